Source: an optimization exercise on an open RTL-to-GDS flow (aim: small area). Production flows keep margins and buffers that such runs may drop.
The RTL was checked by simulation tests, not by an equivalence proof against the original design.
Runs are listed by start time; runs that overlapped did not see each other's results, and the first one shown may already differ from the original design.
The series may have gaps, and a smaller design here may also do less where the tests do not look.
No driver is modelled on the clock port, so clocking that relies on it looks cheaper here than on a real chip.
Power figures rest on the tool's default switching activity, not on a simulated workload.

### config.mk
export PLATFORM = sky130hd
export DESIGN_NAME = automaton
export DESIGN_NICKNAME = automaton
export VERILOG_FILES = /design/flow/design.v
export SDC_FILE = /design/flow/constraint.sdc
export NUM_CORES = 8
export LEC_CHECK = 0
export CAP_MARGIN = 20
export CORE_MARGIN = 2
export CORE_UTILIZATION = 50
export PLACE_DENSITY = 0.6
export SLEW_MARGIN = 20
### design.v
`timescale 1ns / 1ps
module cell_unit(
    input wire CLK,
    input wire i_rst,
    input wire i_cal_stb,
    input wire i_flip,     
    input wire i_lf_tp,
    input wire i_md_tp,
    input wire i_rt_tp,
    input wire i_lf_md,
    input wire i_rt_md,
    input wire i_lf_bt,
    input wire i_md_bt,
    input wire i_rt_bt,
    output wire o_sta
    );
    reg state;
    wire state_next;
    wire [3:0] sum;
    assign sum = i_lf_tp + 
                 i_md_tp + 
                 i_rt_tp + 
                 i_lf_md + 
                 i_rt_md + 
                 i_lf_bt + 
                 i_md_bt + 
                 i_rt_bt;
    assign state_next = (sum == 2 & state) | (sum == 3);
    always @ (posedge CLK or posedge i_rst)
    begin
        if(i_rst) state <= 0;
        else
        begin
            if(i_cal_stb) state <= state_next;
            else state <= i_flip ^ state;
        end
    end
    assign o_sta = state;
endmodule
`timescale 1ns / 1ps
module automaton # (
    parameter SCREEN_WIDTH    = 1024,
    parameter SCREEN_HEIGHT   = 768,
    parameter BOARD_WIDTH     = 50,
    parameter BOARD_HEIGHT    = 38,
    parameter CELL_SIZE       = 20,
    parameter PIXEL_X_WIDTH   = 11,
    parameter PIXEL_Y_WIDTH   = 11,
    parameter CORD_X_WIDTH    = 7,
    parameter CORD_Y_WIDTH    = 7,
    parameter LR_SPACE        = (SCREEN_WIDTH - CELL_SIZE * BOARD_WIDTH) / 2,
    parameter UD_SPACE        = (SCREEN_HEIGHT - CELL_SIZE * BOARD_HEIGHT) / 2
    ) (
    input wire CLK,
    input wire i_rst,
    input wire i_cal_stb,      
    input wire i_clk_tick,      
    input wire [PIXEL_X_WIDTH-1:0] i_inq_x,
    input wire [PIXEL_Y_WIDTH-1:0] i_inq_y,
    input wire [PIXEL_X_WIDTH-1:0] i_sel_x,
    input wire [PIXEL_Y_WIDTH-1:0] i_sel_y,
    output wire o_sta
    );
    (* MAX_FANOUT = 50 *) reg [PIXEL_X_WIDTH-1:0] sel_x_fb1;
    (* MAX_FANOUT = 50 *) reg [PIXEL_Y_WIDTH-1:0] sel_y_fb1;
    (* MAX_FANOUT = 50 *) reg [PIXEL_X_WIDTH-1:0] inq_x_fb1;
    (* MAX_FANOUT = 50 *) reg [PIXEL_Y_WIDTH-1:0] inq_y_fb1;
    (* MAX_FANOUT = 50 *) reg [PIXEL_X_WIDTH-1:0] sel_x_fb2;
    (* MAX_FANOUT = 50 *) reg [PIXEL_Y_WIDTH-1:0] sel_y_fb2;
    (* MAX_FANOUT = 50 *) reg [PIXEL_X_WIDTH-1:0] inq_x_fb2;
    (* MAX_FANOUT = 50 *) reg [PIXEL_Y_WIDTH-1:0] inq_y_fb2;
    reg [CORD_X_WIDTH-1:0] sel_x_fb3;
    reg [CORD_Y_WIDTH-1:0] sel_y_fb3;
    reg [CORD_X_WIDTH-1:0] inq_x_fb3;
    reg [CORD_Y_WIDTH-1:0] inq_y_fb3;
    wire [0:BOARD_WIDTH*BOARD_HEIGHT-1] is_sel;
    wire [0:BOARD_WIDTH*BOARD_HEIGHT-1] cell_sta;
    wire [0:BOARD_WIDTH*BOARD_HEIGHT-1] lf_tp_i;  
    wire [0:BOARD_WIDTH*BOARD_HEIGHT-1] md_tp_i;
    wire [0:BOARD_WIDTH*BOARD_HEIGHT-1] rt_tp_i;
    wire [0:BOARD_WIDTH*BOARD_HEIGHT-1] lf_md_i;
    wire [0:BOARD_WIDTH*BOARD_HEIGHT-1] rt_md_i;
    wire [0:BOARD_WIDTH*BOARD_HEIGHT-1] lf_bt_i;
    wire [0:BOARD_WIDTH*BOARD_HEIGHT-1] md_bt_i;
    wire [0:BOARD_WIDTH*BOARD_HEIGHT-1] rt_bt_i;
    wire [0:BOARD_WIDTH*BOARD_HEIGHT-1] lf_tp_o;  
    wire [0:BOARD_WIDTH*BOARD_HEIGHT-1] md_tp_o;
    wire [0:BOARD_WIDTH*BOARD_HEIGHT-1] rt_tp_o;
    wire [0:BOARD_WIDTH*BOARD_HEIGHT-1] lf_md_o;
    wire [0:BOARD_WIDTH*BOARD_HEIGHT-1] rt_md_o;
    wire [0:BOARD_WIDTH*BOARD_HEIGHT-1] lf_bt_o;
    wire [0:BOARD_WIDTH*BOARD_HEIGHT-1] md_bt_o;
    wire [0:BOARD_WIDTH*BOARD_HEIGHT-1] rt_bt_o;
    always @ (posedge CLK)
    begin
        sel_x_fb1 <= i_sel_x;
        sel_y_fb1 <= i_sel_y;
        inq_x_fb1 <= i_inq_x;
        inq_y_fb1 <= i_inq_y;
        sel_x_fb2 <= sel_x_fb1 - LR_SPACE;
        sel_y_fb2 <= sel_y_fb1 - UD_SPACE;
        inq_x_fb2 <= inq_x_fb1 - LR_SPACE;
        inq_y_fb2 <= inq_y_fb1 - UD_SPACE;
        if(
            sel_x_fb2 >= 0 &&
            sel_x_fb2 <= CELL_SIZE * BOARD_WIDTH &&
            sel_y_fb2 >= 0 &&
            sel_y_fb2 <= CELL_SIZE * BOARD_HEIGHT
        )
        begin
            sel_x_fb3 <= sel_x_fb2 / CELL_SIZE;
            sel_y_fb3 <= sel_y_fb2 / CELL_SIZE;
        end
        else
        begin
            sel_x_fb3 <= 63;
            sel_y_fb3 <= 63;
        end
        if(
            inq_x_fb2 >= 0 &&
            inq_x_fb2 <= CELL_SIZE * BOARD_WIDTH &&
            inq_y_fb2 >= 0 &&
            inq_y_fb2 <= CELL_SIZE * BOARD_HEIGHT
        )
        begin
            inq_x_fb3 <= inq_x_fb2 / CELL_SIZE;
            inq_y_fb3 <= inq_y_fb2 / CELL_SIZE;
        end
        else
        begin
            inq_x_fb3 <= 63;
            inq_y_fb3 <= 63;
        end
    end
    wire [0:(BOARD_WIDTH+2)*(BOARD_HEIGHT+2)-1] pad_sta;
    genvar i, j;
    generate
        for(i = 0; i < BOARD_HEIGHT + 2; i = i + 1)
        begin : pad_row
            for(j = 0; j < BOARD_WIDTH + 2; j = j + 1)
            begin : pad_col
                if(i == 0 || j == 0 || i == BOARD_HEIGHT + 1 || j == BOARD_WIDTH + 1)
                    assign pad_sta[i*(BOARD_WIDTH+2)+j] = 1'b0;
                else
                    assign pad_sta[i*(BOARD_WIDTH+2)+j] = cell_sta[(i-1)*BOARD_WIDTH+(j-1)];
            end
        end
        for(i = 0; i < BOARD_HEIGHT; i = i + 1)
        begin
            for(j = 0; j < BOARD_WIDTH; j = j + 1)
            begin
                assign is_sel[i*BOARD_WIDTH+j] = (sel_y_fb3 == i && sel_x_fb3 == j);
                cell_unit cell_ins (
                    .CLK(CLK),
                    .i_rst(i_rst),
                    .i_cal_stb(i_cal_stb),
                    .i_flip(i_clk_tick & is_sel[i*BOARD_WIDTH+j]),
                    .i_lf_tp(pad_sta[(i)*(BOARD_WIDTH+2)+j]),
                    .i_md_tp(pad_sta[(i)*(BOARD_WIDTH+2)+j+1]),
                    .i_rt_tp(pad_sta[(i)*(BOARD_WIDTH+2)+j+2]),
                    .i_lf_md(pad_sta[(i+1)*(BOARD_WIDTH+2)+j]),
                    .i_rt_md(pad_sta[(i+1)*(BOARD_WIDTH+2)+j+2]),
                    .i_lf_bt(pad_sta[(i+2)*(BOARD_WIDTH+2)+j]),
                    .i_md_bt(pad_sta[(i+2)*(BOARD_WIDTH+2)+j+1]),
                    .i_rt_bt(pad_sta[(i+2)*(BOARD_WIDTH+2)+j+2]),
                    .o_sta(cell_sta[i*BOARD_WIDTH+j])
                );
            end
        end
    endgenerate
    assign o_sta = (inq_x_fb3 < BOARD_WIDTH && inq_y_fb3 < BOARD_HEIGHT) ?
                   cell_sta[inq_y_fb3*BOARD_WIDTH+inq_x_fb3] : 1'b0;
endmodule
### constraint.sdc
create_clock -name core_clock -period 15.0 [get_ports {CLK}]
set_input_delay 3.0000 -clock core_clock [delete_from_list [all_inputs] [get_ports {CLK}]]
set_output_delay 3.0000 -clock core_clock [all_outputs]
set_load 0.01 [all_outputs]
### run.sh
#!/bin/bash
# synth_recipe.tcl (not shown) runs the flow's synth.tcl, then flattens the netlist and writes it again
# the make line also repeats each setting of config.mk as NAME=value (left out here)
make -C /OpenROAD-flow-scripts/flow DESIGN_CONFIG=/design/flow/config.mk WORK_HOME=/design/flow/orfs CLKGATE_MAP_FILE= SYNTH_SCRIPT=/design/flow/synth_recipe.tcl finish
==> impl_metrics.py, run 1 <==
metrics = {
    "status": {
        "result_of_the_run": "complete, no violations",
    },
    "hold_path": {
        "worst_hold_class": "register to register",
        "hp-start": "inq_y_fb1[1]$_DFF_P_",
    },
    "synth": {
        "synth-warning-count": 2,
        "synthCells": 41670,
        "synth_edf_count": 0,
        "synthesis.area_per_instance_um2": 9.940,
        "number_of_synthesized_register_bits": 2016,
        "ys_seq_area_frac": 0.1204,
        "synth_top_cell_by_area": "fa_1",
        "ys_async_rst_share": 0.9425,
        "synth.top_cells.by_count": "inv_1, fa_1, ha_1, nor2_1, xnor2_1",
        "yosys-top-cells-area": "fa_1, ha_1, dfrtp_1",
        "syn_area_um2": 414200,
        "synth_top_area_frac": 0.3506,
        "synth-main-ff-cell": "dfrtp_1",
        "yosysUniqueCellTypes": 92,
        "leading_cell_type_by_number_of_instances_after_synthesis": "inv_1",
    },
    "cts": {
        "cts_max_path_buffers": 4,
        "clock_tree.htree_level_count": 5,
        "insertion_delay_ps": 1070,
        "cts_tree": "built",
        "tritoncts.num_buffers": 321,
        "cts.root.buffer_cell": "clkbuf_16",
        "post_cts_buffers": 0,
        "post_cts_resized": 0,
        "clk_pin_slew_worst_paths_ps": 60,
        "cts.sinks": 2016,
        "post_cts_hold_buffer_count": 0,
    },
    "cells_and_area": {
        "layout.filler_cells": 73430,
        "final_nets": 54200,
        "register_area_um2": 49870,
        "multi_input_area_um2": 324800,
        "area.growth.synth_to_final_pct": 5.858,
        "post_route_cells_drive_above_1_share": 0.03703,
    },
    "die": {
        "core_area_um2": 826600,
        "design.die.area_um2": 835800,
        "boundaryPins": 49,
        "initial_utilization": 0.5011,
        "die_height_um": 914.2,
        "die_width_um": 914.2,
        "fp-row-count": 334,
    },
    "sta": {
        "post-route-worst-setup-slack_ps": 3297,
        "tightest_slew_ps": 1241,
        "hold_viol_final": 0,
        "worst_case_headroom_to_the_max_slew_limit": 0.1694,
        "min_period_over_period": 0.7802,
        "slew_violations": 0,
        "unrepaired_setup_endpoints_after_global_routing": "false",
        "timing.setup.tns_ps": 0,
        "worst_clk_skew_ps": 51.02,
        "fmax_ghz": 0.08545,
        "timing.final.crit_period_ps": 11700,
        "finalSetupViolations": 0,
    },
    "place": {
        "place_ws_ps": 4401,
        "detailed_place_hpwl_um": 941300,
        "placement.io_buffers": 48,
        "place_congestion": 0.9027,
    },
    "power_and_ir_drop": {
        "worst_ir_drop_vdd_mv": 0.2194,
        "power_leakage_uw": 0.1756,
        "power_density_nw_per_um2": 36.75,
    },
    "global_route": {
        "antenna_found_initial": 45,
        "all_layer_global_routing_usage": 0.2891,
        "grt_pass1_wl_um": 1875000,
        "first_global_vias": 321100,
        "grt_overflow_total": 0,
        "grt_start_max_net_pins": 192,
    },
    "worst_setup_path": {
        "path_class": "register to output pin",
        "critical-path-top-cell-by-count": "mux4_2",
        "timing.critical_path.required_ps": 12000,
        "timing.reg2reg.worst_path_depth": 15,
        "worst_ep_arrival_time_ps": 8700,
        "critical-path-max-stage-delay_ps": 910,
        "worst_setup_path_end_kind": "output pin",
        "crit_path_top_delay_cell": "buf_4",
        "cp_cell_sequence": "inv_1 -> ha_4 -> inv_1 -> fa_4 -> xor2_4 -> buf_12 -> buf_4 -> mux4_2 -> mux4_2 -> mux4_2 -> mux4_2 -> mux2i_1 -> a2111oi_2 -> buf_4 -> clkdlybuf4s50_1",
        "critPathCapture": "o_sta",
        "r2r_setup_slack_ps": 9710,
        "worstReg2RegEnd": "inq_y_fb3[0]$_SDFF_PN1_",
        "worst_setup_start_kind": "register",
        "critPathMaxFanout": 43,
        "crit_start": "inq_y_fb3[0]$_SDFF_PN1_",
        "critical_path.reg2reg.startpoint": "inq_y_fb2[9]$_DFF_P_",
    },
    "drt": {
        "route.detailed.wl_per_inst_um": 22.68,
        "viasPerCell": 5.632,
        "ant_nets": 0,
        "initialDrtViolationCount": 18690,
        "finalWirelength_um": 1191000,
        "remaining_drc_errors": 0,
        "dr.pass1.iters": 8,
        "detailroute.via_count": 295800,
    },
    "job": {
        "cap_viol_max_count": 0,
    },
}
## sequential cells by signal, summed over array words and instances, names as in the netlist
register                        count
inq_y_fb1                          11
sel_x_fb3                           7
inq_x_fb2                          11
inq_y_fb2                          11
sel_y_fb2                          11
sel_x_fb2                          11
inq_x_fb1                          11
inq_x_fb3                           7
sel_y_fb1                          11
inq_y_fb3                           7
sel_x_fb1                          11
sel_y_fb3                           7
genblk2.genblk1.cell_ins.state   1900
## final cells by class
class	instances	share of cell area
Multi-Input combinational cell	28940	0.7408
Sequential cell	2016	0.1137
Inverter	9755	0.08351
Tap cell	10920	0.03116
Clock buffer	482	0.02195
Timing Repair Buffer	317	0.006534
Clock inverter	86	0.002286
Antenna cell	10	0.00005707
## report_power, final
part	internal, uW	switching, uW	total [uW]	leakage [uW]
Clock	4670	3440	8110	0.00525
Combinational	717	1790	2510	0.143
Sequential	5460	45.2	5500	0.0275
## per-layer routing
metal	wire [um]	GRT usage	vias to the layer above
met3	62510	0.03511	2267
li1	-	-	132400
met5	191	0	-
met2	590200	0.5047	7302
met4	63440	0.1232	30
met1	474800	0.3638	153900
## layout by cell type (no fill, tap or decap), drive strengths merged, types with 12 or more instances in the layout
cell / count
bufinv: 14
and2: 12
xor2: 27
nand3b: 566
nand3: 786
clkdlybuf4s50: 46
a211oi: 14
o2111ai: 167
nand2b: 804
nor2: 2085
ha: 5545
mux2i: 1510
dfxtp: 116
nor3: 990
xnor2: 1934
a21o: 12
nor2b: 1117
a21oi: 1784
clkinv: 53
mux4: 630
inv: 9770
nand2: 1303
o22ai: 1192
o211ai: 25
fa: 7255
buf: 271
nand4: 15
dfrtp: 1900
o21ai: 831
a31oi: 160
clkbuf: 482
## critical path, delay by kind of cell, from the launching register on
family / cells / cell delay, ps
buffers and inverters: 6 / 2240
muxes: 5 / 2840
xor gates and xnor gates: 1 / 190
DFF: 1 / 380
adders and majority gates: 2 / 1380
AOI/OAI and AO/OA: 1 / 150
## worst min-delay path by stage
stage | depth (start not counted) | end | slack [ps]
floorplan | 0 | inq_x_fb2[0]$_DFF_P_ | 310
global placement | 0 | sel_x_fb2[1]$_DFF_P_ | 310
detailed placement | 0 | sel_x_fb2[1]$_DFF_P_ | 310
CTS | 0 | inq_y_fb2[1]$_DFF_P_ | 320
global route | 0 | inq_y_fb2[1]$_DFF_P_ | 330
finish | 0 | inq_y_fb2[1]$_DFF_P_ | 320
## cell families after synthesis
family | count (synthesis) | synth area share
fa+ha+maj | 12810 | 0.5184
simple gates | 7737 | 0.09291
xor+xnor | 1961 | 0.04146
buf+inv | 10720 | 0.09740
mux | 2145 | 0.07088
flops | 2016 | 0.1204
compound gates | 4280 | 0.05859
other cells | 1 | 0.000009053
## per-stage QoR
stage	cells	hold slack (ps)	utilization	instance area [um^2]	power [uW]
final	52520	321.2	0.5305	438500	16120
after CTS	52510	319.7	0.5304	438400	16260
after global routing	52510	325.3	0.5304	438500	16500
after floorplan	41670	309.6	-	414200	6973
after global placement	51940	314.6	0.5175	427800	8108
after detailed placement	51940	313.2	0.5176	427800	8094
==> inputs of run 2 (changes only) <==
==> design.v (replaced) <==
module automaton (
    input  wire        CLK,
    input  wire        i_rst,
    input  wire        i_cal_stb,
    input  wire        i_clk_tick,
    input  wire [10:0] i_inq_x,
    input  wire [10:0] i_inq_y,
    input  wire [10:0] i_sel_x,
    input  wire [10:0] i_sel_y,
    output wire        o_sta
    );
    localparam W = 50;
    localparam H = 38;
    function [11:0] to_cell;
        input [10:0] x;
        input [10:0] y;
        reg [10:0] xo, yo;
        reg [10:0] cx, cy;
        begin
            xo = x - 11'd12;
            yo = y - 11'd4;
            cx = xo / 11'd20;
            cy = yo / 11'd20;
            if (xo < 11'd1000 && yo < 11'd760)
                to_cell = {cy[5:0], cx[5:0]};
            else
                to_cell = {cy[5:0], 6'd63};
        end
    endfunction
    reg [11:0] sel1, sel2, sel3;    
    reg [11:0] inq1, inq2;
    always @(posedge CLK) begin
        sel1 <= to_cell(i_sel_x, i_sel_y);
        sel2 <= sel1;
        sel3 <= sel2;
        inq1 <= to_cell(i_inq_x, i_inq_y);
        inq2 <= inq1;
    end
    reg clr;
    always @(posedge CLK or posedge i_rst)
        if (i_rst) clr <= 1'b1;
        else       clr <= 1'b0;
    wire cal  = i_cal_stb & ~clr;
    wire hold = ~i_cal_stb & ~clr;
    wire tick = i_clk_tick & ~i_cal_stb;
    reg  [W-1:0] st [0:H-1];
    wire [W-1:0] nx [0:H-1];
    wire [1:0] hh [0:H+1][0:W-1];
    genvar i, j, k;
    generate
        for (j = 0; j < W; j = j + 1) begin : hpad
            assign hh[0][j] = 2'd0;
            assign hh[H+1][j] = 2'd0;
        end
        for (i = 0; i < H; i = i + 1) begin : hrow
            wire [W+1:0] p = {1'b0, st[i], 1'b0};
            for (j = 0; j < W; j = j + 1) begin : hcol
                assign hh[i+1][j] = p[j] + p[j+1] + p[j+2];
            end
        end
        for (k = 0; k < H/2; k = k + 1) begin : pair
            for (j = 0; j < W; j = j + 1) begin : pcol
                wire [2:0] q = hh[2*k+1][j] + hh[2*k+2][j];
                wire q2 = q[2], q1 = q[1], q0 = q[0];
                wire w = q1 ^ q0;
                wire m = q2 ^ (q1 | q0);
                wire [1:0] ha = hh[2*k][j];
                wire [1:0] hb = hh[2*k+3][j];
                wire a3a = ~q2 & (ha[0] ^ q0) & (ha[1] ^ q1);
                wire a4a = m & ~(ha[0] ^ q0) & ~(ha[1] ^ w);
                wire a3b = ~q2 & (hb[0] ^ q0) & (hb[1] ^ q1);
                wire a4b = m & ~(hb[0] ^ q0) & ~(hb[1] ^ w);
                wire la = cal & a3a | st[2*k][j]   & (cal & a4a | hold);
                wire lb = cal & a3b | st[2*k+1][j] & (cal & a4b | hold);
                wire fa = tick && sel3[11:6] == 2*k   && sel3[5:0] == j;
                wire fb = tick && sel3[11:6] == 2*k+1 && sel3[5:0] == j;
                assign nx[2*k][j]   = la ^ fa;
                assign nx[2*k+1][j] = lb ^ fb;
            end
        end
        for (i = 0; i < H; i = i + 1) begin : upd
            always @(posedge CLK) st[i] <= nx[i];
        end
    endgenerate
    reg sta;
    wire [W-1:0] qrow = (inq2[11:6] < H) ? nx[inq2[11:6]] : {W{1'b0}};
    always @(posedge CLK or posedge i_rst)
        if (i_rst) sta <= 1'b0;
        else       sta <= (inq2[5:0] < W) ? qrow[inq2[5:0]] : 1'b0;
    assign o_sta = sta;
endmodule
==> impl_metrics.py, run 2 <==
metrics = {
    "power_and_ir_drop": {
        "power.sequential.fraction": 0.372,
        "switching_share": 0.3124,
        "power_density_nw_per_um2": 47.86,
        "worst_ir_drop_vdd_mv": 0.08305,
        "power_leakage_uw": 0.1254,
        "total_switching_power_uw": 4449,
        "comb_power_share": 0.122,
        "power.internal_uw": 9790,
        "clock_power_share": 0.506,
    },
    "synth": {
        "synth.top_cells.by_count": "xor2_1, inv_1, xnor2_1, fa_1, nor2_1",
        "synth-main-ff-cell": "dfxtp_1",
        "synth_edf_count": 0,
        "synth-warning-count": 2,
        "synthesis.area_per_instance_um2": 8.915,
        "leading_cell_type_by_number_of_instances_after_synthesis": "xor2_1",
        "synth_mux_area_frac": 0.0004814,
        "number_of_synthesized_register_bits": 1962,
        "ys_async_rst_share": 0.001019,
        "synth_simple_gate_area_frac": 0.1042,
        "synthCells": 31200,
        "synth_compound_area_frac": 0.1330,
        "yosysUniqueCellTypes": 121,
        "synthXorXnorAreaFrac": 0.2609,
        "syn_area_um2": 278100,
        "post_synth_fa_ha_maj_area_fraction": 0.2889,
        "synth_top_area_frac": 0.1997,
        "ys_seq_area_frac": 0.1413,
        "synth_top_cell_by_area": "fa_1",
        "combinational_family_with_the_most_area_after_synthesis": "adder cells",
        "yosys-top-cells-area": "fa_1, xor2_1, dfxtp_1",
    },
    "cts": {
        "clk_pin_slew_worst_paths_ps": 60,
        "post_cts_resized": 0,
        "insertion_delay_ps": 1020,
        "cts_tree": "built",
        "tritoncts.num_buffers": 278,
        "post_cts_buffers": 0,
        "cts_max_path_buffers": 4,
        "post_cts_hold_buffer_count": 0,
        "cts.root.buffer_cell": "clkbuf_16",
        "clock_tree.htree_level_count": 5,
        "cts.sinks": 1962,
    },
    "sta": {
        "worst_clk_skew_ps": 52.89,
        "tightest_slew_ps": 1244,
        "timing.setup.tns_ps": 0,
        "slew_violations": 0,
        "min_period_over_period": 0.6347,
        "post-route-worst-setup-slack_ps": 5480,
        "finalSetupViolations": 0,
        "worst_case_headroom_to_the_max_slew_limit": 0.1665,
        "timing.final.crit_period_ps": 9520,
        "unrepaired_setup_endpoints_after_global_routing": "false",
        "fmax_ghz": 0.1050,
        "hold_viol_final": 0,
    },
    "drt": {
        "remaining_drc_errors": 0,
        "dr.pass1.iters": 7,
        "ant_nets": 0,
        "initialDrtViolationCount": 31410,
        "viasPerCell": 6.351,
        "finalWirelength_um": 1176000,
        "detailroute.via_count": 243600,
        "route.detailed.wl_per_inst_um": 30.65,
    },
    "global_route": {
        "grt_overflow_total": 0,
        "grt_pass1_wl_um": 1673000,
        "grt_start_max_net_pins": 153,
        "first_global_vias": 236300,
        "all_layer_global_routing_usage": 0.4069,
        "antenna_found_initial": 126,
    },
    "worst_setup_path": {
        "worst_ep_arrival_time_ps": 10300,
        "critical_path.reg2reg.startpoint": "clr$_DFF_PP1_",
        "worst_setup_path_end_kind": "register",
        "worstReg2RegEnd": "sta$_DFF_PP0_",
        "crit_start": "i_cal_stb",
        "path_class": "input port to register",
        "worst_setup_start_kind": "input port",
        "critPathCapture": "sta$_DFF_PP0_",
        "r2r_setup_slack_ps": 6840,
        "critPathMaxFanout": 49,
        "timing.reg2reg.worst_path_depth": 16,
        "timing.critical_path.required_ps": 15780,
    },
    "place": {
        "placement.io_buffers": 42,
        "detailed_place_hpwl_um": 895700,
        "place_ws_ps": 4849,
        "dpl.cell_count": 37790,
        "place_congestion": 0.9965,
    },
    "cells_and_area": {
        "post_route_cells_drive_above_1_share": 0.03727,
        "area.growth.synth_to_final_pct": 6.978,
        "mostFrequentLayoutCell": "xor2_1",
        "stdcell_count": 38360,
        "final_cell_mix": "xor2_1, inv_1, xnor2_1",
        "top_register": "st",
        "largest_register_ff_count": 1900,
        "final_nets": 35590,
    },
    "die": {
        "die_width_um": 749.8,
        "core_area_um2": 553400,
        "die_height_um": 749.8,
        "fp-row-count": 273,
        "design.die.area_um2": 562200,
        "boundaryPins": 49,
        "initial_utilization": 0.5026,
    },
    "status": {
        "result_of_the_run": "complete, no violations",
    },
    "job": {
        "cap_viol_max_count": 0,
    },
    "hold_path": {
        "worst_hold_class": "register to register",
    },
}
==> run 2: routing by layer <==
metal	track usage	vias to the layer above	part of all wire
met5	0	-	0.00047
met4	0.2589	72	0.078
met3	0.1113	3666	0.12
met2	0.5931	15090	0.41
met1	0.5311	119900	0.38
li1	-	104900	-
==> run 2: worst max-delay path, cell delays in order <==
cell,delay [ps]
buf_16,290
buf_4,540
and4b_1,440
nand3_4,590
buf_4,570
buf_4,730
nor2_1,120
xnor2_1,250
a22oi_1,230
nand4_1,130
a211o_1,280
nor4_1,920
o32a_1,310
mux2i_1,140
a32o_1,420
or3_1,610
and4_1,510
==> run 2: layout make-up <==
class | count | area (um^2)
Antenna cell | 91 | 227.7
Clock buffer | 400 | 8259
Clock inverter | 84 | 1107
Fill cell | 50780 | 255800
Inverter | 4023 | 15110
Multi-Input combinational cell | 24020 | 219900
Sequential cell | 1962 | 39300
Tap cell | 7287 | 9117
Timing Repair Buffer | 498 | 4461
==> run 2: power by group through the flow <==
stage	Clock (uW)	Sequential, uW	Combinational, uW
final	7200	5290	1740
after floorplan	0	5360	783
after global placement	0	5400	1620
after detailed placement	0	5400	1630
after CTS	7190	5290	1630
after global routing	7390	5290	1730
==> run 2: logic make-up (layout without fill, tap and decap cells) <==
group | Yosys count | count (layout)
fa+ha+maj | 4758 | 4758
xor+xnor | 8284 | 8284
compound gates | 4806 | 4806
buf+inv | 5216 | 5005
flops | 1962 | 1962
mux | 13 | 13
other cells | 1 | 92
simple gates | 6157 | 6157
==> run 2: how the worst min path moves through the flow <==
stage / from / endpoint / slack, ps / cells after the start
2_1_floorplan: inq1[0]$_SDFF_PN1_ / inq2[0]$_DFF_P_ / 310 / 0
3_3_place_gp: sel2[4]$_DFF_P_ / sel3[4]$_DFF_P_ / 310 / 0
3_5_place_dp: sel2[0]$_DFF_P_ / sel3[0]$_DFF_P_ / 310 / 0
4_1_cts: sel1[8]$_DFF_P_ / sel2[8]$_DFF_P_ / 320 / 0
5_1_grt: sel2[10]$_DFF_P_ / sel3[10]$_DFF_P_ / 320 / 0
6_report: sel2[6]$_DFF_P_ / sel3[6]$_DFF_P_ / 320 / 0
==> run 2: through the flow <==
step	instance area, um^2	power [uW]	utilization	hold WS, ps
finish	297500	14240	0.5377	316.4
global route	297300	14410	0.5373	322.2
CTS	297200	14110	0.5372	318.1
detailed placement	287900	7030	0.5202	312.1
global placement	287900	7021	0.5202	312.9
floorplan	278100	6148	-	309.6
==> inputs of run 3 (changes only) <==
--- a/design.v
+++ b/design.v
@@ -1,2 +1,22 @@
+module lf_fa (input wire a, input wire b, input wire c, output wire s, output wire co);
+    assign {co, s} = a + b + c;
+endmodule
+module lf_ha (input wire a, input wire b, output wire s, output wire co);
+    assign {co, s} = a + b;
+endmodule
+module lf_cell (
+    input  wire h1, input wire h0,
+    input  wire q1, input wire q0, input wire w,
+    input  wire p,  input wire m,
+    input  wire s,  input wire hold,
+    input  wire flip,
+    output wire d
+    );
+    wire n0 = ~(h0 ^ q0);
+    wire n1 = ~(h1 ^ q1);
+    wire g  = ~(h1 ^ w);
+    wire l  = ~(p | n0 | n1) | s & (m & n0 & g | hold);
+    assign d = l ^ flip;
+endmodule
 module automaton (
     input  wire        CLK,
@@ -54,27 +74,29 @@
         end
         for (i = 0; i < H; i = i + 1) begin : hrow
-            wire [W+1:0] p = {1'b0, st[i], 1'b0};
             for (j = 0; j < W; j = j + 1) begin : hcol
-                assign hh[i+1][j] = p[j] + p[j+1] + p[j+2];
+                if (j == 0)
+                    lf_ha u (.a(st[i][j]), .b(st[i][j+1]), .s(hh[i+1][j][0]), .co(hh[i+1][j][1]));
+                else if (j == W-1)
+                    lf_ha u (.a(st[i][j-1]), .b(st[i][j]), .s(hh[i+1][j][0]), .co(hh[i+1][j][1]));
+                else
+                    lf_fa u (.a(st[i][j-1]), .b(st[i][j]), .c(st[i][j+1]), .s(hh[i+1][j][0]), .co(hh[i+1][j][1]));
             end
         end
         for (k = 0; k < H/2; k = k + 1) begin : pair
             for (j = 0; j < W; j = j + 1) begin : pcol
-                wire [2:0] q = hh[2*k+1][j] + hh[2*k+2][j];
-                wire q2 = q[2], q1 = q[1], q0 = q[0];
+                wire [1:0] ta = hh[2*k+1][j];
+                wire [1:0] tb = hh[2*k+2][j];
+                wire q0, c0, q1, q2;
+                lf_ha ul (.a(ta[0]), .b(tb[0]), .s(q0), .co(c0));
+                lf_fa uh (.a(ta[1]), .b(tb[1]), .c(c0), .s(q1), .co(q2));
                 wire w = q1 ^ q0;
-                wire m = q2 ^ (q1 | q0);
-                wire [1:0] ha = hh[2*k][j];
-                wire [1:0] hb = hh[2*k+3][j];
-                wire a3a = ~q2 & (ha[0] ^ q0) & (ha[1] ^ q1);
-                wire a4a = m & ~(ha[0] ^ q0) & ~(ha[1] ^ w);
-                wire a3b = ~q2 & (hb[0] ^ q0) & (hb[1] ^ q1);
-                wire a4b = m & ~(hb[0] ^ q0) & ~(hb[1] ^ w);
-                wire la = cal & a3a | st[2*k][j]   & (cal & a4a | hold);
-                wire lb = cal & a3b | st[2*k+1][j] & (cal & a4b | hold);
+                wire p = q2 | ~cal;
+                wire m = (q2 ^ (q1 | q0)) & cal;
                 wire fa = tick && sel3[11:6] == 2*k   && sel3[5:0] == j;
                 wire fb = tick && sel3[11:6] == 2*k+1 && sel3[5:0] == j;
-                assign nx[2*k][j]   = la ^ fa;
-                assign nx[2*k+1][j] = lb ^ fb;
+                lf_cell ca (.h1(hh[2*k][j][1]), .h0(hh[2*k][j][0]), .q1(q1), .q0(q0), .w(w), .p(p), .m(m),
+                            .s(st[2*k][j]), .hold(hold), .flip(fa), .d(nx[2*k][j]));
+                lf_cell cb (.h1(hh[2*k+3][j][1]), .h0(hh[2*k+3][j][0]), .q1(q1), .q0(q0), .w(w), .p(p), .m(m),
+                            .s(st[2*k+1][j]), .hold(hold), .flip(fb), .d(nx[2*k+1][j]));
             end
         end
==> flow/run.sh (new file) <==
#!/bin/bash
# Standard synthesis, then its combinational logic re-mapped for area
# (flip-flops untouched), then the standard layout from floorplan on.
set -euo pipefail
W=$(pwd)
R=$W/orfs/results/$FLOW_PLATFORM/automaton/base
LIB=$FLOW_HOME/platforms/$FLOW_PLATFORM/lib/sky130_fd_sc_hd__tt_025C_1v80.lib
YOSYS=$(command -v yosys || echo $FLOW_HOME/../tools/install/yosys/bin/yosys)

bash standard.sh synth > synth_standard.log 2>&1
cp $R/1_2_yosys.v $W/standard_netlist.v

DU=""
for c in $(sed -n '/DONT_USE_CELLS/,/^#/p' $FLOW_HOME/platforms/$FLOW_PLATFORM/config.mk | grep -o 'sky130_fd_sc_hd__[a-z0-9_]*'); do
  DU="$DU -dont_use $c"
done
python3 flow/genmap.py $LIB > $W/cellmap.v
sed -e "s|@LIB@|$LIB|g" -e "s|@IN@|$W/standard_netlist.v|" -e "s|@TOP@|$FLOW_TOP|" -e "s|@MAP@|$W/cellmap.v|" \
    -e "s|@DONTUSE@|$DU|" -e "s|@SCRIPT@|$W/flow/area.abc|" -e "s|@OUT@|$W/remapped.v|" \
    flow/remap.ys > $W/remap_run.ys
$YOSYS -s $W/remap_run.ys > remap.log 2>&1

cp $W/remapped.v $R/1_2_yosys.v
rm -f $R/1_synth.odb $R/1_synth.sdc
bash standard.sh synth > synth_odb.log 2>&1
cmp -s $W/remapped.v $R/1_2_yosys.v || { echo "re-mapped netlist was overwritten"; exit 1; }
bash standard.sh > layout.log 2>&1
test -f out/final.def
==> flow/area.abc (new file) <==
&get -n
&st
&dch -f
&nf
&st
&syn2
&dch -f
&nf
&put
==> flow/genmap.py (new file) <==
import re, sys
lib = open(sys.argv[1]).read()
out = []
for m in re.finditer(r'\n    cell \("?(\w+)"?\) \{', lib):
    name = m.group(1)
    # cell body: up to next "\n    cell (" or end
    start = m.end()
    nxt = lib.find('\n    cell (', start)
    body = lib[start: nxt if nxt > 0 else len(lib)]
    if re.search(r'\b(ff|latch|statetable)\s*\(', body):
        continue
    pins = re.findall(r'\n        pin \("?(\w+)"?\) \{(.*?)\n        \}', body, re.S)
    ins, outs = [], []
    for pn, pb in pins:
        d = re.search(r'direction\s*:\s*"?(\w+)"?', pb)
        if not d: continue
        if d.group(1) == 'input': ins.append(pn)
        elif d.group(1) == 'output':
            f = re.search(r'function\s*:\s*"([^"]*)"', pb)
            if not f: break
            outs.append((pn, f.group(1)))
    else:
        if not outs or not name.startswith('sky130_fd_sc_hd__'): continue
        if any(k in name for k in ('lpflow', 'probe', '__fa_', '__ha_', '__conb_', '__fah')): continue
        lines = [f"(* techmap_celltype = \"{name}\" *)",
                 f"module _map_{name} ({', '.join(ins + [o for o,_ in outs])});"]
        lines += [f"  input {p};" for p in ins]
        for o, f in outs:
            e = f.replace('!', '~').replace('+', '|').replace('*', '&')
            e = re.sub(r'(\w)\s+(?=[\w(~])', r'\1 & ', e)
            e = re.sub(r'\)\s+(?=[\w(~])', ') & ', e)
            lines += [f"  output {o};", f"  assign {o} = {e};"]
        lines.append("endmodule")
        out.append("\n".join(lines))
print("\n\n".join(out))
==> flow/remap.ys (new file) <==
# Re-map the standard synthesis for area: flip-flops, adders and tie cells
# stay as they are (instances, names, cell types); every other cell is read
# as its logic function and the whole is mapped again with ABC.
read_liberty -lib @LIB@
read_verilog @IN@
hierarchy -top @TOP@
techmap -map @MAP@
techmap
opt -fast
opt_clean
abc -liberty @LIB@ @DONTUSE@ -script @SCRIPT@
opt_clean -purge
setundef -zero
splitnets
opt_clean -purge
check -assert
tee -o remap_stat.txt stat -liberty @LIB@
write_verilog -noattr -noexpr -nohex -nodec @OUT@
==> standard.sh (new file) <==
#!/bin/bash
# synth_recipe.tcl (not shown) runs the flow's synth.tcl, then flattens the netlist and writes it again
# the make line also repeats each setting of config.mk as NAME=value (left out here)
make -C /OpenROAD-flow-scripts/flow DESIGN_CONFIG=/design/flow/config.mk WORK_HOME=/design/flow/orfs CLKGATE_MAP_FILE= SYNTH_SCRIPT=/design/flow/synth_recipe.tcl "${@:-finish}"
--- a/config.mk
+++ b/config.mk
@@ -11,2 +11,4 @@
 export PLACE_DENSITY = 0.6
 export SLEW_MARGIN = 20
+export SYNTH_HIERARCHICAL = 1
+export SYNTH_MINIMUM_KEEP_SIZE = 0
removed: run.sh
==> impl_metrics.py, run 3 <==
metrics = {
    "cts": {
        "clock_tree.htree_level_count": 5,
        "clk_pin_slew_worst_paths_ps": 60,
        "cts_tree": "built",
        "cts.root.buffer_cell": "clkbuf_16",
        "post_cts_hold_buffer_count": 0,
        "insertion_delay_ps": 1030,
        "cts_max_path_buffers": 4,
        "tritoncts.num_buffers": 279,
        "post_cts_resized": 0,
        "post_cts_buffers": 0,
        "cts.sinks": 1962,
    },
    "worst_setup_path": {
        "worst_ep_arrival_time_ps": 9800,
        "timing.critical_path.required_ps": 15910,
        "critPathMaxFanout": 22,
        "worst_setup_path_end_kind": "register",
        "r2r_setup_slack_ps": 7340,
        "crit_start": "i_cal_stb",
        "worst_setup_start_kind": "input port",
        "critical_path.reg2reg.startpoint": "clr$_DFF_PP1_",
        "path_class": "input port to register",
    },
    "sta": {
        "fmax_ghz": 0.1126,
        "finalHoldWorstSlack_ps": 325.0,
        "worst_clk_skew_ps": 80.86,
        "worst_case_headroom_to_the_max_slew_limit": 0.1274,
        "min_period_over_period": 0.5921,
        "unrepaired_setup_endpoints_after_global_routing": "false",
        "post-route-worst-setup-slack_ps": 6118,
        "tightest_slew_ps": 1306,
        "finalSetupViolations": 0,
        "hold_viol_final": 0,
        "slew_violations": 0,
        "timing.final.crit_period_ps": 8882,
    },
    "synth": {
        "synthCells": 26710,
        "syn_area_um2": 261400,
        "synth-warning-count": 9,
        "synthesis.area_per_instance_um2": 9.785,
    },
    "power_and_ir_drop": {
        "power_leakage_uw": 0.1446,
        "worst_ir_drop_vdd_mv": 0.08571,
        "total_switching_power_uw": 5752,
        "comb_power_share": 0.235,
        "switching_share": 0.3500,
        "clock_power_share": 0.430,
        "power.sequential.fraction": 0.335,
        "power.total_uw": 16430,
        "power.internal_uw": 10680,
        "power_density_nw_per_um2": 57.59,
    },
    "global_route": {
        "first_global_vias": 226000,
        "grt_pass1_wl_um": 1471000,
        "all_layer_global_routing_usage": 0.3700,
        "grt_start_max_net_pins": 172,
        "antenna_found_initial": 71,
        "grt_overflow_total": 0,
    },
    "drt": {
        "route.detailed.wl_per_inst_um": 28.68,
        "initialDrtViolationCount": 21680,
        "finalWirelength_um": 1003000,
        "dr.pass1.iters": 6,
        "viasPerCell": 6.393,
        "ant_nets": 0,
        "remaining_drc_errors": 0,
        "detailroute.via_count": 223600,
    },
    "die": {
        "core_area_um2": 520900,
        "fp-row-count": 265,
        "design.die.area_um2": 528500,
        "die_width_um": 727.0,
        "die_height_um": 727.0,
        "boundaryPins": 49,
        "initial_utilization": 0.5018,
    },
    "cells_and_area": {
        "area.growth.synth_to_final_pct": 9.173,
        "layout.filler_cells": 46200,
        "largest_register_ff_count": 1900,
        "register_area_um2": 39300,
        "post_route_cells_drive_above_1_share": 0.03483,
        "top_register": "st",
        "final_cell_mix": "xor2_1, fa_1, ha_1",
        "finalInstanceArea_um2": 285300,
        "final_nets": 32560,
        "mostFrequentLayoutCell": "xor2_1",
        "multi_input_area_um2": 217000,
    },
    "place": {
        "placement.io_buffers": 42,
        "place_ws_ps": 5271,
        "postPlaceCellArea_um2": 275900,
        "place_congestion": 0.9967,
        "detailed_place_hpwl_um": 797800,
    },
    "status": {
        "result_of_the_run": "complete, no violations",
    },
    "hold_path": {
        "worst_hold_class": "register to register",
        "hp-start": "inq1[3]$_SDFF_PN1_",
    },
    "job": {
        "cap_viol_max_count": 0,
    },
}
-- run 3: final timing paths --
kind	cells after the start	endpoint
worst max-delay path	15	sta$_DFF_PP0_
min in group asynchronous	2	sta$_DFF_PP0_
max in group asynchronous	2	clr$_DFF_PP1_
worst min register to register	0	inq2[3]$_DFF_P_
worst max register to register	18	sta$_DFF_PP0_
worst min-delay path	0	inq2[3]$_DFF_P_
-- run 3: critical path: stages --
cell and delay (ps):
buf_2 420, nand4bb_1 990, nor2_4 1070, buf_4 640, nand2_1 140, xor2_1 200, a221o_1 330, a2111o_1 380
nor3b_1 770, o21ai_0 180, a31oi_1 640, nor4_1 290, o21ai_0 260, o21ai_0 140, o221a_1 270
-- run 3: final cells by class --
cell class,count,share of cell area
multi-input cells,23150,0.7604
flip-flops and latches,1962,0.1377
clock buffers,415,0.02939
clock inverters,81,0.003227
diodes,57,0.0004999
well taps,6942,0.03044
inverters,1944,0.02558
repair buffers,419,0.01278
-- run 3: through the flow --
step / instances / TNS [ps] / utilization
5_1_grt: 34910 / 0 / 0.5476
3_5_place_dp: 34410 / 0 / 0.5296
6_report: 34970 / 0 / 0.5478
3_3_place_gp: 34410 / 0 / 0.5296
2_1_floorplan: 27050 / -6941700 / -
4_1_cts: 34910 / 0 / 0.5475
-- run 3: power groups by stage --
stage                     logic, uW  clock network (uW)  registers (uW)
after CTS                      3750                7110            5510
after detailed placement       3730                   0            5620
final                          3860                7070            5510
after global placement         3660                   0            5620
after floorplan                2790                   0            5520
after global routing           4150                7290            5520
-- run 3: per-layer routing --
layer	up-vias	global-route usage	routed length [um]
li1	98380	-	-
met1	111400	0.4659	392100
met2	10650	0.5619	430900
met3	3036	0.07850	91050
met4	36	0.2703	88420
met5	-	0	293
==> inputs of run 4 (changes only) <==
--- a/flow/run.sh
+++ b/flow/run.sh
@@ -25,4 +25,7 @@
 bash standard.sh synth > synth_odb.log 2>&1
 cmp -s $W/remapped.v $R/1_2_yosys.v || { echo "re-mapped netlist was overwritten"; exit 1; }
+# Clock tree: larger sink clusters and no dummy loads, which the tree's
+# balance does not need here.
+export CTS_ARGS="-sink_clustering_enable -repair_clock_nets -dont_use_dummy_load -sink_clustering_size 20 -sink_clustering_max_diameter 80 -buf_list {sky130_fd_sc_hd__clkbuf_4 sky130_fd_sc_hd__clkbuf_8 sky130_fd_sc_hd__clkbuf_16}"
 bash standard.sh > layout.log 2>&1
 test -f out/final.def
==> flow/area.abc (replaced) <==
&get -n
&st
&dch -f
&nf -p -R 1000 -F 8 -A 4 -C 32
&put
--- a/flow/genmap.py
+++ b/flow/genmap.py
@@ -22,5 +22,5 @@
     else:
         if not outs or not name.startswith('sky130_fd_sc_hd__'): continue
-        if any(k in name for k in ('lpflow', 'probe', '__fa_', '__ha_', '__conb_', '__fah')): continue
+        if any(k in name for k in ('lpflow', 'probe', '__fa_', '__conb_', '__fah')): continue
         lines = [f"(* techmap_celltype = \"{name}\" *)",
                  f"module _map_{name} ({', '.join(ins + [o for o,_ in outs])});"]
--- a/flow/remap.ys
+++ b/flow/remap.ys
@@ -1,3 +1,3 @@
-# Re-map the standard synthesis for area: flip-flops, adders and tie cells
+# Re-map the standard synthesis for area: flip-flops, full adders and tie cells
 # stay as they are (instances, names, cell types); every other cell is read
 # as its logic function and the whole is mapped again with ABC.
==> impl_metrics.py, run 4 <==
metrics = {
    "sta": {
        "min_period_over_period": 0.6550,
        "timing.setup.tns_ps": 0,
        "tightest_slew_ps": 1310,
        "slew_violations": 0,
        "finalSetupViolations": 0,
        "hold_viol_final": 0,
        "unrepaired_setup_endpoints_after_global_routing": "false",
        "timing.final.crit_period_ps": 9825,
        "fmax_ghz": 0.1018,
        "worst_clk_skew_ps": 106.5,
        "worst_case_headroom_to_the_max_slew_limit": 0.1175,
    },
    "cts": {
        "cts_max_path_buffers": 4,
        "insertion_delay_ps": 1040,
        "post_cts_resized": 0,
        "clock_tree.htree_level_count": 4,
        "cts.root.buffer_cell": "clkbuf_16",
        "cts.sinks": 1962,
        "clk_pin_slew_worst_paths_ps": 60,
        "post_cts_buffers": 0,
        "tritoncts.num_buffers": 203,
        "cts_tree": "built",
        "post_cts_hold_buffer_count": 0,
    },
    "drt": {
        "route.detailed.wl_per_inst_um": 30.28,
        "viasPerCell": 6.705,
        "finalWirelength_um": 1119000,
        "initialDrtViolationCount": 35610,
        "route.top_layer_used": "met5",
        "routedLengthMet1_um": 423100,
        "remaining_drc_errors": 0,
        "ant_nets": 0,
        "dr.pass1.iters": 10,
        "met3RoutedLength_um": 152500,
        "detailroute.via_count": 247800,
        "routed-wl-met2_um": 455400,
    },
    "place": {
        "dpl.cell_count": 36620,
        "place_congestion": 1.029,
        "placement.io_buffers": 42,
        "detailed_place_hpwl_um": 866900,
    },
    "global_route": {
        "antenna_found_initial": 124,
        "grt_overflow_total": 0,
        "grt_pass1_wl_um": 1588000,
        "all_layer_global_routing_usage": 0.4354,
        "first_global_vias": 227100,
        "grt_start_max_net_pins": 179,
    },
    "worst_setup_path": {
        "path_class": "input port to register",
        "critPathMaxFanout": 24,
        "worst_setup_path_end_kind": "register",
        "worst_setup_start_kind": "input port",
        "worst_ep_arrival_time_ps": 10660,
        "timing.critical_path.required_ps": 15840,
    },
    "cells_and_area": {
        "final_nets": 33180,
        "fin_util": 0.5401,
        "mostFrequentLayoutCell": "nor2_1",
        "stdcell_count": 36950,
        "top_register": "st",
        "final_cell_mix": "nor2_1, nand2_1, xor2_1",
        "post_route_cells_drive_above_1_share": 0.02507,
        "largest_register_ff_count": 1900,
        "area.growth.synth_to_final_pct": 7.785,
    },
    "die": {
        "boundaryPins": 49,
        "fp-row-count": 257,
        "initial_utilization": 0.5011,
        "die_width_um": 704.1,
        "design.die.area_um2": 495800,
        "core_area_um2": 489100,
        "die_height_um": 704.1,
    },
    "job": {
        "cap_viol_max_count": 0,
    },
    "synth": {
        "synth-warning-count": 9,
        "syn_area_um2": 245100,
        "synthesis.area_per_instance_um2": 8.281,
        "synthCells": 29590,
    },
    "power_and_ir_drop": {
        "power_density_nw_per_um2": 56.96,
        "worst_ir_drop_vdd_mv": 0.1004,
        "power_leakage_uw": 0.1001,
        "power.total_uw": 15050,
    },
    "hold_path": {
        "worst_hold_class": "register to register",
    },
    "status": {
        "result_of_the_run": "complete, no violations",
    },
}
run 4: cell count changes in the layout (fill, tap and decap cells not counted), sizes merged, moves of 874 or more:
cell,before,now
o2111ai,3,877
xor2,7139,4258
a21oi,314,1715
clkinv,1994,22
and2,21,990
nor2,1899,5612
ha,1986,0
nand2,1648,4478
a32oi,1573,23
run 4: area by class of cell:
class                      instances  area (um^2)
sequential                      1962        39300
timing repair buffer             452         4262
tap                             6475         8102
clock buffer                     203         5080
antenna                          128        320.3
fill                           45570       224900
inverter                          23        86.33
multi-input combinational      27710       207000
run 4: per-stage QoR:
step           instance area [um^2]  hold slack (ps)  setup slack, ps
2_1_floorplan                245500            309.6           -10270
3_3_place_gp                 258700            309.9             4922
3_5_place_dp                 258700            312.1             4933
4_1_cts                      263800            325.4             5899
5_1_grt                      263900            331.6             5337
6_report                     264100            326.9             5175
run 4: worst max-delay path, stage by stage:
cell	delay, ps
clkdlybuf4s50_1	780
nand2b_1	370
nor2_1	190
nand4_1	420
nor2_4	940
buf_12	350
buf_4	520
nand2_1	120
xor2_1	240
a22o_1	240
a221oi_1	210
nand4_1	130
nor4_1	970
o21ai_0	740
a41oi_1	410
o21ai_0	110
a21oi_1	470
a221oi_1	110
buf_4	240
run 4: path summary, 6_finish.rpt:
check | startpoint | end | slack, ps | cells past startpoint
hold reg to reg | inq1[6]$_DFF_P_ | inq2[6]$_DFF_P_ | 330 | 0
setup / recovery | i_cal_stb | sta$_DFF_PP0_ | 5180 | 19
max in group asynchronous | i_rst | clr$_DFF_PP1_ | 12590 | 2
hold / removal | inq1[6]$_DFF_P_ | inq2[6]$_DFF_P_ | 330 | 0
min in group asynchronous | i_rst | sta$_DFF_PP0_ | 2230 | 2
setup reg to reg | inq2[6]$_DFF_P_ | sta$_DFF_PP0_ | 7460 | 18
run 4: report_power, final:
part           total, uW  internal (uW)  switching (uW)
clock               4870           2360            2510
sequential          5730           5350             388
combinational       4440           1390            3050
run 4: metal layers:
metal  vias up  global-route usage
li1     107600                   -
met1    120300              0.5640
met2     16230              0.6140
met3      3554              0.1380
met4        46              0.3042
met5         -           0.0003845
==> inputs of run 5 (changes only) <==
--- a/design.v
+++ b/design.v
@@ -7,6 +7,6 @@
 module lf_cell (
     input  wire h1, input wire h0,
-    input  wire q1, input wire q0, input wire w,
-    input  wire p,  input wire m,
+    input  wire q1, input wire q0,
+    input  wire p,  input wire m0, input wire m1,
     input  wire s,  input wire hold,
     input  wire flip,
@@ -15,6 +15,5 @@
     wire n0 = ~(h0 ^ q0);
     wire n1 = ~(h1 ^ q1);
-    wire g  = ~(h1 ^ w);
-    wire l  = ~(p | n0 | n1) | s & (m & n0 & g | hold);
+    wire l  = ~(p | n0 | n1) | s & (n0 & (n1 ? m0 : m1) | hold);
     assign d = l ^ flip;
 endmodule
@@ -90,12 +89,12 @@
                 lf_ha ul (.a(ta[0]), .b(tb[0]), .s(q0), .co(c0));
                 lf_fa uh (.a(ta[1]), .b(tb[1]), .c(c0), .s(q1), .co(q2));
-                wire w = q1 ^ q0;
                 wire p = q2 | ~cal;
                 wire m = (q2 ^ (q1 | q0)) & cal;
+                wire m0 = m & ~q0, m1 = m & q0;
                 wire fa = tick && sel3[11:6] == 2*k   && sel3[5:0] == j;
                 wire fb = tick && sel3[11:6] == 2*k+1 && sel3[5:0] == j;
-                lf_cell ca (.h1(hh[2*k][j][1]), .h0(hh[2*k][j][0]), .q1(q1), .q0(q0), .w(w), .p(p), .m(m),
+                lf_cell ca (.h1(hh[2*k][j][1]), .h0(hh[2*k][j][0]), .q1(q1), .q0(q0), .m0(m0), .m1(m1), .p(p),
                             .s(st[2*k][j]), .hold(hold), .flip(fa), .d(nx[2*k][j]));
-                lf_cell cb (.h1(hh[2*k+3][j][1]), .h0(hh[2*k+3][j][0]), .q1(q1), .q0(q0), .w(w), .p(p), .m(m),
+                lf_cell cb (.h1(hh[2*k+3][j][1]), .h0(hh[2*k+3][j][0]), .q1(q1), .q0(q0), .m0(m0), .m1(m1), .p(p),
                             .s(st[2*k+1][j]), .hold(hold), .flip(fb), .d(nx[2*k+1][j]));
             end
--- a/config.mk
+++ b/config.mk
@@ -8,6 +8,6 @@
 export CAP_MARGIN = 20
 export CORE_MARGIN = 2
-export CORE_UTILIZATION = 50
-export PLACE_DENSITY = 0.6
+export CORE_UTILIZATION = 60
+export PLACE_DENSITY = 0.68
 export SLEW_MARGIN = 20
 export SYNTH_HIERARCHICAL = 1
==> impl_metrics.py, run 5 <==
metrics = {
    "drt": {
        "route.detailed.wl_per_inst_um": 28.65,
        "viasPerCell": 6.866,
        "ant_nets": 0,
        "remaining_drc_errors": 0,
        "detailroute.via_count": 237100,
        "dr.pass1.iters": 15,
        "finalWirelength_um": 989500,
        "initialDrtViolationCount": 29020,
    },
    "place": {
        "placement.io_buffers": 40,
        "dpl.cell_count": 34190,
        "detailed_place_hpwl_um": 770600,
        "place_congestion": 1.020,
    },
    "sta": {
        "fmax_ghz": 0.09820,
        "unrepaired_setup_endpoints_after_global_routing": "false",
        "hold_viol_final": 0,
        "timing.final.crit_period_ps": 10180,
        "timing.setup.tns_ps": 0,
        "tightest_slew_ps": 1241,
        "finalHoldWorstSlack_ps": 323.3,
        "finalSetupViolations": 0,
        "worst_case_headroom_to_the_max_slew_limit": 0.1707,
        "min_period_over_period": 0.6789,
        "slew_violations": 0,
        "worst_clk_skew_ps": 61.76,
    },
    "cells_and_area": {
        "final_cell_mix": "xor2_1, nand2_1, nor2_1",
        "mostFrequentLayoutCell": "xor2_1",
        "fin_util": 0.6441,
        "post_route_cells_drive_above_1_share": 0.02536,
        "area.growth.synth_to_final_pct": 7.021,
        "final_nets": 31760,
        "top_register": "st",
        "largest_register_ff_count": 1900,
        "stdcell_count": 34530,
    },
    "power_and_ir_drop": {
        "power.internal_uw": 8141,
        "worst_ir_drop_vdd_mv": 0.08537,
        "power_density_nw_per_um2": 48.91,
        "power_leakage_uw": 0.1166,
        "power.sequential.fraction": 0.430,
        "clock_power_share": 0.341,
        "switching_share": 0.3627,
        "total_switching_power_uw": 4634,
        "comb_power_share": 0.229,
    },
    "synth": {
        "syn_area_um2": 244100,
        "synthCells": 28110,
        "synthesis.area_per_instance_um2": 8.682,
        "synth-warning-count": 9,
    },
    "global_route": {
        "first_global_vias": 224600,
        "grt_start_max_net_pins": 155,
        "all_layer_global_routing_usage": 0.4642,
        "grt_overflow_total": 0,
        "grt_pass1_wl_um": 1431000,
        "antenna_found_initial": 111,
    },
    "cts": {
        "post_cts_resized": 0,
        "insertion_delay_ps": 1010,
        "clk_pin_slew_worst_paths_ps": 70,
        "cts_tree": "built",
        "tritoncts.num_buffers": 173,
        "post_cts_buffers": 0,
        "clock_tree.htree_level_count": 4,
        "cts.sinks": 1962,
        "post_cts_hold_buffer_count": 0,
        "cts.root.buffer_cell": "clkbuf_16",
        "cts_max_path_buffers": 4,
    },
    "hold_path": {
        "worst_hold_class": "register to register",
    },
    "status": {
        "result_of_the_run": "complete, no violations",
    },
    "die": {
        "boundaryPins": 49,
        "initial_utilization": 0.6019,
        "die_width_um": 641.8,
        "design.die.area_um2": 411900,
        "die_height_um": 641.8,
        "fp-row-count": 234,
        "core_area_um2": 405500,
    },
    "worst_setup_path": {
        "worst_setup_path_end_kind": "register",
        "timing.critical_path.required_ps": 15770,
        "critPathMaxFanout": 17,
        "path_class": "input port to register",
        "worst_ep_arrival_time_ps": 10960,
        "worst_setup_start_kind": "input port",
    },
    "job": {
        "cap_viol_max_count": 0,
    },
}
-- run 5: power groups by stage --
stage | Clock [uW] | Combinational [uW] | Sequential (uW)
4_1_cts | 4340 | 2780 | 5490
3_3_place_gp | 0 | 2700 | 5610
2_1_floorplan | 0 | 1990 | 5510
6_report | 4350 | 2930 | 5490
5_1_grt | 4510 | 3100 | 5500
3_5_place_dp | 0 | 2770 | 5610
-- run 5: path summary, 6_finish.rpt --
kind                                  start               end  slack [ps]  cells after the start
setup / recovery                  i_cal_stb     sta$_DFF_PP0_        4820                     19
hold / removal             sel2[11]$_DFF_P_  sel3[11]$_DFF_P_         320                      0
setup reg to reg            sel3[6]$_DFF_P_     sta$_DFF_PP0_        6940                     15
hold reg to reg            sel2[11]$_DFF_P_  sel3[11]$_DFF_P_         320                      0
max in group asynchronous             i_rst     clr$_DFF_PP1_       12550                      2
min in group asynchronous             i_rst     sta$_DFF_PP0_        2210                      2
-- run 5: critical path, stage by stage --
cell and delay, ps:
clkdlybuf4s50_1 540, nand2b_1 570, nor2_1 330, nand2_1 370, or2_0 630, nor2_4 570, buf_4 560, nand2_1 130
xor2_1 280, a22oi_1 150, nand4_1 170, nor4_1 120, a31oi_1 720, nor2_1 120, nor3_1 190, o21ai_0 320
o21ai_0 750, nand2_1 460, a222oi_1 920
-- run 5: cell type report --
| type | count | area [um^2] |
|---|---|---|
| tap | 5428 | 6792 |
| antenna | 163 | 407.9 |
| inverter | 24 | 91.34 |
| clock buffer | 173 | 4329 |
| sequential | 1962 | 39300 |
| timing repair buffer | 457 | 3989 |
| fill | 34960 | 144300 |
| multi-input combinational | 26320 | 206300 |
-- run 5: layer usage --
metal	up-vias	wire, um	track usage
met5	-	1351	0.01735
li1	103100	-	-
met2	15250	425300	0.6973
met1	113900	340100	0.5343
met3	4762	129900	0.1627
met4	57	92820	0.3764
-- run 5: through the flow --
stage                     setup WS (ps)  cell area, um^2  total power [uW]
final                              4817           261200             12780
after global routing               5169           260900             13100
after CTS                          5547           260700             12600
after detailed placement           4544           256400              8374
after global placement             4537           256400              8309
after floorplan                   -1828           244800              7505
==> inputs of run 6 (changes only) <==
--- a/flow/run.sh
+++ b/flow/run.sh
@@ -27,5 +27,5 @@
 # Clock tree: larger sink clusters and no dummy loads, which the tree's
 # balance does not need here.
-export CTS_ARGS="-sink_clustering_enable -repair_clock_nets -dont_use_dummy_load -sink_clustering_size 20 -sink_clustering_max_diameter 80 -buf_list {sky130_fd_sc_hd__clkbuf_4 sky130_fd_sc_hd__clkbuf_8 sky130_fd_sc_hd__clkbuf_16}"
+export CTS_ARGS="-sink_clustering_enable -repair_clock_nets -dont_use_dummy_load -sink_clustering_size 16 -sink_clustering_max_diameter 60 -buf_list sky130_fd_sc_hd__clkbuf_8"
 bash standard.sh > layout.log 2>&1
 test -f out/final.def
--- a/config.mk
+++ b/config.mk
@@ -6,9 +6,9 @@
 export NUM_CORES = 8
 export LEC_CHECK = 0
-export CAP_MARGIN = 20
+export CAP_MARGIN = 5
 export CORE_MARGIN = 2
-export CORE_UTILIZATION = 60
-export PLACE_DENSITY = 0.68
-export SLEW_MARGIN = 20
+export CORE_UTILIZATION = 50
+export PLACE_DENSITY = 0.6
+export SLEW_MARGIN = 5
 export SYNTH_HIERARCHICAL = 1
 export SYNTH_MINIMUM_KEEP_SIZE = 0
==> impl_metrics.py, run 6 <==
metrics = {
    "status": {
        "result_of_the_run": "complete, no violations",
    },
    "job": {
        "cap_viol_max_count": 0,
    },
    "drt": {
        "ant_nets": 0,
        "viasPerCell": 6.543,
        "finalWirelength_um": 1015000,
        "remaining_drc_errors": 0,
        "route.detailed.wl_per_inst_um": 28.51,
        "detailroute.via_count": 232900,
        "dr.pass1.iters": 11,
        "initialDrtViolationCount": 26690,
    },
    "cells_and_area": {
        "post_route_cells_drive_above_1_share": 0.02949,
        "largest_register_ff_count": 1900,
        "mostFrequentLayoutCell": "xor2_1",
        "final_cell_mix": "xor2_1, nand2_1, nor2_1",
        "area.growth.synth_to_final_pct": 7.401,
        "final_nets": 31890,
        "top_register": "st",
        "finalInstanceArea_um2": 262100,
    },
    "worst_setup_path": {
        "crit_path_top_delay_cell": "o21ai_0",
        "critPathMaxFanout": 17,
        "worst_setup_start_kind": "input port",
        "worst_ep_arrival_time_ps": 11900,
        "critical-path-top-cell-by-count": "nand2_1",
        "worst_setup_path_end_kind": "register",
        "crit_start": "i_cal_stb",
        "timing.critical_path.required_ps": 16020,
        "path_class": "input port to register",
        "critical_path.reg2reg.startpoint": "sel3[7]$_DFF_P_",
        "critical-path-max-stage-delay_ps": 1050,
        "cp_cell_sequence": "clkdlybuf4s50_1 -> nand2b_1 -> nor2_1 -> nand2_1 -> or2_0 -> nor2_4 -> buf_4 -> nand2_1 -> xor2_1 -> a21oi_1 -> nand3_1 -> nor4_1 -> a31oi_1 -> nor2_1 -> nor3_1 -> o21ai_0 -> o21ai_0 -> nand2_1 -> a222oi_1",
    },
    "hold_path": {
        "hp-start": "inq1[6]$_DFF_P_",
        "worst_hold_class": "register to register",
    },
    "die": {
        "initial_utilization": 0.5019,
        "die_width_um": 702.7,
        "die_height_um": 702.7,
        "fp-row-count": 256,
        "core_area_um2": 486200,
        "boundaryPins": 49,
        "design.die.area_um2": 493700,
    },
    "power_and_ir_drop": {
        "power_density_nw_per_um2": 48.14,
        "power_leakage_uw": 0.1167,
        "worst_ir_drop_vdd_mv": 0.06805,
    },
    "global_route": {
        "all_layer_global_routing_usage": 0.3984,
        "grt_pass1_wl_um": 1456000,
        "grt_start_max_net_pins": 138,
        "grt_overflow_total": 0,
        "first_global_vias": 222500,
        "antenna_found_initial": 90,
    },
    "sta": {
        "slew_violations": 0,
        "finalHoldWorstSlack_ps": 313.6,
        "worst_clk_skew_ps": 122.0,
        "tightest_slew_ps": 1413,
        "fmax_ghz": 0.09195,
        "timing.final.crit_period_ps": 10880,
        "finalSetupViolations": 0,
        "min_period_over_period": 0.7250,
        "worst_case_headroom_to_the_max_slew_limit": 0.04819,
        "unrepaired_setup_endpoints_after_global_routing": "false",
        "hold_viol_final": 0,
    },
    "cts": {
        "cts.sinks": 1962,
        "cts_max_path_buffers": 4,
        "clock_tree.htree_level_count": 5,
        "post_cts_hold_buffer_count": 0,
        "insertion_delay_ps": 1260,
        "post_cts_buffers": 0,
        "tritoncts.num_buffers": 304,
        "clk_pin_slew_worst_paths_ps": 100,
        "cts_tree": "built",
        "cts.root.buffer_cell": "clkbuf_8",
        "post_cts_resized": 0,
    },
    "synth": {
        "synthCells": 28110,
        "synth-warning-count": 9,
        "synthesis.area_per_instance_um2": 8.682,
        "syn_area_um2": 244100,
    },
    "place": {
        "detailed_place_hpwl_um": 791300,
        "place_congestion": 0.9896,
        "postPlaceCellArea_um2": 257700,
        "placement.io_buffers": 40,
    },
}
[run 6: cell type report]
| type | instances | area (um^2) |
|---|---|---|
| fill | 45290 | 224100 |
| multi-input combinational | 26320 | 206300 |
| sequential | 1962 | 39300 |
| tap | 6450 | 8070 |
| clock buffer | 304 | 4184 |
| timing repair buffer | 449 | 3934 |
| antenna | 78 | 195.2 |
| inverter | 24 | 91.34 |
[run 6: through the flow]
step | utilization | setup TNS, ps | total power [uW] | setup WS, ps | instances
2_1_floorplan | - | -154230 | 7505 | -1828 | 28310
3_3_place_gp | 0.5301 | 0 | 8348 | 3889 | 35210
3_5_place_dp | 0.5301 | 0 | 8401 | 3939 | 35210
6_report | 0.5391 | 0 | 12620 | 4124 | 35590
5_1_grt | 0.5388 | 0 | 12980 | 4538 | 35530
4_1_cts | 0.5387 | 0 | 12500 | 5231 | 35510
[run 6: path summary, 6_finish.rpt]
path / endpoint / slack (ps) / depth (start not counted)
worst max-delay path: sta$_DFF_PP0_ / 4120 / 19
worst min-delay path: inq2[6]$_DFF_P_ / 310 / 0
worst max register to register: sta$_DFF_PP0_ / 6320 / 16
worst min register to register: inq2[6]$_DFF_P_ / 310 / 0
max in group asynchronous: clr$_DFF_PP1_ / 12900 / 2
min in group asynchronous: sta$_DFF_PP0_ / 1910 / 2
[run 6: worst max-delay path, delay by kind of cell]
| kind | cells | cell delay, ps |
|---|---|---|
| XOR/XNOR | 1 | 400 |
| AO/OA/AOI/OAI | 5 | 3300 |
| AND/OR/NAND/NOR | 11 | 3970 |
| buffers and inverters | 2 | 1180 |
[run 6: layer usage]
metal,up-vias,GRT usage,share of wire
met4,92,0.2727,0.078
met5,-,0.003137,0.00075
li1,103200,-,-
met3,3673,0.1152,0.11
met2,12630,0.6211,0.44
met1,113300,0.4751,0.37
[run 6: where the power goes]
| group | switching (uW) | internal [uW] |
|---|---|---|
| combinational | 2090 | 818 |
| clock | 2420 | 1780 |
| sequential | 214 | 5290 |
| total | 4720 | 7890 |
==> inputs of run 7 (changes only) <==
--- a/flow/run.sh
+++ b/flow/run.sh
@@ -28,4 +28,6 @@
 # balance does not need here.
 export CTS_ARGS="-sink_clustering_enable -repair_clock_nets -dont_use_dummy_load -sink_clustering_size 16 -sink_clustering_max_diameter 60 -buf_list sky130_fd_sc_hd__clkbuf_8"
+bash standard.sh cts > layout_to_cts.log 2>&1
+RESULTS=$R LIB=$LIB openroad -no_init -exit flow/downsize.tcl > downsize.log 2>&1
 bash standard.sh > layout.log 2>&1
 test -f out/final.def
==> flow/downsize.tcl (new file) <==
# Area recovery after clock tree synthesis, on the placed design: every cell
# that has a smaller variant of the same function (a lower drive strength)
# is tried at the smaller size and kept there when slew and capacitance keep
# their margin, setup slack stays above 2 ns and, for clock buffers, every
# flip-flop clock pin's estimated slew stays below CLK_MAX.  Narrower cells
# keep their place, so the placement stays legal.
set R $::env(RESULTS)
read_db $R/4_cts.odb
read_liberty $::env(LIB)
read_sdc $R/4_cts.sdc
source $::env(FLOW_HOME)/platforms/$::env(FLOW_PLATFORM)/setRC.tcl
set CLK_MAX 0.100
report_design_area
proc cell_area {m} { return [expr [$m getWidth]*[$m getHeight]] }
proc smaller_masters {mname} {
  if {![regexp {^(sky130_fd_sc_hd__[a-z0-9]+)_([0-9]+)$} $mname -> base n]} { return {} }
  set out {}
  set db [ord::get_db]
  set cur [$db findMaster $mname]
  set ca [cell_area $cur]
  foreach k {0 1 2 3 4 6 8 12 16} {
    if {$k >= $n} continue
    set m [$db findMaster ${base}_$k]
    if {$m == "NULL" || $m == ""} continue
    if {[cell_area $m] < $ca} { lappend out [list [cell_area $m] ${base}_$k] }
  }
  set out [lsort -real -index 0 $out]
  set names {}
  foreach x $out { lappend names [lindex $x 1] }
  return $names
}
proc clk_slew_worst {} {
  set w 0
  foreach p [get_pins -hierarchical */CLK] {
    set s [get_property $p slew_max]
    if {$s > $w} {set w $s}
  }
  return $w
}
# flip-flop clock pins driven straight by a clock buffer
proc leaf_clk_pins {inst} {
  set pins {}
  foreach it [$inst getITerms] {
    if {![$it isOutputSignal]} continue
    foreach l [[$it getNet] getITerms] {
      if {[$l getMTerm] != "NULL" && [[$l getMTerm] getName] == "CLK"} {
        lappend pins [get_pins [[$l getInst] getName]/CLK]
      }
    }
  }
  return $pins
}
proc pins_slew_worst {pins} {
  set w 0
  foreach p $pins {
    set s [get_property $p slew_max]
    if {$s > $w} {set w $s}
  }
  return $w
}
proc ok_state {slew0 cap0 wns_min clk_max} {
  set s [sta::max_slew_check_slack_limit]
  set c [sta::max_capacitance_check_slack_limit]
  if {$s < [expr min($slew0, $::SLEW_R)]} { return 0 }
  if {$c < [expr min($cap0, $::CAP_R)]} { return 0 }
  if {[sta::worst_slack_cmd max] < $wns_min} { return 0 }
  return 1
}
proc reest {inst} {
  foreach it [$inst getITerms] {
    set n [$it getNet]
    if {$n == "NULL" || $n == ""} continue
    set sn [get_nets -quiet [$n getName]]
    if {$sn != ""} { est::estimate_parasitic_net $sn }
  }
}
set SLEW_R 0.15
set CAP_R 0.15
estimate_parasitics -placement
set slew0 [sta::max_slew_check_slack_limit]
set cap0 [sta::max_capacitance_check_slack_limit]
puts "start: slew ratio $slew0 cap ratio $cap0 wns [sta::worst_slack_cmd max] clk [clk_slew_worst]"
set gained 0
set nswap 0
set ntry 0
foreach inst [[ord::get_db_block] getInsts] {
  set m [$inst getMaster]
  if {[$m getType] != "CORE"} continue
  set mname [$m getName]
  if {[regexp {df|fill|tap|decap|conb|diode} $mname]} continue
  set cands [smaller_masters $mname]
  if {$cands == {}} continue
  set isclk [regexp {clkbuf} $mname]
  if {$isclk} {
    set leaf [leaf_clk_pins $inst]
    if {$leaf == {}} continue
  }
  incr ntry
  foreach c $cands {
    set old [$inst getMaster]
    set iname [$inst getName]
    replace_cell $iname $c
    reest $inst
    set good [ok_state $slew0 $cap0 2e-9 0]
    if {$good && $isclk} {
      if {[pins_slew_worst $leaf] > $::CLK_MAX} { set good 0 }
    }
    if {$good} {
      set gained [expr $gained + ([cell_area $old] - [cell_area [$inst getMaster]])/1e6]
      incr nswap
      break
    } else {
      replace_cell $iname [$old getName]
      reest $inst
    }
  }
}
estimate_parasitics -placement
puts "tried $ntry, downsized $nswap cells, area recovered $gained um2; slew ratio [sta::max_slew_check_slack_limit] cap ratio [sta::max_capacitance_check_slack_limit] wns [sta::worst_slack_cmd max] clk [clk_slew_worst]"
report_design_area
check_placement
write_db $R/4_cts.odb
==> impl_metrics.py, run 7 <==
metrics = {
    "worst_setup_path": {
        "timing.critical_path.required_ps": 15980,
        "cp_cell_sequence": "clkdlybuf4s50_1 -> nand2b_1 -> nor2_1 -> nand2_1 -> or2_0 -> nor2_1 -> buf_2 -> buf_2 -> nand2_1 -> xor2_1 -> a222oi_1 -> nand4_1 -> nor4_2 -> nor3_1 -> o21ai_0 -> o21ai_0 -> nand2_1 -> a222oi_1",
        "worst_setup_start_kind": "input port",
        "crit_start": "i_cal_stb",
        "worst_setup_path_end_kind": "register",
        "critical-path-top-cell-by-count": "nand2_1",
        "crit_path_top_delay_cell": "buf_2",
        "worst_ep_arrival_time_ps": 12470,
        "path_class": "input port to register",
        "critical_path.reg2reg.startpoint": "sel3[6]$_DFF_P_",
        "critical-path-max-stage-delay_ps": 990,
        "critPathMaxFanout": 20,
    },
    "hold_path": {
        "hp-start": "inq1[6]$_DFF_P_",
        "worst_hold_class": "register to register",
    },
    "status": {
        "failed_checks": "max-capacitance violations, max-slew violations",
        "result_of_the_run": "failed layout checks",
    },
    "cts": {
        "clk_pin_slew_worst_paths_ps": 100,
        "clock_tree.htree_level_count": 5,
        "cts.root.buffer_cell": "clkbuf_8",
        "post_cts_hold_buffer_count": 0,
        "cts_tree": "built",
        "tritoncts.num_buffers": 304,
        "cts_max_path_buffers": 4,
        "post_cts_resized": 0,
        "post_cts_buffers": 0,
        "insertion_delay_ps": 1240,
        "cts.sinks": 1962,
    },
    "sta": {
        "min_period_over_period": 0.7659,
        "worst_clk_skew_ps": 114.7,
        "slew_violations": 17,
        "unrepaired_setup_endpoints_after_global_routing": "false",
        "finalSetupViolations": 0,
        "timing.final.crit_period_ps": 11490,
        "tightest_slew_ps": 1550,
        "fmax_ghz": 0.08704,
        "finalHoldWorstSlack_ps": 317.9,
        "worst_case_headroom_to_the_max_slew_limit": -0.03311,
        "hold_viol_final": 0,
    },
    "cells_and_area": {
        "top_register": "st",
        "mostFrequentLayoutCell": "xor2_1",
        "final_cell_mix": "xor2_1, nand2_1, nor2_1",
        "largest_register_ff_count": 1900,
        "multi_input_area_um2": 205600,
        "layout.filler_cells": 45880,
        "final_nets": 31890,
        "fin_util": 0.5326,
        "area.growth.synth_to_final_pct": 6.111,
        "register_area_um2": 39300,
        "post_route_cells_drive_above_1_share": 0.02374,
    },
    "power_and_ir_drop": {
        "power_leakage_uw": 0.1158,
        "worst_ir_drop_vdd_mv": 0.06590,
        "power_density_nw_per_um2": 46.09,
    },
    "synth": {
        "synthesis.area_per_instance_um2": 8.682,
        "synth-warning-count": 9,
        "syn_area_um2": 244100,
        "synthCells": 28110,
    },
    "drt": {
        "route.detailed.wl_per_inst_um": 28.45,
        "finalWirelength_um": 1014000,
        "ant_nets": 0,
        "remaining_drc_errors": 0,
        "dr.pass1.iters": 14,
        "initialDrtViolationCount": 27050,
        "detailroute.via_count": 233500,
        "viasPerCell": 6.549,
    },
    "die": {
        "die_height_um": 702.7,
        "initial_utilization": 0.5019,
        "fp-row-count": 256,
        "boundaryPins": 49,
        "die_width_um": 702.7,
        "design.die.area_um2": 493700,
        "core_area_um2": 486200,
    },
    "place": {
        "place_congestion": 0.9896,
        "placement.io_buffers": 40,
        "detailed_place_hpwl_um": 791300,
    },
    "global_route": {
        "first_global_vias": 222500,
        "antenna_found_initial": 109,
        "grt_pass1_wl_um": 1455000,
        "all_layer_global_routing_usage": 0.3983,
        "grt_start_max_net_pins": 138,
        "grt_overflow_total": 0,
    },
    "job": {
        "cap_viol_max_count": 1,
    },
}
==> run 7: final cells by class <==
| class | count | share of cell area |
|---|---|---|
| multi-input combinational | 26320 | 0.7938 |
| sequential | 1962 | 0.1518 |
| antenna | 136 | 0.001314 |
| inverter | 24 | 0.0003527 |
| tap | 6450 | 0.03116 |
| clock buffer | 304 | 0.01172 |
| timing repair buffer | 449 | 0.009924 |
==> run 7: stage by stage <==
step                instances  power, uW  area [um^2]  setup WS (ps)  TNS (ps)
floorplan               28310       7505       244800          -1828   -154230
global placement        35210       8348       257700           3889         0
detailed placement      35210       8401       257700           3939         0
CTS                     35510      12500       261900           5231         0
global route            35550      12310       258700           3814         0
finish                  35650      11940       259000           3511         0
==> run 7: metal layers <==
layer	track usage	up-vias	wire length [um]
met2	0.6215	13010	448800
met3	0.1142	3622	115800
li1	-	103300	-
met1	0.4758	113400	371200
met4	0.2708	66	77580
met5	0.003431	-	745
==> run 7: critical path: cells and delay by family <==
family / cells / cell delay [ps]
AO/OA/AOI/OAI: 4 / 2380
AND/OR/NAND/NOR: 10 / 4250
buffers and inverters: 3 / 2450
XOR/XNOR: 1 / 280
==> run 7: power by group <==
part           switching, uW  internal, uW
Clock                   2330          1270
Sequential               213          5290
Combinational           2050           782
==> run 7: final timing paths <==
path | endpoint | slack (ps) | cells after the start
max reg2reg | sta$_DFF_PP0_ | 5390 | 15
min in group asynchronous | sta$_DFF_PP0_ | 1930 | 2
max | sta$_DFF_PP0_ | 3510 | 18
max in group asynchronous | clr$_DFF_PP1_ | 12880 | 2
min reg2reg | inq2[6]$_DFF_P_ | 320 | 0
min | inq2[6]$_DFF_P_ | 320 | 0
==> inputs of run 8 (changes only) <==
--- a/flow/run.sh
+++ b/flow/run.sh
@@ -27,5 +27,5 @@
 # Clock tree: larger sink clusters and no dummy loads, which the tree's
 # balance does not need here.
-export CTS_ARGS="-sink_clustering_enable -repair_clock_nets -dont_use_dummy_load -sink_clustering_size 16 -sink_clustering_max_diameter 60 -buf_list sky130_fd_sc_hd__clkbuf_8"
+export CTS_ARGS="-sink_clustering_enable -repair_clock_nets -dont_use_dummy_load -sink_clustering_size 20 -sink_clustering_max_diameter 80 -buf_list {sky130_fd_sc_hd__clkbuf_4 sky130_fd_sc_hd__clkbuf_8 sky130_fd_sc_hd__clkbuf_16}"
 bash standard.sh cts > layout_to_cts.log 2>&1
 RESULTS=$R LIB=$LIB openroad -no_init -exit flow/downsize.tcl > downsize.log 2>&1
--- a/flow/downsize.tcl
+++ b/flow/downsize.tcl
@@ -2,5 +2,5 @@
 # that has a smaller variant of the same function (a lower drive strength)
 # is tried at the smaller size and kept there when slew and capacitance keep
-# their margin, setup slack stays above 2 ns and, for clock buffers, every
+# their margin (and the cell's own net a wide one), setup slack stays above 2 ns and, for clock buffers, every
 # flip-flop clock pin's estimated slew stays below CLK_MAX.  Narrower cells
 # keep their place, so the placement stays legal.
@@ -59,4 +59,20 @@
   return $w
 }
+# worst slew on the net a cell drives (its output pin and every load pin)
+proc out_slew_worst {inst} {
+  set w 0
+  foreach it [$inst getITerms] {
+    if {![$it isOutputSignal]} continue
+    set n [$it getNet]
+    if {$n == "NULL" || $n == ""} continue
+    foreach l [$n getITerms] {
+      set p [get_pins -quiet [[$l getInst] getName]/[[$l getMTerm] getName]]
+      if {$p == ""} continue
+      set sl [get_property $p slew_max]
+      if {$sl > $w} {set w $sl}
+    }
+  }
+  return $w
+}
 proc ok_state {slew0 cap0 wns_min clk_max} {
   set s [sta::max_slew_check_slack_limit]
@@ -75,6 +91,7 @@
   }
 }
-set SLEW_R 0.15
-set CAP_R 0.15
+set SLEW_R 0.2
+set CAP_R 0.2
+set NET_SLEW_MAX 0.9
 estimate_parasitics -placement
 set slew0 [sta::max_slew_check_slack_limit]
@@ -103,4 +120,5 @@
     reest $inst
     set good [ok_state $slew0 $cap0 2e-9 0]
+    if {$good && [out_slew_worst $inst] > $::NET_SLEW_MAX} { set good 0 }
     if {$good && $isclk} {
       if {[pins_slew_worst $leaf] > $::CLK_MAX} { set good 0 }
--- a/config.mk
+++ b/config.mk
@@ -6,9 +6,9 @@
 export NUM_CORES = 8
 export LEC_CHECK = 0
-export CAP_MARGIN = 5
+export CAP_MARGIN = 20
 export CORE_MARGIN = 2
 export CORE_UTILIZATION = 50
 export PLACE_DENSITY = 0.6
-export SLEW_MARGIN = 5
+export SLEW_MARGIN = 20
 export SYNTH_HIERARCHICAL = 1
 export SYNTH_MINIMUM_KEEP_SIZE = 0
==> impl_metrics.py, run 8 <==
metrics = {
    "status": {
        "result_of_the_run": "complete, no violations",
    },
    "cts": {
        "clk_pin_slew_worst_paths_ps": 80,
        "cts.root.buffer_cell": "clkbuf_16",
        "cts.sinks": 1962,
        "tritoncts.num_buffers": 186,
        "post_cts_resized": 0,
        "cts_tree": "built",
        "clock_tree.htree_level_count": 4,
        "post_cts_buffers": 0,
        "cts_max_path_buffers": 4,
        "insertion_delay_ps": 960,
        "post_cts_hold_buffer_count": 0,
    },
    "worst_setup_path": {
        "cp.buffers_inverters": 3,
        "crit_start": "i_cal_stb",
        "path_class": "input port to register",
        "cp.depth": 18,
        "critical_path.reg2reg.startpoint": "sel3[7]$_DFF_P_",
        "worst_ep_arrival_time_ps": 12340,
        "worst_setup_path_end_kind": "register",
        "worstReg2RegEnd": "sta$_DFF_PP0_",
        "cp_cell_sequence": "clkdlybuf4s50_1 -> nand2b_1 -> nor2_1 -> nand2_1 -> or2_0 -> nor2_4 -> buf_1 -> buf_2 -> nand2_1 -> xor2_1 -> a222oi_1 -> nand3_1 -> nor4_2 -> nor3_1 -> o21ai_0 -> o21ai_0 -> nand2_1 -> a222oi_1",
        "timing.reg2reg.worst_path_depth": 15,
        "cp_top_family": "simple AND/OR/NAND/NOR gates",
        "critPathMaxFanout": 17,
        "critical-path-max-stage-delay_ps": 1110,
        "r2r_setup_slack_ps": 5840,
        "timing.critical_path.required_ps": 15730,
        "worst_setup_start_kind": "input port",
        "critPathCapture": "sta$_DFF_PP0_",
        "crit_path_top_delay_cell": "nor4_2",
        "critical-path-top-cell-by-count": "nand2_1",
    },
    "sta": {
        "min_period_over_period": 0.7740,
        "tightest_slew_ps": 1390,
        "worst_case_headroom_to_the_max_slew_limit": 0.06345,
        "worst_clk_skew_ps": 88.65,
        "timing.setup.tns_ps": 0,
        "unrepaired_setup_endpoints_after_global_routing": "false",
        "slew_violations": 0,
        "hold_viol_final": 0,
        "fmax_ghz": 0.08614,
        "timing.final.crit_period_ps": 11610,
        "finalSetupViolations": 0,
    },
    "place": {
        "placement.io_buffers": 40,
        "postPlaceCellArea_um2": 257800,
        "detailed_place_hpwl_um": 791400,
        "place_congestion": 0.9896,
    },
    "synth": {
        "synthCells": 28110,
        "synthesis.area_per_instance_um2": 8.682,
        "syn_area_um2": 244100,
        "synth-warning-count": 9,
    },
    "cells_and_area": {
        "fin_util": 0.5343,
        "mostFrequentLayoutCell": "xor2_1",
        "final_cell_mix": "xor2_1, nand2_1, nor2_1",
        "finalInstanceArea_um2": 259800,
        "largest_register_ff_count": 1900,
        "post_route_cells_drive_above_1_share": 0.02142,
        "area.growth.synth_to_final_pct": 6.436,
        "top_register": "st",
        "final_nets": 31770,
    },
    "die": {
        "initial_utilization": 0.5019,
        "core_area_um2": 486200,
        "design.die.area_um2": 493700,
        "fp-row-count": 256,
        "die_width_um": 702.7,
        "boundaryPins": 49,
        "die_height_um": 702.7,
    },
    "hold_path": {
        "worst_hold_class": "register to register",
        "timing.hold.worst_path_depth": 0,
    },
    "power_and_ir_drop": {
        "power_leakage_uw": 0.1160,
        "worst_ir_drop_vdd_mv": 0.08921,
        "power_density_nw_per_um2": 46.78,
    },
    "drt": {
        "initialDrtViolationCount": 26970,
        "finalWirelength_um": 1012000,
        "remaining_drc_errors": 0,
        "route.detailed.wl_per_inst_um": 28.51,
        "dr.pass1.iters": 11,
        "viasPerCell": 6.551,
        "ant_nets": 0,
        "detailroute.via_count": 232600,
    },
    "global_route": {
        "all_layer_global_routing_usage": 0.3975,
        "first_global_vias": 221100,
        "grt_start_max_net_pins": 138,
        "grt_overflow_total": 0,
        "antenna_found_initial": 111,
        "grt_pass1_wl_um": 1452000,
    },
    "job": {
        "cap_viol_max_count": 0,
    },
}
run 8: cell types whose count changed in the layout (fill, tap and decap cells not counted), moves of 3 or more:
| cell | previous run | this run |
|---|---|---|
| buf_1 | 61 | 24 |
| buf_2 | 297 | 221 |
| clkbuf_16 | 0 | 76 |
| clkbuf_4 | 123 | 12 |
| buf_8 | 1 | 15 |
| clkbuf_8 | 138 | 97 |
| clkbuf_2 | 41 | 0 |
| buf_4 | 33 | 129 |
| buf_12 | 0 | 3 |
| diode_2 | 136 | 111 |
| nor2_1 | 2973 | 2966 |
| nor2_4 | 9 | 17 |
run 8: cell type report:
type / instances / area (um^2)
diodes: 111 / 277.8
clock buffers: 186 / 3331
fillers: 45520 / 226500
inverters: 24 / 91.34
multi-input cells: 26320 / 205600
flip-flops and latches: 1962 / 39300
well taps: 6450 / 8070
repair buffers: 450 / 3053
run 8: where the power goes:
group / leakage, uW / switching [uW] / total, uW / internal [uW]
combinational: 0.0985 / 2050 / 2840 / 790
clock: 0.00169 / 2290 / 3810 / 1520
sequential: 0.0158 / 214 / 5500 / 5290
total: 0.116 / 4560 / 12200 / 7600
run 8: worst min path at each step:
stage	slack, ps	to	start
floorplan	310	inq2[0]$_DFF_P_	inq1[0]$_SDFF_PN1_
global placement	310	sel2[6]$_DFF_P_	sel1[6]$_DFF_P_
detailed placement	310	inq2[2]$_DFF_P_	inq1[2]$_SDFF_PN1_
CTS	330	sel2[1]$_DFF_P_	sel1[1]$_SDFF_PN1_
global route	330	inq2[3]$_DFF_P_	inq1[3]$_SDFF_PN1_
finish	330	inq2[0]$_DFF_P_	inq1[0]$_SDFF_PN1_
run 8: routing by layer:
metal | global-route usage | up-vias | part of all wire
met5 | 0.002451 | - | 0.00081
met4 | 0.2656 | 79 | 0.076
met3 | 0.1113 | 3525 | 0.11
met2 | 0.6235 | 12500 | 0.44
met1 | 0.4758 | 113500 | 0.37
li1 | - | 103000 | -
run 8: metrics by stage:
stage	instances	total power (uW)	setup WS, ps	hold WS, ps
global placement	35210	8348	3889	310.4
detailed placement	35210	8401	3942	312.0
floorplan	28310	7505	-1828	309.6
CTS	35400	12870	4946	327.8
global route	35420	12490	3965	330.8
finish	35510	12150	3391	325.9
==> inputs of run 9 (changes only) <==
--- a/flow/run.sh
+++ b/flow/run.sh
@@ -27,7 +27,9 @@
 # Clock tree: larger sink clusters and no dummy loads, which the tree's
 # balance does not need here.
-export CTS_ARGS="-sink_clustering_enable -repair_clock_nets -dont_use_dummy_load -sink_clustering_size 20 -sink_clustering_max_diameter 80 -buf_list {sky130_fd_sc_hd__clkbuf_4 sky130_fd_sc_hd__clkbuf_8 sky130_fd_sc_hd__clkbuf_16}"
+export CTS_ARGS="-sink_clustering_enable -repair_clock_nets -dont_use_dummy_load -sink_clustering_size 16 -sink_clustering_max_diameter 60 -buf_list sky130_fd_sc_hd__clkbuf_8"
 bash standard.sh cts > layout_to_cts.log 2>&1
 RESULTS=$R LIB=$LIB openroad -no_init -exit flow/downsize.tcl > downsize.log 2>&1
+# more rounds of antenna repair after detailed routing than the default 5
+export MAX_REPAIR_ANTENNAS_ITER_DRT=12
 bash standard.sh > layout.log 2>&1
 test -f out/final.def
==> impl_metrics.py, run 9 <==
metrics = {
    "status": {
        "result_of_the_run": "complete, no violations",
    },
    "sta": {
        "tightest_slew_ps": 1348,
        "post-route-worst-setup-slack_ps": 4074,
        "finalSetupViolations": 0,
        "timing.final.crit_period_ps": 10930,
        "worst_clk_skew_ps": 123.1,
        "slew_violations": 0,
        "hold_viol_final": 0,
        "worst_case_headroom_to_the_max_slew_limit": 0.09151,
        "unrepaired_setup_endpoints_after_global_routing": "false",
        "fmax_ghz": 0.09153,
        "min_period_over_period": 0.7284,
    },
    "die": {
        "core_area_um2": 486200,
        "initial_utilization": 0.5019,
        "die_height_um": 702.7,
        "die_width_um": 702.7,
        "design.die.area_um2": 493700,
        "fp-row-count": 256,
        "boundaryPins": 49,
    },
    "cells_and_area": {
        "post_route_cells_drive_above_1_share": 0.02566,
        "stdcell_count": 35640,
        "fin_util": 0.5337,
        "largest_register_ff_count": 1900,
        "top_register": "st",
        "final_cell_mix": "xor2_1, nand2_1, nor2_1",
        "register_area_um2": 39300,
        "multi_input_area_um2": 205700,
        "final_nets": 31900,
        "area.growth.synth_to_final_pct": 6.330,
        "layout.filler_cells": 45720,
        "mostFrequentLayoutCell": "xor2_1",
    },
    "worst_setup_path": {
        "worst_ep_arrival_time_ps": 11900,
        "critPathMaxFanout": 14,
        "timing.critical_path.required_ps": 15980,
        "worst_setup_start_kind": "input port",
        "worst_setup_path_end_kind": "register",
        "path_class": "input port to register",
        "timing.reg2reg.worst_path_depth": 19,
    },
    "synth": {
        "synthesis.area_per_instance_um2": 8.682,
        "synth-warning-count": 9,
        "synthCells": 28110,
        "syn_area_um2": 244100,
    },
    "drt": {
        "detailroute.via_count": 233600,
        "remaining_drc_errors": 0,
        "ant_nets": 0,
        "viasPerCell": 6.555,
        "initialDrtViolationCount": 27480,
        "route.detailed.wl_per_inst_um": 28.47,
        "finalWirelength_um": 1015000,
        "dr.pass1.iters": 13,
    },
    "cts": {
        "post_cts_buffers": 0,
        "clock_tree.htree_level_count": 5,
        "tritoncts.num_buffers": 312,
        "cts_tree": "built",
        "post_cts_resized": 0,
        "cts.sinks": 1962,
        "insertion_delay_ps": 1220,
        "cts.root.buffer_cell": "clkbuf_8",
        "post_cts_hold_buffer_count": 0,
        "clk_pin_slew_worst_paths_ps": 90,
        "cts_max_path_buffers": 4,
    },
    "place": {
        "place_congestion": 0.9896,
        "placement.io_buffers": 40,
        "detailed_place_hpwl_um": 791400,
        "dpl.cell_count": 35210,
        "place_ws_ps": 3942,
    },
    "global_route": {
        "grt_overflow_total": 0,
        "grt_start_max_net_pins": 138,
        "antenna_found_initial": 118,
        "grt_pass1_wl_um": 1456000,
        "all_layer_global_routing_usage": 0.3984,
        "first_global_vias": 222000,
    },
    "power_and_ir_drop": {
        "power.sequential.fraction": 0.459,
        "worst_ir_drop_vdd_mv": 0.06852,
        "power.internal_uw": 7349,
        "switching_share": 0.3874,
        "clock_power_share": 0.304,
        "power_density_nw_per_um2": 46.23,
        "total_switching_power_uw": 4648,
        "comb_power_share": 0.237,
        "power_leakage_uw": 0.1160,
    },
    "hold_path": {
        "timing.hold.worst_path_depth": 0,
        "worst_hold_class": "register to register",
    },
    "job": {
        "cap_viol_max_count": 0,
    },
}
run 9: final timing paths:
check / start / to / slack [ps]
max: i_cal_stb / sta$_DFF_PP0_ / 4070
min reg2reg: inq1[0]$_SDFF_PN1_ / inq2[0]$_DFF_P_ / 330
min: inq1[0]$_SDFF_PN1_ / inq2[0]$_DFF_P_ / 330
min in group asynchronous: i_rst / sta$_DFF_PP0_ / 1960
max in group asynchronous: i_rst / clr$_DFF_PP1_ / 12860
max reg2reg: sel3[6]$_DFF_P_ / sta$_DFF_PP0_ / 6230
run 9: power groups by stage:
stage | clock, uW | sequential (uW) | combinational, uW
2_1_floorplan | 0 | 5510 | 1990
3_3_place_gp | 0 | 5620 | 2730
3_5_place_dp | 0 | 5620 | 2780
4_1_cts | 4300 | 5510 | 2790
5_1_grt | 3820 | 5510 | 3010
6_report | 3650 | 5500 | 2840
run 9: area by class of cell:
class                   instances  area share
inverters                      24   0.0003520
multi-input cells           26320      0.7925
flip-flops and latches       1962      0.1514
repair buffers                450     0.01176
clock buffers                 312     0.01172
well taps                    6450     0.03110
diodes                        118    0.001138
run 9: per-layer routing:
metal | share of wire | up-vias | track usage
li1 | - | 103300 | -
met1 | 0.37 | 113600 | 0.4767
met2 | 0.44 | 13040 | 0.6231
met3 | 0.12 | 3617 | 0.1124
met4 | 0.077 | 58 | 0.2684
met5 | 0.00083 | - | 0.004510
run 9: worst max-delay path: stages:
cell	delay, ps
clkdlybuf4s50_1	540
nand2b_1	590
nor2_1	370
nand2_1	210
or2_0	500
nor2_4	760
buf_1	780
nand2_1	160
xor2_1	240
nand2_1	130
nand4_1	150
o32ai_1	90
o21ai_0	1070
nor2_1	70
nor3_1	200
o21ai_0	370
o21ai_0	990
nand2_1	560
a222oi_1	1030
run 9: stage by stage:
step / instance area (um^2) / hold slack [ps] / power (uW) / setup TNS [ps]
after floorplan: 244800 / 309.6 / 7505 / -154230
after detailed placement: 257800 / 312.0 / 8401 / 0
final: 259500 / 328.5 / 12000 / 0
after global placement: 257700 / 310.4 / 8348 / 0
after global routing: 259300 / 337.0 / 12350 / 0
after CTS: 262100 / 310.9 / 12590 / 0
==> inputs of run 10 (changes only) <==
--- a/flow/run.sh
+++ b/flow/run.sh
@@ -27,5 +27,5 @@
 # Clock tree: larger sink clusters and no dummy loads, which the tree's
 # balance does not need here.
-export CTS_ARGS="-sink_clustering_enable -repair_clock_nets -dont_use_dummy_load -sink_clustering_size 16 -sink_clustering_max_diameter 60 -buf_list sky130_fd_sc_hd__clkbuf_8"
+export CTS_ARGS="-sink_clustering_enable -repair_clock_nets -dont_use_dummy_load -sink_clustering_size 20 -sink_clustering_max_diameter 80 -buf_list {sky130_fd_sc_hd__clkbuf_4 sky130_fd_sc_hd__clkbuf_8 sky130_fd_sc_hd__clkbuf_16}"
 bash standard.sh cts > layout_to_cts.log 2>&1
 RESULTS=$R LIB=$LIB openroad -no_init -exit flow/downsize.tcl > downsize.log 2>&1
--- a/config.mk
+++ b/config.mk
@@ -8,6 +8,6 @@
 export CAP_MARGIN = 20
 export CORE_MARGIN = 2
-export CORE_UTILIZATION = 50
-export PLACE_DENSITY = 0.6
+export CORE_UTILIZATION = 56
+export PLACE_DENSITY = 0.66
 export SLEW_MARGIN = 20
 export SYNTH_HIERARCHICAL = 1
==> impl_metrics.py, run 10 <==
metrics = {
    "drt": {
        "initialDrtViolationCount": 28990,
        "ant_nets": 0,
        "route.detailed.wl_per_inst_um": 28.68,
        "dr.pass1.iters": 13,
        "detailroute.via_count": 236400,
        "viasPerCell": 6.792,
        "remaining_drc_errors": 0,
        "finalWirelength_um": 998300,
    },
    "cells_and_area": {
        "top_register": "st",
        "final_nets": 31770,
        "mostFrequentLayoutCell": "xor2_1",
        "largest_register_ff_count": 1900,
        "layout.filler_cells": 38960,
        "final_cell_mix": "xor2_1, nand2_1, nor2_1",
        "post_route_cells_drive_above_1_share": 0.02108,
        "area.growth.synth_to_final_pct": 6.027,
        "stdcell_count": 34810,
    },
    "worst_setup_path": {
        "cp_top_family": "compound AO/OA/AOI/OAI gates",
        "worst_setup_start_kind": "input port",
        "critical-path-max-stage-delay_ps": 1040,
        "critical_path.reg2reg.startpoint": "clr$_DFF_PP1_",
        "cp_cell_sequence": "clkdlybuf4s50_1 -> nand2b_4 -> buf_6 -> buf_2 -> buf_4 -> a211oi_1 -> o21ai_0 -> nor2_1 -> a31oi_1 -> o21ai_0 -> a32oi_1 -> xor2_1 -> a221oi_1 -> nand4_1 -> nor4_2 -> nor3_1 -> o21ai_0 -> o21ai_0 -> nand2_1 -> a222oi_1 -> clkbuf_4",
        "timing.critical_path.required_ps": 15850,
        "crit_path_top_delay_cell": "nor4_2",
        "cp.buffers_inverters": 5,
        "r2r_setup_slack_ps": 6390,
        "worst_setup_path_end_kind": "register",
        "path_class": "input port to register",
        "critPathMaxFanout": 76,
        "worst_ep_arrival_time_ps": 11420,
        "worstReg2RegEnd": "sta$_DFF_PP0_",
        "timing.reg2reg.worst_path_depth": 20,
        "critical-path-top-cell-by-count": "o21ai_0",
    },
    "cts": {
        "tritoncts.num_buffers": 174,
        "insertion_delay_ps": 990,
        "clock_tree.htree_level_count": 4,
        "post_cts_hold_buffer_count": 0,
        "post_cts_buffers": 0,
        "post_cts_resized": 0,
        "clk_pin_slew_worst_paths_ps": 90,
        "cts_tree": "built",
        "cts.sinks": 1962,
        "cts.root.buffer_cell": "clkbuf_16",
        "cts_max_path_buffers": 4,
    },
    "die": {
        "boundaryPins": 49,
        "core_area_um2": 434200,
        "die_height_um": 664.2,
        "design.die.area_um2": 441100,
        "initial_utilization": 0.5621,
        "die_width_um": 664.2,
        "fp-row-count": 242,
    },
    "sta": {
        "tightest_slew_ps": 1387,
        "min_period_over_period": 0.7047,
        "timing.setup.tns_ps": 0,
        "worst_clk_skew_ps": 85.21,
        "unrepaired_setup_endpoints_after_global_routing": "false",
        "worst_case_headroom_to_the_max_slew_limit": 0.06540,
        "hold_viol_final": 0,
        "timing.final.crit_period_ps": 10570,
        "fmax_ghz": 0.09460,
        "finalSetupViolations": 0,
        "slew_violations": 0,
        "finalHoldWorstSlack_ps": 316.6,
    },
    "power_and_ir_drop": {
        "switching_share": 0.3747,
        "worst_ir_drop_vdd_mv": 0.07693,
        "clock_power_share": 0.309,
        "power_leakage_uw": 0.1159,
        "total_switching_power_uw": 4519,
        "power.sequential.fraction": 0.456,
        "power.internal_uw": 7543,
        "comb_power_share": 0.235,
        "power_density_nw_per_um2": 46.61,
    },
    "hold_path": {
        "timing.hold.worst_path_depth": 0,
        "worst_hold_class": "register to register",
        "hp-start": "inq1[4]$_SDFF_PN1_",
        "hold_path_end": "inq2[4]$_DFF_P_",
    },
    "job": {
        "cap_viol_max_count": 0,
    },
    "synth": {
        "synth-warning-count": 9,
        "syn_area_um2": 244100,
        "synthesis.area_per_instance_um2": 8.682,
        "synthCells": 28110,
    },
    "place": {
        "dpl.cell_count": 34500,
        "place_congestion": 0.9949,
        "detailed_place_hpwl_um": 771800,
        "placement.io_buffers": 40,
    },
    "status": {
        "result_of_the_run": "complete, no violations",
    },
    "global_route": {
        "grt_overflow_total": 0,
        "grt_pass1_wl_um": 1438000,
        "first_global_vias": 222800,
        "grt_start_max_net_pins": 152,
        "antenna_found_initial": 98,
        "all_layer_global_routing_usage": 0.4370,
    },
}
## run 10: worst max-delay path by stage
stage | from | endpoint | depth (start not counted)
4_1_cts | i_cal_stb | sta$_DFF_PP0_ | 17
3_3_place_gp | i_cal_stb | sta$_DFF_PP0_ | 17
3_5_place_dp | i_cal_stb | sta$_DFF_PP0_ | 17
2_1_floorplan | i_cal_stb | sta$_DFF_PP0_ | 15
6_report | i_cal_stb | sta$_DFF_PP0_ | 21
5_1_grt | i_cal_stb | sta$_DFF_PP0_ | 21
## run 10: cell type report
| type | count | area [um^2] | area share |
|---|---|---|---|
| multi-input cells | 26320 | 205600 | 0.7946 |
| flip-flops and latches | 1962 | 39300 | 0.1519 |
| well taps | 5734 | 7174 | 0.02772 |
| clock buffers | 174 | 3191 | 0.01233 |
| repair buffers | 459 | 3074 | 0.01188 |
| diodes | 132 | 330.3 | 0.001276 |
| inverters | 24 | 91.34 | 0.0003530 |
## run 10: through the flow
stage / utilization / setup WS, ps / power, uW / instance area, um^2
after floorplan: - / -1828 / 7505 / 244800
after global placement: 0.5916 / 4185 / 8298 / 256900
after detailed placement: 0.5916 / 4196 / 8369 / 256900
after CTS: 0.6016 / 5199 / 12620 / 261200
after global routing: 0.5954 / 4561 / 12370 / 258500
final: 0.5960 / 4429 / 12060 / 258800
## run 10: layer usage
| layer | GRT usage | vias up | wire, um | share of wire |
|---|---|---|---|---|
| met3 | 0.1435 | 4272 | 126600 | 0.13 |
| met5 | 0 | - | 335 | 0.00034 |
| met2 | 0.6595 | 14920 | 430700 | 0.43 |
| li1 | - | 103000 | - | - |
| met4 | 0.3481 | 34 | 91400 | 0.092 |
| met1 | 0.5105 | 114200 | 349300 | 0.35 |
## run 10: worst register-to-register path, stage by stage (launching register included)
cell	delay [ps]
dfstp_2	560
nand2b_4	450
buf_6	550
buf_2	940
buf_4	780
a211oi_1	230
o21ai_0	180
nor2_1	80
a31oi_1	150
o21ai_0	110
a32oi_1	230
xor2_1	150
a221oi_1	460
nand4_1	160
nor4_2	1040
nor3_1	80
o21ai_0	800
o21ai_0	680
nand2_1	510
a222oi_1	130
clkbuf_4	210
## run 10: power by group through the flow
stage	logic (uW)	registers, uW	clock network [uW]
finish	2830	5500	3730
global route	3000	5510	3870
CTS	2760	5500	4360
detailed placement	2750	5620	0
global placement	2680	5610	0
floorplan	1990	5510	0

-- port drivers added, routing unchanged --
How much do the figures lean on ideal ports? The routed layouts below were timed once more, with nothing changed but the port constraints. Step 1: set_driving_cell puts a clkbuf_16 on CLK and a buf_2 on each other input, an assumption about the parent block. Step 2 moves the port delays by t, midway between the first and last clock arrival at a register: inputs arrive t later, outputs are due t later. That takes back most of the time a late clock gives input paths. Three values: ideal ports, drivers, drivers and shift; two values: the first two.
| run | t, ns | slack for setup (ns) | latest minus earliest clock arrival (ns) | worst data-port slew with drivers (ns) | cell pins on the clock port's net |
|---|---|---|---|---|---|
| run 1 | 1.178 | 3.297 / 3.159 / 4.337 | 0.074 / 0.074 | 0.08 | 1 |
| run 2 | 1.120 | 5.480 / 5.447 / 4.327 | 0.063 / 0.063 | 0.26 | 1 |
| run 3 | 1.113 | 6.118 / 6.018 / 4.905 | 0.081 / 0.082 | 0.26 | 1 |
| run 4 | 1.119 | 5.175 / 5.260 / 4.141 | 0.120 / 0.120 | 0.08 | 1 |
| run 5 | 1.087 | 4.817 / 4.910 / 3.822 | 0.074 / 0.075 | 0.04 | 1 |
| run 6 | 1.317 | 4.124 / 4.221 / 2.905 | 0.148 / 0.147 | 0.03 | 1 |
| run 7 | 1.297 | 3.511 / 3.607 / 2.310 | 0.144 / 0.144 | 0.03 | 1 |
| run 8 | 1.062 | 3.391 / 3.495 / 2.432 | 0.128 / 0.129 | 0.03 | 1 |
| run 9 | 1.284 | 4.074 / 4.173 / 2.888 | 0.151 / 0.151 | 0.03 | 1 |
| run 10 | 1.070 | 4.429 / 4.512 / 3.442 | 0.093 / 0.093 | 0.05 | 1 |
The setup slack of run 6, which loses most, moves by +0.097 ns with the drivers and by -1.219 ns with both steps.
